What follows belongs to an exercise in optimizing a design on an open flow for small area; a production flow would make more cautious choices. The RTL was checked by simulation tests, not by an equivalence proof against the original design. Runs are listed by start time; runs that overlapped did not see each other's results, and the first one shown may already differ from the original design. Some runs may be left out. An edit can pass the tests and still lose a function that they never use. Power and IR drop assume default switching activity.

==> design/flow/design.v <==
module pc_reg (
    input clk,
    input rst_n,
    input wire[31:0] jump_addr_i,
    input wire       jump_ena_i,
    output reg[31:0] pc_o
);
    always @(posedge clk ) begin
        if(!rst_n)
            pc_o <= 32'b0;
        else if(jump_ena_i)
            pc_o <= jump_addr_i;
        else
            pc_o <= pc_o + 32'd4;
    end
endmodule  
module ifeach (
    input [31:0]    pc_addr_i,
    input [31:0]    rom_inst_i,
    output [31:0]   if_rom_addr_o,
    output [31:0]   inst_addr_o,
    output [31:0]   inst_o
);
    assign if_rom_addr_o = pc_addr_i;
    assign inst_addr_o = pc_addr_i;
    assign inst_o = rom_inst_i;
endmodule  
module if_id (
    input clk,
    input rst_n,
    input [31:0] inst_i,
    input [31:0] inst_addr_i,
    input wire hold_flag_i,
    output reg [31:0] inst_o,
    output reg [31:0] inst_addr_o
);
  always @(posedge clk) begin
      if(!rst_n || hold_flag_i) begin
            inst_o <= 32'h00000013;
            inst_addr_o <= 32'd0;
      end else begin
            inst_o <= inst_i;
            inst_addr_o <= inst_addr_i;
      end
  end
endmodule  
module id (
    input [31:0]    inst_addr_i,
    input [31:0]    inst_i,
    output reg[4:0]   rs1_addr_o,
    output reg[4:0]   rs2_addr_o,
    input [31:0]    rs1_data_i,
    input [31:0]    rs2_data_i,
    output wire[31:0]   inst_addr_o,
    output wire[31:0]   inst_o,
    output reg[31:0]    op_1_o,
    output reg[31:0]    op_2_o,
    output reg[4:0]     wd_addr_o,
    output reg          reg_wen    
);
    assign inst_addr_o = inst_addr_i;
    assign inst_o = inst_i;
    wire [6:0] opcode;
    wire [4:0] rd;
    wire [2:0] func3;
    wire [4:0] rs1;
    wire [4:0] rs2;
    wire [6:0] func7;
    assign {func7, rs2, rs1, func3, rd, opcode} = inst_i;
  always @(*) begin
      case(opcode) 
         7'b0010011:begin
             case (func3)
                3'b000, 3'b010, 3'b011, 3'b100, 3'b110, 3'b111: begin
                    rs1_addr_o  = rs1;
                    rs2_addr_o  = 'b0;
                    op_1_o      = rs1_data_i;
                    op_2_o      = {{20{func7[6]}}, func7, rs2};
                    wd_addr_o   = rd;
                    reg_wen     = 1'b1;
                end
                3'b001, 3'b101: begin
                    rs1_addr_o  = rs1;
                    rs2_addr_o  = 'b0;
                    op_1_o      = rs1_data_i;
                    op_2_o      = {27'b0, rs2};
                    wd_addr_o   = rd;
                    reg_wen     = 1'b1;
                end
                default: begin
                    rs1_addr_o  = 'b0;
                    rs2_addr_o  = 'b0;
                    op_1_o      = 32'b0;
                    op_2_o      = 32'b0;
                    wd_addr_o   = 5'b0;
                    reg_wen     = 1'b0;
                end
             endcase
         end
         7'b0110011: begin
             case (func3)
                3'b000, 3'b001, 3'b010, 3'b011, 3'b100, 3'b101, 3'b110, 3'b111: begin
                    rs1_addr_o  = rs1;
                    rs2_addr_o  = rs2;
                    op_1_o      = rs1_data_i;
                    op_2_o      = rs2_data_i;
                    wd_addr_o   = rd;
                    reg_wen     = 1'b1;
                end   
                default: begin
                    rs1_addr_o  = 'b0;
                    rs2_addr_o  = 'b0;
                    op_1_o      = 32'b0;
                    op_2_o      = 32'b0;
                    wd_addr_o   = 5'b0;
                    reg_wen     = 1'b0;
                end 
             endcase
         end
         7'b1100011: begin
            case(func3)
                3'b001, 3'b000, 3'b100, 3'b101, 3'b110, 3'b111: begin
                    rs1_addr_o  = rs1;
                    rs2_addr_o  = rs2;
                    op_1_o      = rs1_data_i;
                    op_2_o      = rs2_data_i;
                    wd_addr_o   = 5'b0;
                    reg_wen     = 1'b0;
                end
                default: begin
                    rs1_addr_o  = 'b0;
                    rs2_addr_o  = 'b0;
                    op_1_o      = 32'b0;
                    op_2_o      = 32'b0;
                    wd_addr_o   = 5'b0;
                    reg_wen     = 1'b0;
                end
            endcase
         end
         7'b0110111: begin
            rs1_addr_o  = 'b0;
            rs2_addr_o  = 'b0;
            op_1_o      = {inst_i[31:12],12'b0};
            op_2_o      = 32'b0;
            wd_addr_o   = rd;
            reg_wen     = 1'b1;
        end
         7'b1101111: begin
            rs1_addr_o  = 'b0;
            rs2_addr_o  = 'b0;
            op_1_o      = {{12{inst_i[31]}}, inst_i[19:12], inst_i[20], inst_i[30:21], 1'b0};
            op_2_o      = 32'b0;
            wd_addr_o   = rd;
            reg_wen     = 1'b1;
         end
          7'b1100111: begin
            rs1_addr_o  = rs1;
            rs2_addr_o  = 'b0;
            op_1_o      = rs1_data_i;
            op_2_o      = {{20{func7[6]}}, func7, rs2};
            wd_addr_o   = rd;
            reg_wen     = 1'b1;
         end
         7'b0010111: begin
            rs1_addr_o  = 'b0;
            rs2_addr_o  = 'b0;
            op_1_o      = {inst_i[31:12],12'b0};
            op_2_o      = 32'b0;
            wd_addr_o   = rd;
            reg_wen     = 1'b1;
         end
        default: begin
            rs1_addr_o  = 'b0;
            rs2_addr_o  = 'b0;
            op_1_o      = 32'b0;
            op_2_o      = 32'b0;
            wd_addr_o   = 5'b0;
            reg_wen     = 1'b0;
        end 
      endcase
  end
endmodule  
module id_ex (
    input clk,
    input rst_n,
    input [31:0]   inst_i,
    input [31:0]   inst_addr_i,
    input [31:0]   rs1_data_i,
    input [31:0]   rs2_data_i,
    input [4:0]    wd_addr_i,
    input wire     rd_wen_i,
    input wire     hold_flag_i,
    output reg [31:0]   inst_addr_o,
    output reg [31:0]   inst_o,
    output reg [31:0]   rs1_data_o,
    output reg [31:0]   rs2_data_o,
    output reg [4:0]    rd_addr_o,
    output reg          rd_wen_o
);
  always @(posedge clk) begin
      if(!rst_n || hold_flag_i) begin
            inst_addr_o     <= 32'b0;
            inst_o          <= 32'h00000013;
            rs1_data_o      <= 32'b0;
            rs2_data_o      <= 32'b0;
            rd_addr_o       <= 5'b0;
            rd_wen_o        <= 1'b0;
      end else begin
            inst_addr_o     <= inst_addr_i;
            inst_o          <= inst_i;
            rs1_data_o      <= rs1_data_i;
            rs2_data_o      <= rs2_data_i;
            rd_addr_o       <= wd_addr_i;
            rd_wen_o        <= rd_wen_i;          
      end  
  end
endmodule  
module ex (
    input [31:0]        inst_i,
    input [31:0]        inst_addr_i,
    input [31:0]  rs1_data_i,
    input [31:0]  rs2_data_i,
    input [4:0]         rd_addr_i,
    input wire          rd_wen_i,
    output reg[4:0]     rd_addr_o,
    output reg[31:0]    rd_data_o,
    output reg          rd_wen_o,
    output reg[31:0]    jump_addr_o,
    output reg          jump_ena_o,
    output reg          hold_flag_o
);
    wire [6:0] opcode;
    wire [4:0] rd;
    wire [2:0] func3;
    wire [4:0] rs1;
    wire [4:0] rs2;
    wire [6:0] func7;
    wire op1_i_equal_op2_i;
    wire op1_i_less_than_op2_i_signed;
    wire op1_i_less_than_op2_i_unsigned;
    wire[31:0] jump_imm;
    assign {func7, rs2, rs1, func3, rd, opcode}   = inst_i;
    assign op1_i_equal_op2_i                      = (rs1_data_i == rs2_data_i);
    assign op1_i_less_than_op2_i_signed           = ($signed(rs1_data_i) < $signed(rs2_data_i));
    assign op1_i_less_than_op2_i_unsigned         = (rs1_data_i < rs2_data_i);
    assign jump_imm                               = {{20{func7[6]}}, rd[0], func7[5:0], rd[4:1], 1'b0};
  always @(*) begin
      case(opcode)
        7'b0010011: begin
            jump_addr_o = 32'b0;
            jump_ena_o  = 1'b0;
            hold_flag_o = 1'b0;
            case (func3)
                3'b000: begin
                    rd_addr_o = rd_addr_i;
                    rd_data_o = rs1_data_i + rs2_data_i;
                    rd_wen_o = rd_wen_i;
                end
                3'b010: begin
                    rd_addr_o = rd_addr_i;
                    rd_data_o = {31'b0, op1_i_less_than_op2_i_signed};
                    rd_wen_o = rd_wen_i;
                end
                3'b011: begin
                    rd_addr_o = rd_addr_i;
                    rd_data_o = {31'b0, op1_i_less_than_op2_i_unsigned};
                    rd_wen_o = rd_wen_i;
                end
                3'b100: begin
                    rd_addr_o = rd_addr_i;
                    rd_data_o = rs1_data_i ^ rs2_data_i;
                    rd_wen_o = rd_wen_i;
                end
                3'b110: begin
                    rd_addr_o = rd_addr_i;
                    rd_data_o = rs1_data_i | rs2_data_i;
                    rd_wen_o = rd_wen_i;
                end
                3'b111: begin
                    rd_addr_o = rd_addr_i;
                    rd_data_o = rs1_data_i & rs2_data_i;
                    rd_wen_o = rd_wen_i;
                end
                3'b001: begin
                    rd_addr_o = rd_addr_i;
                    rd_data_o = rs1_data_i << rs2_data_i;
                    rd_wen_o = rd_wen_i;
                end
                3'b101: begin
                    rd_addr_o = rd_addr_i;
                    rd_wen_o = rd_wen_i;
                    if(func7[5] == 1'b1) begin
                        rd_data_o = $signed(rs1_data_i)>>>rs2_data_i;
                    end else begin
                        rd_data_o = rs1_data_i>>rs2_data_i;
                    end
                end
                default: begin
                    rd_addr_o = 'b0;
                    rd_data_o = 'b0;
                    rd_wen_o = 'b0;
                end
            endcase
        end
        7'b0110011: begin
            jump_addr_o = 32'b0;
            jump_ena_o  = 1'b0;
            hold_flag_o = 1'b0;
            case (func3)
                3'b000: begin
                    if(func7 == 7'b000_0000) begin
                        rd_data_o = rs1_data_i + rs2_data_i;
                        rd_addr_o = rd_addr_i;
                        rd_wen_o = rd_wen_i;
                    end
                    else if(func7 == 7'b010_0000) begin
                        rd_data_o = rs1_data_i - rs2_data_i;
                        rd_addr_o = rd_addr_i;
                        rd_wen_o = rd_wen_i;
                    end
                    else begin
                        rd_data_o = 'b0;
                        rd_addr_o = 'b0;
                        rd_wen_o = 'b0;
                    end
                end 
                3'b001: begin
                    rd_data_o = rs1_data_i << rs2_data_i[4:0];
                    rd_addr_o = rd_addr_i;
                    rd_wen_o = rd_wen_i;
                end
                3'b010: begin
                    rd_data_o = {31'b0, op1_i_less_than_op2_i_signed};
                    rd_addr_o = rd_addr_i;
                    rd_wen_o = rd_wen_i;
                end
                3'b011: begin
                    rd_data_o = {31'b0, op1_i_less_than_op2_i_unsigned};
                    rd_addr_o = rd_addr_i;
                    rd_wen_o = rd_wen_i;
                end
                3'b100: begin
                    rd_data_o = rs2_data_i ^ rs1_data_i;
                    rd_addr_o = rd_addr_i;
                    rd_wen_o = rd_wen_i;
                end
                3'b101: begin
                    rd_addr_o = rd_addr_i;
                    rd_wen_o = rd_wen_i;
                    if(func7 == 7'b010_0000) begin
                        rd_data_o = $signed(rs1_data_i) >>> rs2_data_i[4:0];
                    end else begin
                        rd_data_o = rs1_data_i >> rs2_data_i[4:0];
                    end
                end
                3'b110: begin
                    rd_data_o = rs2_data_i | rs1_data_i;
                    rd_addr_o = rd_addr_i;
                    rd_wen_o = rd_wen_i;
                end
                3'b111: begin
                    rd_data_o = rs2_data_i & rs1_data_i;
                    rd_addr_o = rd_addr_i;
                    rd_wen_o = rd_wen_i;
                end
                default: begin
                    rd_addr_o = 'b0;
                    rd_data_o = 'b0;
                    rd_wen_o = 'b0;
                end
            endcase
        end 
        7'b1100011: begin
            rd_addr_o = 'b0;
            rd_data_o = 'b0;
            rd_wen_o = 'b0;
            case(func3) 
                3'b001: begin
                    jump_addr_o = (inst_addr_i + jump_imm) & {32{~op1_i_equal_op2_i}};
                    jump_ena_o  = ~op1_i_equal_op2_i;
                    hold_flag_o = 1'b0;
                end
                3'b000: begin
                    jump_addr_o = (inst_addr_i + jump_imm) & {32{op1_i_equal_op2_i}};
                    jump_ena_o  = op1_i_equal_op2_i;
                    hold_flag_o = 1'b0;
                end
                 3'b100: begin
                    jump_addr_o = (inst_addr_i + jump_imm) & {32{op1_i_less_than_op2_i_signed}};
                    jump_ena_o  = op1_i_less_than_op2_i_signed;
                    hold_flag_o = 1'b0;
                 end
                 3'b101: begin
                    jump_addr_o = (inst_addr_i + jump_imm) & {32{~op1_i_less_than_op2_i_signed}};
                    jump_ena_o  = ~op1_i_less_than_op2_i_signed;
                    hold_flag_o = 1'b0;
                 end
                 3'b110: begin
                    jump_addr_o = (inst_addr_i + jump_imm) & {32{op1_i_less_than_op2_i_unsigned}};
                    jump_ena_o  = op1_i_less_than_op2_i_unsigned;
                    hold_flag_o = 1'b0;
                 end
                 3'b111: begin
                    jump_addr_o = (inst_addr_i + jump_imm) & {32{~op1_i_less_than_op2_i_unsigned}};
                    jump_ena_o  = ~op1_i_less_than_op2_i_unsigned;
                    hold_flag_o = 1'b0;
                 end
                default: begin
                    jump_addr_o = 32'b0;
                    jump_ena_o  = 1'b0;
                    hold_flag_o = 1'b0;
                end
            endcase
        end
        7'b0110111: begin
            jump_addr_o = 32'b0;
            jump_ena_o  = 1'b0;
            hold_flag_o = 1'b0;
            rd_addr_o = rd_addr_i;
            rd_data_o = rs1_data_i;
            rd_wen_o = rd_wen_i;
        end
        7'b0010111: begin
            jump_addr_o = 32'b0;
            jump_ena_o  = 1'b0;
            hold_flag_o = 1'b0;
            rd_addr_o = rd_addr_i;
            rd_data_o = rs1_data_i + inst_addr_i;
            rd_wen_o = rd_wen_i;
        end
        7'b1101111: begin
            jump_addr_o = rs1_data_i + inst_addr_i;
            jump_ena_o  = 1'b1;
            hold_flag_o = 1'b0;
            rd_addr_o = rd_addr_i;
            rd_data_o = inst_addr_i+32'h4;
            rd_wen_o = rd_wen_i;
        end
        7'b1100111: begin
            jump_addr_o = rs1_data_i + rs2_data_i;
            jump_ena_o  = 1'b1;
            hold_flag_o = 1'b0;
            rd_addr_o = rd_addr_i;
            rd_data_o = inst_addr_i+32'h4;
            rd_wen_o = rd_wen_i;
        end
        default: begin
            jump_addr_o = 32'b0;
            jump_ena_o  = 1'b0;
            hold_flag_o = 1'b0;
            rd_addr_o = 'b0;
            rd_data_o = 'b0;
            rd_wen_o = 'b0;
        end
      endcase
  end
endmodule  
module regs (
    input clk,
    input rst_n,
    input [4:0] reg1_raddr_i,
    input [4:0] reg2_raddr_i,
    output reg [31:0] reg1_rdata_o,
    output reg [31:0] reg2_rdata_o,
    input [31:0] reg_wdata_i,
    input [4:0]  reg_waddr_i,
    input wire   reg_wen
);
    reg[31:0] rf[0:31];
    integer i;
    always @(*) begin
        if(!rst_n) begin
            reg1_rdata_o = 32'b0;
            reg2_rdata_o = 32'b0;
        end  else begin
            if(reg1_raddr_i == 32'b0)
                reg1_rdata_o = 32'b0;
            else if(reg_wen && reg1_raddr_i == reg_waddr_i)
                reg1_rdata_o = reg_wdata_i;
            else
                reg1_rdata_o = rf[reg1_raddr_i];
            if(reg2_raddr_i == 32'b0)
                reg2_rdata_o = 32'b0;
            else if(reg_wen && reg2_raddr_i == reg_waddr_i)
                reg2_rdata_o = reg_wdata_i;
            else
                reg2_rdata_o = rf[reg2_raddr_i];
        end
    end
    always @(posedge clk) begin
        if(!rst_n) begin
            for(i=0;i<32;i=i+1) begin
                rf[i] <= 32'b0;
            end
        end else begin
            if(reg_wen && reg_waddr_i != 5'b0) 
                rf[reg_waddr_i] <= reg_wdata_i;
        end
    end
endmodule  
module ctrl (
    input wire[31:0]    jump_addr_i,
    input wire          jump_ena_i,
    input wire          hold_flag_i,
    output wire[31:0]    jump_addr_o,
    output wire          jump_ena_o,
    output wire          hold_flag_o
);
    assign jump_addr_o = jump_addr_i;
    assign jump_ena_o = jump_ena_i;
    assign hold_flag_o = hold_flag_i | jump_ena_i;
endmodule  
module riscv_top (
    input           clk,
    input           rst_n,
    input [31:0]    inst_i,
    output[31:0]    inst_addr_o
);
    wire [31:0]     pc_io;
    wire [31:0]     if_inst_addr;
    wire [31:0]     if_inst;
    wire [31:0]     if_id_inst_addr;
    wire [31:0]     if_id_inst;
    wire [4:0]      id_rs1_addr;
    wire [4:0]      id_rs2_addr;
    wire [31:0]     regs_rs1_data;
    wire [31:0]     regs_rs2_data;
    wire [31:0]     id_inst_addr;
    wire [31:0]     id_inst;
    wire [31:0]     id_op_1;
    wire [31:0]     id_op_2;
    wire [4:0]      id_wd_addr;
    wire            id_reg_wen;  
    wire [31:0]     id_ex_inst_addr;
    wire [31:0]     id_ex_inst;
    wire [31:0]     id_ex_rs1_data;
    wire [31:0]     id_ex_rs2_data;
    wire [4:0]      id_ex_rd_addr;
    wire            id_ex_rd_wen;    
    wire [4:0]      ex_rd_addr;
    wire [31:0]     ex_rd_data;
    wire            ex_rd_wen;
    wire [31:0]     ex_jump_addr;
    wire            ex_jump_ena;
    wire            ex_hold_flag;
    wire [31:0]     ctrl_jump_addr;
    wire            ctrl_jump_ena;
    wire            ctrl_hold_flag;
    pc_reg m_pc_reg(
        .clk            (clk),
        .rst_n          (rst_n),
        .jump_addr_i    (ctrl_jump_addr),
        .jump_ena_i     (ctrl_jump_ena),        
        .pc_o           (pc_io)
    );
    ifeach m_ifeach(
        .pc_addr_i      (pc_io),
        .rom_inst_i     (inst_i),
        .if_rom_addr_o  (inst_addr_o),
        .inst_addr_o    (if_inst_addr),
        .inst_o         (if_inst)
    );
    if_id m_if_id(
        .clk            (clk),
        .rst_n          (rst_n),
        .hold_flag_i    (ctrl_hold_flag),
        .inst_i         (if_inst),
        .inst_addr_i    (if_inst_addr),
        .inst_o         (if_id_inst),
        .inst_addr_o    (if_id_inst_addr)
    );
    id m_id (
        .inst_addr_i    (if_id_inst_addr),
        .inst_i         (if_id_inst),
        .rs1_addr_o     (id_rs1_addr),
        .rs2_addr_o     (id_rs2_addr),
        .rs1_data_i     (regs_rs1_data),
        .rs2_data_i     (regs_rs2_data),
        .inst_addr_o    (id_inst_addr),
        .inst_o         (id_inst),
        .op_1_o         (id_op_1),
        .op_2_o         (id_op_2),
        .wd_addr_o      (id_wd_addr),
        .reg_wen        (id_reg_wen) 
    );    
    regs m_regs(
        .clk            (clk),
        .rst_n          (rst_n),
        .reg1_raddr_i   (id_rs1_addr),
        .reg2_raddr_i   (id_rs2_addr),
        .reg1_rdata_o   (regs_rs1_data),
        .reg2_rdata_o   (regs_rs2_data),
        .reg_wdata_i    (ex_rd_data),
        .reg_waddr_i    (ex_rd_addr),
        .reg_wen        (ex_rd_wen)
    );
    id_ex m_id_ex(
        .clk            (clk),
        .rst_n          (rst_n),
        .hold_flag_i    (ctrl_hold_flag),
        .inst_i         (id_inst),
        .inst_addr_i    (id_inst_addr),
        .rs1_data_i     (id_op_1),
        .rs2_data_i     (id_op_2),
        .wd_addr_i      (id_wd_addr),
        .rd_wen_i       (id_reg_wen),
        .inst_addr_o    (id_ex_inst_addr),
        .inst_o         (id_ex_inst),
        .rs1_data_o     (id_ex_rs1_data),
        .rs2_data_o     (id_ex_rs2_data),
        .rd_addr_o      (id_ex_rd_addr),
        .rd_wen_o       (id_ex_rd_wen)
    );
    ex m_ex(
        .inst_i         (id_ex_inst),
        .inst_addr_i    (id_ex_inst_addr),
        .rs1_data_i     (id_ex_rs1_data),
        .rs2_data_i     (id_ex_rs2_data),
        .rd_addr_i      (id_ex_rd_addr),
        .rd_wen_i       (id_ex_rd_wen),
        .rd_addr_o      (ex_rd_addr),
        .rd_data_o      (ex_rd_data),
        .rd_wen_o       (ex_rd_wen),
        .jump_addr_o    (ex_jump_addr),
        .jump_ena_o     (ex_jump_ena),
        .hold_flag_o    (ex_hold_flag)
    );
    ctrl m_ctrl(
        .jump_addr_i    (ex_jump_addr),
        .jump_ena_i     (ex_jump_ena),
        .hold_flag_i    (ex_hold_flag),
        .jump_addr_o    (ctrl_jump_addr),
        .jump_ena_o     (ctrl_jump_ena),
        .hold_flag_o    (ctrl_hold_flag)
    );
endmodule  
==> design/flow/run.sh <==
#!/bin/bash
# synth_recipe.tcl (not shown) runs the flow's synth.tcl, then flattens the netlist and writes it again
# the make line also repeats each setting of config.mk as NAME=value (left out here)
make -C /OpenROAD-flow-scripts/flow DESIGN_CONFIG=/design/flow/config.mk WORK_HOME=/design/flow/orfs CLKGATE_MAP_FILE= SYNTH_SCRIPT=/design/flow/synth_recipe.tcl finish
==> design/flow/config.mk <==
export PLATFORM = sky130hd
export DESIGN_NAME = riscv_top
export DESIGN_NICKNAME = riscv_top
export VERILOG_FILES = /design/flow/design.v
export SDC_FILE = /design/flow/constraint.sdc
export NUM_CORES = 4
export LEC_CHECK = 0
export CAP_MARGIN = 30
export CORE_MARGIN = 2
export CORE_UTILIZATION = 35
export SLEW_MARGIN = 30
==> design/flow/constraint.sdc <==
create_clock -name core_clock -period 8.0 [get_ports {clk}]
set_input_delay 1.6000 -clock core_clock [delete_from_list [all_inputs] [get_ports {clk}]]
set_output_delay 1.6000 -clock core_clock [all_outputs]
set_load 0.01 [all_outputs]
==> key figures, run 1 <==
Synthesis
  – Sequential area share after synthesis: 45.1%
  – Synth top area cells: edfxtp_1 (39%), nor2_1 (6.9%), mux2_2 (6.0%)
  – Netlist cell types: around 100
  – Top cell type's share of synthesized area: 39.4%
  – Syn avg cell area: about 10 um^2
  – Yosys top cell by area: edfxtp_1
  – Top FF cell, synth: edfxtp_1
  – Yosys Warn Count: 6
  – Yosys reg bits: 1244
  – Synth Cell Area: 0.0780 mm^2
  – EDFF count, synth: 1024
  – Fraction of registers with async set/reset: 0%
  – Cells after synthesis: 8027

Global routing
  – Vias in the first global route: 68600
  – Initial antenna violation count: 32
  – Global router's overall resource usage: 34.0%
  – Largest net degree at the start of global routing: 117
  – Remaining global-route overflow: 0
  – Global-route wire length before repair: 547000 um

Min path
  – HP Class: register to register

STA
  – Endpoints failing hold: 0
  – Final period util: 82.0%
  – Hold Slack: around 0.41 ns
  – Setup violators final: 0
  – Fmax: 0.152 GHz
  – Max-slew violations: 0
  – Worst setup margin: 1.44 ns
  – Relative slew margins: around a fifth
  – Layout Skew: approximately 0.1 ns
  – Final min period: 6.56 ns
  – Final setup TNS: 0 ns
  – RSZ-0062 raised after global routing: false
  – Tightest Pin Transition: 1.19 ns

Place
  – Placed Instances: around 11000
  – Setup WS pre-CTS: 1.89 ns
  – Cell Area, Placed: slightly above 0.08 mm^2
  – Port Buf Inserts: 65
  – DP HPWL: 269000 um
  – GPL Wtd Cong: 1.07

Power
  – VDD IR max: 0.189 mV
  – Power per Cell Area: ~180 mW/mm^2
  – Leakage power: 30.1 nW

Floorplan
  – # IOs: 66
  – DIE WIDTH: approximately 480 um
  – Core area: 0.222 mm^2
  – Die area: 0.227 mm^2
  – Die Ht: 476 um
  – Num rows: between 150 and 200
  – Starting Density: 35.2%

Clock tree
  – CTS max path bufs: 3
  – CTS root buf: clkbuf_16
  – Resize count post-CTS: 0
  – CTS tree: yes
  – TritonCTS Sinks: 1244
  – CTS buffer count: 141
  – H-tree Lvls: 4
  – Clk slew on worst S/H paths: around 0.060 ns
  – Hold_buf cts: 0
  – Clk Latency, worst-skew pair: between 0.8 and 0.9 ns
  – Post-CTS Setup Bufs: 0

Setup path
  – Crit path max fanout: 14
  – Arr. time, crit path: 7.27 ns
  – Critical path class: register to register
  – CP max-delay cell: nor3_1
  – Largest delay share family, worst path: simple AND/OR/NAND/NOR gates
  – Worst path required time: 8.71 ns
  – Slowest stage delay, CP: between 0.9 and 1 ns
  – Critical path buffers and inverters: 4
  – Crit. End Element: register
  – Critical Path, Cell by Cell: inv_1 -> ha_1 -> inv_1 -> a2111oi_0 -> a21o_1 -> o211ai_1 -> nand2b_1 -> a21oi_1 -> nor3b_2 -> buf_4 -> nand3_1 -> buf_4 -> nor3_1 -> a22o_1
  – Startpoint type of the worst setup path: register

Routing
  – Remaining antenna violation count: 0
  – Via Count: 72200
  – Vias/cell: 6.63
  – DR pass1 iterations: 8
  – DRC viols: 0
  – Final Routed Wirelength: 397000 um
  – WL/cell: between 30 and 40 um
  – Iter 0 DRT Violations: between 10000 and 15000

Cells and area
  – Total Nets Final: 7986
  – Design area: slightly below 0.09 mm^2
  – Register area: 0.0352 mm^2
  – Final Non-Filler Cells: 10900
  – Layout cells sized above 1: 16.1%
  – Area delta synth->final: 11.9%
  – Multi-input logic area: 0.0403 mm^2
  – Fill count: 21800

Run
  – Max-Cap Viols: 0

Status
  – Status: complete, no violations
## placed cells by master, fill, tap and decap left out, types with 71 or more instances in the layout
cell type / count
inv_1: 116
a21o_1: 71
xnor2_1: 113
mux4_2: 170
clkbuf_16: 143
nand2_1: 504
and2_1: 134
a221o_1: 163
a21oi_1: 706
dfxtp_1: 207
nor3_1: 144
ha_1: 160
nor2_1: 1424
o21ai_0: 310
nand3_1: 133
a31oi_1: 86
edfxtp_1: 1024
mux2_2: 413
a221oi_1: 248
buf_4: 268
## sequential cells by signal, indices dropped and copies added, names as in the netlist
register / cells
m_if_id.inst_addr_o: 32
m_id_ex.inst_addr_o: 32
m_id_ex.inst_o: 22
m_regs.rf: 1024
m_id_ex.rs2_data_o: 32
m_id_ex.rs1_data_o: 32
m_id_ex.rd_wen_o: 1
m_id_ex.rd_addr_o: 5
m_pc_reg.pc_o: 32
m_if_id.inst_o: 32
## final timing paths
check                                                         from                                 end  slack (ns)  cells past startpoint
worst min-delay path            m_if_id.inst_addr_o[19]$_SDFF_PP0_  m_id_ex.inst_addr_o[19]$_SDFF_PP0_        0.41                      1
worst max-delay path              m_id_ex.rs2_data_o[5]$_SDFF_PP0_    m_id_ex.rs1_data_o[8]$_SDFF_PP0_        1.44                     14
worst min register to register  m_if_id.inst_addr_o[19]$_SDFF_PP0_  m_id_ex.inst_addr_o[19]$_SDFF_PP0_        0.41                      1
worst max register to register    m_id_ex.rs2_data_o[5]$_SDFF_PP0_    m_id_ex.rs1_data_o[8]$_SDFF_PP0_        1.44                     14
## Yosys cell counts (all sizes together), types with 31 or more instances
cell,n
o221ai,41
nand2,558
mux2,414
nor2,1441
and2,136
a21o,71
nor3,153
o32ai,34
dfxtp,220
o21ai,332
a21oi,713
nand2b,69
clkbuf,611
a31oi,89
a221oi,248
and3,66
mux2i,45
ha,160
buf,151
nand3,139
mux4,170
a221o,163
a211oi,70
xnor2,113
inv,120
edfxtp,1024
nor2b,44
nor4,39
xor2,51
o2111ai,31
## layer usage
layer	wire (um)	vias up	part of all wire, %	global-route usage [%]
met3	47800	1335	12	9.40
met5	316	-	0.080	0.512
met4	31800	28	8.0	22.6
met2	175000	5587	44	52.7
met1	142000	35700	36	41.2
li1	-	29500	-	-
## where the power goes
group	switching (mW)	internal [mW]
combinational	1.60	0.578
sequential	0.163	7.19
clock	2.93	3.65
total	4.69	11.4
## metrics by stage
step                      total power, mW  utilization, %
final                                16.1            39.3
after global routing                 16.4            39.3
after CTS                            16.0            39.3
after detailed placement             9.53            37.2
after global placement               9.51            37.1
after floorplan                      8.52               -
## cell type report
type	count	share of cell area (%)
antenna	11	0.0316
clock buffer	176	4.28
clock inverter	80	0.982
inverter	123	0.531
multi-input combinational	5929	46.2
sequential	1244	40.3
tap	2975	4.27
timing repair buffer	349	3.37
## cells by family after synthesis
| family | count (synthesis) | share of synthesized area [%] |
|---|---|---|
| simple gates | 2776 | 15.6 |
| compound gates | 2164 | 18.9 |
| flops | 1244 | 45.1 |
| buf+inv | 885 | 4.44 |
| mux | 629 | 11.5 |
| fa+ha+maj | 164 | 2.67 |
| xor+xnor | 164 | 1.84 |
| other cells | 1 | 0.00481 |
==> inputs of run 2 (changes only) <==
==> design/flow/design.v (replaced) <==
module rf_rd_bit (
    input  [32:1] sel,
    input  [32:1] d,
    output        y
);
    assign y = |(sel & d);
endmodule
module riscv_top (
    input           clk,
    input           rst_n,
    input  [31:0]   inst_i,
    output [31:0]   inst_addr_o
);
    localparam [2:0] C_NONE   = 3'b000;
    localparam [2:0] C_BRANCH = 3'b001;
    localparam [2:0] C_OPIMM  = 3'b010;
    localparam [2:0] C_OP     = 3'b011;
    localparam [2:0] C_LUI    = 3'b100;
    localparam [2:0] C_AUIPC  = 3'b101;
    localparam [2:0] C_JAL    = 3'b110;
    localparam [2:0] C_JALR   = 3'b111;
    reg  [31:0] pc;          
    reg  [31:7] d_ir;        
    reg  [6:0]  d_op;
    reg         d_v;         
    reg  [31:7] e_ir;        
    reg  [2:0]  e_cls;
    wire        taken;
    wire [31:0] target;
    assign inst_addr_o = pc;
    reg  [2:0]  d_cls;
    always @(*) begin
        case (d_op)
            7'b0010011: d_cls = C_OPIMM;
            7'b0110011: d_cls = (d_ir[14:12] == 3'b000 && d_ir[31:25] != 7'b0000000 &&
                                 d_ir[31:25] != 7'b0100000) ? C_NONE : C_OP;
            7'b1100011: d_cls = (d_ir[14:13] == 2'b01) ? C_NONE : C_BRANCH;
            7'b0110111: d_cls = C_LUI;
            7'b0010111: d_cls = C_AUIPC;
            7'b1101111: d_cls = C_JAL;
            7'b1100111: d_cls = C_JALR;
            default:    d_cls = C_NONE;
        endcase
    end
    wire d_b30 = (d_op == 7'b0110011) ? (d_ir[31:25] == 7'b0100000) : d_ir[30];
    wire kill = !rst_n || taken;
    always @(posedge clk) begin
        if (!rst_n)     pc <= 32'b0;
        else if (taken) pc <= target;
        else            pc <= pc + 32'd4;
        d_ir  <= inst_i[31:7];
        d_op  <= inst_i[6:0];
        d_v   <= !kill;
        e_ir  <= {d_ir[31], d_b30, d_ir[29:7]};
        e_cls <= (kill || !d_v) ? C_NONE : d_cls;
    end
    wire [2:0]  f3   = e_ir[14:12];
    wire [4:0]  rs1a = e_ir[19:15];
    wire [4:0]  rs2a = e_ir[24:20];
    wire [4:0]  rda  = e_ir[11:7];
    wire        b30  = e_ir[30];
    wire is_branch = (e_cls == C_BRANCH);
    wire is_op     = (e_cls == C_OP);
    wire is_alu    = (e_cls == C_OPIMM) || is_op;
    wire is_lui    = (e_cls == C_LUI);
    wire is_auipc  = (e_cls == C_AUIPC);
    wire is_jal    = (e_cls == C_JAL);
    wire is_jalr   = (e_cls == C_JALR);
    wire we        = e_cls[2] | e_cls[1];
    wire use_rs1   = is_alu || is_branch || is_jalr;
    wire use_rs2   = is_op || is_branch;
    wire use_pc    = is_auipc || is_jal;
    wire [31:0] pc_ex = pc - 32'd8;
    wire [31:0] imm_i = {{20{e_ir[31]}}, e_ir[31:20]};
    wire [31:0] imm_b = {{20{e_ir[31]}}, e_ir[7], e_ir[30:25], e_ir[11:8], 1'b0};
    wire [31:0] imm_j = {{12{e_ir[31]}}, e_ir[19:12], e_ir[20], e_ir[30:21], 1'b0};
    wire [31:0] imm_u = {e_ir[31:12], 12'b0};
    wire [31:0] imm   = e_cls[2] ? (e_cls[1] ? (e_cls[0] ? imm_i : imm_j) : imm_u) : imm_i;
    reg  [31:0] rf [1:31];
    wire [31:0] wd;
    wire [31:0] wdr = rst_n ? wd : 32'b0;
    integer k;
    always @(posedge clk) begin
        for (k = 1; k < 32; k = k + 1) begin
            if (!rst_n || (we && rda == k))
                rf[k] <= wdr;
        end
    end
    reg  [32:1] sel1, sel2;
    always @(*) begin
        for (k = 1; k < 32; k = k + 1) begin
            sel1[k] = use_rs1 && (rs1a == k);
            sel2[k] = use_rs2 && (rs2a == k);
        end
        sel1[32] = use_pc;
        sel2[32] = !use_rs2;
    end
    wire [31:0] a, b;
    genvar gi, gj;
    generate
        for (gi = 0; gi < 32; gi = gi + 1) begin : g_rd
            wire [31:1] col;
            for (gj = 1; gj < 32; gj = gj + 1) begin : g_col
                assign col[gj] = rf[gj][gi];
            end
            rf_rd_bit u_rd1 (.sel(sel1), .d({pc_ex[gi], col}), .y(a[gi]));
            rf_rd_bit u_rd2 (.sel(sel2), .d({imm[gi],   col}), .y(b[gi]));
        end
    endgenerate
    wire        sub = is_branch || (is_alu && f3[2:1] == 2'b01) ||
                      (is_op && f3 == 3'b000 && b30);
    wire [32:0] s1  = {1'b0, a} + {1'b0, b ^ {32{sub}}} + {32'b0, sub};
    wire [31:0] sum = s1[31:0];
    wire        eq  = (a == b);
    wire        ltu = !s1[32];
    wire        lt  = (a[31] ^ b[31]) ? a[31] : sum[31];
    wire        left = (f3 == 3'b001);
    wire [4:0]  sham = b[4:0];
    reg  [31:0] a_rev, sl;
    always @(*) begin
        for (k = 0; k < 32; k = k + 1) a_rev[k] = a[31-k];
    end
    wire [31:0] sh_in = left ? a_rev : a;
    wire        fill  = !left && b30 && a[31];
    wire [63:0] sh_w  = {{32{fill}}, sh_in} >> sham;
    wire [31:0] sr    = sh_w[31:0];
    always @(*) begin
        for (k = 0; k < 32; k = k + 1) sl[k] = sr[31-k];
    end
    reg [31:0] alu;
    always @(*) begin
        case (f3)
            3'b000: alu = sum;
            3'b001: alu = sl;
            3'b010: alu = {31'b0, lt};
            3'b011: alu = {31'b0, ltu};
            3'b100: alu = a ^ b;
            3'b101: alu = sr;
            3'b110: alu = a | b;
            default: alu = a & b;
        endcase
    end
    wire [31:0] sum2 = pc_ex + (is_branch ? imm_b : 32'd4);
    assign wd = is_alu ? alu : (e_cls[1] ? sum2 : sum);
    wire cond = (f3[2] ? (f3[1] ? ltu : lt) : eq) ^ f3[0];
    assign taken  = is_jal || is_jalr || (is_branch && cond);
    assign target = is_branch ? sum2 : sum;
endmodule
--- a/design/flow/config.mk
+++ b/design/flow/config.mk
@@ -7,5 +7,6 @@
 export LEC_CHECK = 0
 export CAP_MARGIN = 30
 export CORE_MARGIN = 2
-export CORE_UTILIZATION = 35
+export CORE_UTILIZATION = 40
 export SLEW_MARGIN = 30
+export SYNTH_HIERARCHICAL = 1
==> key figures, run 2 <==
Setup path
  – Worst path required time: 8.44 ns
  – Startpoint type of the worst setup path: register
  – Crit. End Element: register
  – Crit path max fanout: 31
  – Arr. time, crit path: 8.13 ns
  – Critical path class: register to register

Synthesis
  – Fraction of registers with async set/reset: 0%
  – Yosys reg bits: 1085
  – Netlist cell types: 77
  – Yosys Warn Count: 8
  – Top cell type's share of synthesized area: 55.8%
  – Top FF cell, synth: edfxtp_1
  – Cells after synthesis: 4210
  – Compound-Gate Fraction of Synth Area: 21.6%
  – Sequential area share after synthesis: 59.3%
  – Xor/xnor cell area share of the yosys netlist: 2.35%
  – Area share of fa/ha/maj cells after synthesis: just over 3%
  – EDFF count, synth: 992
  – Synth Cell Area: roughly 0.053 mm^2
  – Mux contribution to synthesized area: 2.42%
  – Post-synth top cells: edfxtp_1 (992), a22oi_1 (971), nand4_1 (265)
  – Count leader, synth: edfxtp_1
  – Yosys top cell by area: edfxtp_1
  – Synth top area cells: edfxtp_1 (56%), a22oi_1 (14%), dfxtp_1 (3.5%)
  – Largest family of logic cells by synthesized area: compound AO/OA/AOI/OAI gates
  – Post-Synth Simple-Gate Area: 9.55%
  – Syn avg cell area: 12.7 um^2

Cells and area
  – Multi-input logic area: 0.0217 mm^2
  – Register area: roughly 0.032 mm^2
  – Area delta synth->final: 17.6%
  – Final Non-Filler Cells: between 6000 and 7000
  – Final Core Density: 47.5%
  – Max FFs per register: 992
  – Commonest non-fill, non-tap cell in the layout: edfxtp_1
  – Most flop-heavy register: rf
  – Largest registers: rf (992), pc (32)
  – Total Nets Final: 4670
  – Fill count: 11700
  – Layout cells sized above 1: 14.7%
  – Most frequent cells in the layout: edfxtp_1 (992), a22oi_1 (971), nand4_1 (265)

Place
  – Setup WS pre-CTS: 0.638 ns
  – Placed Instances: 6148
  – DP HPWL: 167000 um
  – GPL Wtd Cong: between 1 and 1.5
  – Port Buf Inserts: 65

Power
  – Power per Cell Area: 212 mW/mm^2
  – VDD IR max: between 0.15 and 0.2 mV
  – Leakage power: around 22 nW

Routing
  – Via Count: around 45000
  – Final Routed Wirelength: 245000 um
  – Vias/cell: between 7 and 8
  – DRC viols: 0
  – Iter 0 DRT Violations: between 7000 and 8000
  – DR pass1 iterations: 7
  – WL/cell: 38.4 um
  – Remaining antenna violation count: 0

Floorplan
  – Core area: 0.132 mm^2
  – Die Ht: 369 um
  – Die area: 0.136 mm^2
  – # IOs: 66
  – Starting Density: 40.4%
  – Num rows: 133
  – DIE WIDTH: 369 um

STA
  – Tightest Pin Transition: 1.14 ns
  – Hold Slack: 0.324 ns
  – Final period util: 96.2%
  – Fmax: 0.130 GHz
  – Layout Skew: 0.0654 ns
  – Final setup TNS: 0 ns
  – Relative slew margins: a little under a quarter
  – Worst setup margin: 0.307 ns
  – Final min period: between 7 and 8 ns
  – Setup violators final: 0
  – Endpoints failing hold: 0
  – RSZ-0062 raised after global routing: false
  – Max-slew violations: 0

Global routing
  – Remaining global-route overflow: 0
  – Global-route wire length before repair: 335000 um
  – Initial antenna violation count: 56
  – Global router's overall resource usage: 35.0%
  – Largest net degree at the start of global routing: 49
  – Vias in the first global route: 41000

Clock tree
  – CTS buffer count: 111
  – TritonCTS Sinks: approximately 1100
  – CTS root buf: clkbuf_16
  – Clk slew on worst S/H paths: 0.06 ns
  – Post-CTS Setup Bufs: 0
  – CTS tree: yes
  – Clk Latency, worst-skew pair: 0.78 ns
  – Hold_buf cts: 0
  – Resize count post-CTS: 0
  – H-tree Lvls: 3
  – CTS max path bufs: 3

Run
  – Max-Cap Viols: 0

Status
  – Status: complete, no violations

Min path
  – HP Class: register to register
run 2: cell types whose count changed in the layout (fill, tap and decap cells not counted), moves of 116 or more:
cell / previous run / this run
mux4_2: 170 / 35
a221oi_1: 248 / 12
a221o_1: 163 / 3
mux2_2: 413 / 3
a21oi_1: 706 / 127
nand2_1: 504 / 209
a22oi_1: 25 / 971
o21ai_0: 310 / 107
nor2_1: 1424 / 139
and2_1: 134 / 16
dfxtp_1: 207 / 91
nor3_1: 144 / 18
nand4_1: 23 / 265
run 2: worst max-delay path, stage by stage, from the launching register on:
cell	delay, ns
dfxtp_1	0.41
nor2_1	0.21
nand3_1	0.13
or3_1	0.39
nor4_1	0.42
nand2_1	0.17
nor3_1	0.18
buf_4	0.17
nand2_1	0.07
xnor2_1	0.21
a22oi_1	0.23
nand4_1	0.65
or4_1	1.14
mux4_2	0.66
mux2i_1	0.26
mux2i_1	0.15
o21ai_0	0.49
a21oi_1	0.26
o21ai_0	0.48
a21oi_1	0.22
o21ai_0	0.14
a21oi_2	0.08
buf_12	0.19
run 2: report_power, final:
group	internal [mW]	switching, mW
clock	3.02	2.31
combinational	0.306	0.872
sequential	6.61	0.212
total	9.93	3.39
run 2: metrics by stage:
stage / area, um^2 / total power [mW]
6_report: 62700 / 13.3
5_1_grt: 62700 / 13.6
4_1_cts: 62700 / 13.3
3_5_place_dp: 58900 / 8.06
3_3_place_gp: 58900 / 8.04
2_1_floorplan: 53400 / 7.44
run 2: Yosys stat by module (local to each module, per instance):
module | cells inside | flops+latches | times used
riscv_top | 2866 | 1085 | 1
rf_rd_bit | 21 | 0 | 64
run 2: logic make-up after synthesis:
logic type / Yosys count
AO/OA/AOI/OAI: 1571
XOR/XNOR: 143
adder cells (fa/ha/maj): 130
buffers and inverters: 224
flip-flops: 1085
multiplexers: 85
AND/OR/NAND/NOR: 972
run 2: final timing paths:
kind	startpoint	endpoint	slack, ns	cells past startpoint
worst max-delay path	pc[5]$_SDFF_PN0_	rf[6][25]$_DFFE_PP_	0.31	22
worst min-delay path	d_ir[23]$_DFF_P_	e_ir[23]$_DFF_P_	0.32	0
worst max register to register	pc[5]$_SDFF_PN0_	rf[6][25]$_DFFE_PP_	0.31	22
worst min register to register	d_ir[23]$_DFF_P_	e_ir[23]$_DFF_P_	0.32	0
run 2: metal layers:
metal / vias up / GRT usage [%] / wire [um]
met5: - / 0 / 274
met1: 22300 / 44.8 / 87700
met2: 3750 / 50.4 / 104000
met3: 740 / 11.9 / 34200
met4: 40 / 23.0 / 19500
li1: 18200 / - / -
run 2: area by class of cell:
class | count | area share [%]
clock inverter | 58 | 1.03
tap | 1755 | 3.50
timing repair buffer | 309 | 4.72
sequential | 1085 | 50.5
multi-input combinational | 2901 | 34.7
clock buffer | 152 | 4.94
antenna | 24 | 0.0958
inverter | 98 | 0.587
==> inputs of run 3 (changes only) <==
--- a/design/flow/design.v
+++ b/design/flow/design.v
@@ -28,6 +28,27 @@
     wire        taken;
     wire [31:0] target;
     assign inst_addr_o = pc;
+    function [32:0] bk_carry(input [31:0] pp, input [31:0] gg, input cin);
+        reg [31:0] G, P;
+        integer l, i;
+        begin
+            G = gg; P = pp;
+            G[0] = gg[0] | (pp[0] & cin);
+            for (l = 0; l < 5; l = l + 1)
+                for (i = 0; i < 32; i = i + 1)
+                    if (((i + 1) % (2 << l)) == 0) begin
+                        G[i] = G[i] | (P[i] & G[i - (1 << l)]);
+                        P[i] = P[i] & P[i - (1 << l)];
+                    end
+            for (l = 3; l >= 0; l = l - 1)
+                for (i = 0; i < 32; i = i + 1)
+                    if (((i + 1) % (2 << l)) == (1 << l) && i >= (2 << l)) begin
+                        G[i] = G[i] | (P[i] & G[i - (1 << l)]);
+                        P[i] = P[i] & P[i - (1 << l)];
+                    end
+            bk_carry = {G, cin};
+        end
+    endfunction
     reg  [2:0]  d_cls;
     always @(*) begin
         case (d_op)
@@ -109,11 +130,14 @@
     endgenerate
     wire        sub = is_branch || (is_alu && f3[2:1] == 2'b01) ||
                       (is_op && f3 == 3'b000 && b30);
-    wire [32:0] s1  = {1'b0, a} + {1'b0, b ^ {32{sub}}} + {32'b0, sub};
-    wire [31:0] sum = s1[31:0];
-    wire        eq  = (a == b);
-    wire        ltu = !s1[32];
-    wire        lt  = (a[31] ^ b[31]) ? a[31] : sum[31];
+    wire [31:0] bx  = b ^ {32{sub}};
+    wire [31:0] p   = a ^ bx;
+    wire [31:0] g   = a & bx;
+    wire [32:0] c   = bk_carry(p, g, sub);
+    wire [31:0] sum = p ^ c[31:0];
+    wire        eq  = &p;                
+    wire        ltu = !c[32];
+    wire        lt  = p[31] ? sum[31] : a[31];
     wire        left = (f3 == 3'b001);
     wire [4:0]  sham = b[4:0];
     reg  [31:0] a_rev, sl;
@@ -127,21 +151,20 @@
     always @(*) begin
         for (k = 0; k < 32; k = k + 1) sl[k] = sr[31-k];
     end
-    reg [31:0] alu;
-    always @(*) begin
-        case (f3)
-            3'b000: alu = sum;
-            3'b001: alu = sl;
-            3'b010: alu = {31'b0, lt};
-            3'b011: alu = {31'b0, ltu};
-            3'b100: alu = a ^ b;
-            3'b101: alu = sr;
-            3'b110: alu = a | b;
-            default: alu = a & b;
-        endcase
-    end
-    wire [31:0] sum2 = pc_ex + (is_branch ? imm_b : 32'd4);
-    assign wd = is_alu ? alu : (e_cls[1] ? sum2 : sum);
+    wire [31:0] i2   = is_branch ? imm_b : 32'd4;
+    wire [32:0] c2   = bk_carry(pc_ex ^ i2, pc_ex & i2, 1'b0);
+    wire [31:0] sum2 = pc_ex ^ i2 ^ c2[31:0];
+    wire s_sum  = (is_alu && f3 == 3'b000) || is_lui || is_auipc;
+    wire s_sl   = is_alu && f3 == 3'b001;
+    wire s_lt   = is_alu && f3 == 3'b010;
+    wire s_ltu  = is_alu && f3 == 3'b011;
+    wire s_sr   = is_alu && f3 == 3'b101;
+    wire s_p    = is_alu && (f3 == 3'b100 || f3 == 3'b110);
+    wire s_g    = is_alu && (f3 == 3'b110 || f3 == 3'b111);
+    wire s_link = is_jal || is_jalr;
+    assign wd = ({32{s_sum}} & sum) | ({32{s_sl}} & sl) | ({32{s_sr}} & sr) |
+                ({32{s_p}} & p) | ({32{s_g}} & g) | ({32{s_link}} & sum2) |
+                {31'b0, (s_lt && lt) || (s_ltu && ltu)};
     wire cond = (f3[2] ? (f3[1] ? ltu : lt) : eq) ^ f3[0];
     assign taken  = is_jal || is_jalr || (is_branch && cond);
     assign target = is_branch ? sum2 : sum;
==> key figures, run 3 <==
STA
  – Endpoints failing hold: 0
  – Final period util: 97.3%
  – Relative slew margins: 25.5%
  – Final min period: between 7 and 8 ns
  – Tightest Pin Transition: 1.11 ns
  – Setup violators final: 0
  – Layout Skew: 0.0600 ns
  – Max-slew violations: 0
  – Worst setup margin: 0.214 ns
  – Hold Slack: 0.323 ns
  – Fmax: 0.128 GHz

Setup path
  – Critical path class: register to register
  – Crit path max fanout: 23
  – Worst path required time: 8.67 ns
  – R2R depth: 27
  – Crit. End Element: register
  – Arr. time, crit path: 8.46 ns
  – Startpoint type of the worst setup path: register

Run
  – Max-Cap Viols: 0

Power
  – Comb pwr share: 6.3%
  – Sequential share of power: 51.6%
  – Leakage power: 20.9 nW
  – Net Sw Power: 3.06 mW
  – Internal power: 9.62 mW
  – Switching share of power: approximately 24%
  – VDD IR max: about 0.17 mV
  – Power per Cell Area: between 200 and 250 mW/mm^2
  – Clock power frac: 42.1%

Synthesis
  – EDFF count, synth: about 990
  – Sequential area share after synthesis: 61.8%
  – Yosys top cell by area: edfxtp_1
  – Area share of fa/ha/maj cells after synthesis: 2.77%
  – Count leader, synth: edfxtp_1
  – Fraction of registers with async set/reset: 0%
  – Top FF cell, synth: edfxtp_1
  – Synth Cell Area: 0.0512 mm^2
  – Yosys reg bits: around 1100
  – Xor/xnor cell area share of the yosys netlist: slightly above 2%
  – Mux contribution to synthesized area: 2.61%
  – Top cell type's share of synthesized area: 58.1%
  – Post-synth top cells: edfxtp_1 (992), a22oi_1 (965), nand4_1 (268)
  – Cells after synthesis: between 3000 and 4000
  – Netlist cell types: 79
  – Yosys Warn Count: 8
  – Synth top area cells: edfxtp_1 (58%), a22oi_1 (14%), dfxtp_1 (3.6%)
  – Syn avg cell area: about 14 um^2
  – Largest family of logic cells by synthesized area: compound AO/OA/AOI/OAI gates
  – Compound-Gate Fraction of Synth Area: a little over a fifth
  – Post-Synth Simple-Gate Area: under 10%

Routing
  – DRC viols: 0
  – Via Count: 41900
  – Vias/cell: 7.09
  – DR pass1 iterations: 9
  – WL/cell: 38.8 um
  – Remaining antenna violation count: 0
  – Final Routed Wirelength: 229000 um
  – Iter 0 DRT Violations: 6853

Place
  – Setup WS pre-CTS: 0.314 ns
  – Port Buf Inserts: 65
  – GPL Wtd Cong: ~1.1
  – DP HPWL: 154000 um

Clock tree
  – CTS buffer count: 114
  – H-tree Lvls: 3
  – CTS max path bufs: 3
  – Clk slew on worst S/H paths: 0.07 ns
  – TritonCTS Sinks: between 1000 and 1500
  – Clk Latency, worst-skew pair: 0.78 ns
  – CTS tree: yes
  – CTS root buf: clkbuf_16
  – Hold_buf cts: 0

Cells and area
  – Layout cells sized above 1: 16.5%
  – Fill count: 11000
  – Most frequent cells in the layout: edfxtp_1 (992), a22oi_1 (965), nand4_1 (268)
  – Register area: 0.0317 mm^2
  – Total Nets Final: approximately 4200
  – Commonest non-fill, non-tap cell in the layout: edfxtp_1
  – Max FFs per register: just under 1000
  – Multi-input logic area: 0.0197 mm^2
  – Largest registers: rf (992), pc (32)
  – Area delta synth->final: 18.5%
  – Most flop-heavy register: rf

Floorplan
  – Core area: 0.127 mm^2
  – Num rows: 131
  – # IOs: 66
  – Die area: ~0.13 mm^2
  – Starting Density: 40.2%
  – DIE WIDTH: 362 um
  – Die Ht: ~360 um

Status
  – Status: complete, no violations

Global routing
  – Vias in the first global route: 38200
  – Remaining global-route overflow: 0
  – Initial antenna violation count: 47
  – Global router's overall resource usage: between 30 and 40%
  – Largest net degree at the start of global routing: 52
  – Global-route wire length before repair: 309000 um

Min path
  – Hold path cells: 0
  – HP Class: register to register
run 3: cell type report:
type                            count  share of cell area (%)
Antenna cell                       26                   0.107
Clock buffer                      146                    4.91
Clock inverter                     68                    1.23
Inverter                           33                   0.212
Multi-Input combinational cell   2542                    32.5
Sequential cell                  1085                    52.1
Tap cell                         1662                    3.43
Timing Repair Buffer              342                    5.47
run 3: layer usage:
metal	global-route usage, %	up-vias	routed length (um)
li1	-	16800	-
met1	44.5	21000	84400
met3	8.92	647	29800
met5	0	-	179
met4	22.6	28	17800
met2	49.0	3333	97000
run 3: modules after synthesis, one instance, submodules excluded:
module | flip-flops and latches | copies in the design | cells
riscv_top | 1085 | 1 | 2421
rf_rd_bit | 0 | 64 | 21
run 3: worst paths after layout:
| kind | from | to | slack (ns) |
|---|---|---|---|
| hold reg to reg | d_ir[10]$_DFF_P_ | e_ir[10]$_DFF_P_ | 0.32 |
| hold / removal | d_ir[10]$_DFF_P_ | e_ir[10]$_DFF_P_ | 0.32 |
| setup reg to reg | e_ir[21]$_DFF_P_ | e_cls[2]$_SDFF_PP0_ | 0.21 |
| setup / recovery | e_ir[21]$_DFF_P_ | e_cls[2]$_SDFF_PP0_ | 0.21 |
run 3: power by group through the flow:
stage               combinational [mW]  clock (mW)  sequential, mW
floorplan                        0.392           0            6.63
global placement                 0.762           0            6.65
detailed placement               0.761           0            6.66
CTS                              0.763        5.37            6.54
global route                     0.805        5.59            6.56
finish                           0.793        5.35            6.55
run 3: repair_timing:
| action | in CTS | in global routing |
|---|---|---|
| gates resized for setup | 0 | 10 |
| buffers inserted | 0 | 7 |
| endpoints found under the setup margin | 0 | 15 |
run 3: kinds of logic (layout without fill, tap and decap cells):
| group | after synthesis | count (layout) |
|---|---|---|
| DFF | 1085 | 1085 |
| other | 0 | 26 |
| adders and majority gates | 95 | 95 |
| xor gates and xnor gates | 117 | 117 |
| muxes | 95 | 95 |
| and+or+nand+nor | 799 | 802 |
| AOI/OAI and AO/OA | 1433 | 1433 |
| buffers and inverters | 141 | 589 |
run 3: critical path: stages (launching register included):
cell and delay, ns:
dfxtp_1 0.42, buf_4 0.24, nand3_1 0.40, nor2_2 0.11
buf_4 0.22, buf_4 0.28, a22oi_1 0.26, nand4_1 0.55
or4_1 0.74, xor2_1 0.26, ha_1 0.44, nand4_1 0.19
nor3_1 0.28, o21ai_0 0.21, nand3_1 0.17, a21o_1 0.26
a211o_1 0.20, a21o_1 0.12, a21oi_1 0.07, fa_1 0.43
mux2i_1 0.19, nor3b_1 0.08, a31o_2 0.22, a31oi_2 0.26
mux2i_4 0.32, buf_4 0.24, nand2_1 0.13, nor4_1 0.33
run 3: metrics by stage:
step            TNS, ns  total power [mW]  cell area (um^2)  cells  util (%)
2_1_floorplan         0              7.02             51300   3765         -
6_report              0              12.7             60700   5904      47.7
3_5_place_dp          0              7.42             56700   5651      44.5
5_1_grt        -0.00526              13.0             60600   5880      47.6
3_3_place_gp          0              7.41             56500   5647      44.4
4_1_cts               0              12.7             60400   5865      47.4
==> inputs of run 4 (changes only) <==
==> design/flow/design.v (replaced) <==
module rf_ao3n (
    input  [2:0] sel,
    input  [2:0] d,
    output       y_n
);
    assign y_n = ~|(sel & d);
endmodule
module rf_rd_bit (
    input  [32:1] sel,
    input  [32:1] d,
    output        y
);
    wire [10:0] t_n;
    genvar gk;
    generate
        for (gk = 0; gk < 10; gk = gk + 1) begin : g_t
            rf_ao3n u_t (.sel(sel[3*gk+3:3*gk+1]), .d(d[3*gk+3:3*gk+1]), .y_n(t_n[gk]));
        end
    endgenerate
    assign t_n[10] = ~|(sel[32:31] & d[32:31]);
    assign y = ~&t_n;
endmodule
module sh_mux2i (
    input         s,
    input  [31:0] d1,
    input  [31:0] d0,
    output [31:0] y
);
    assign y = ~(s ? d1 : d0);
endmodule
module riscv_top (
    input           clk,
    input           rst_n,
    input  [31:0]   inst_i,
    output [31:0]   inst_addr_o
);
    localparam [3:0] C_NONE   = 4'b0000;
    localparam [3:0] C_LUI    = 4'b0001;
    localparam [3:0] C_OPIMM  = 4'b1000;
    localparam [3:0] C_JALR   = 4'b1001;
    localparam [3:0] C_OP     = 4'b1100;
    localparam [3:0] C_BRANCH = 4'b1101;
    localparam [3:0] C_AUIPC  = 4'b0010;
    localparam [3:0] C_JAL    = 4'b0011;
    reg  [31:0] pc;          
    reg  [31:7] d_ir;        
    reg  [3:0]  d_cls;
    reg  [31:7] e_ir;        
    reg  [3:0]  e_cls;
    wire        taken;
    wire [31:0] target;
    assign inst_addr_o = pc;
    function [32:0] bk_carry(input [31:0] pp, input [31:0] gg, input cin);
        reg [31:0] G, P;
        integer l, i;
        begin
            G = gg; P = pp;
            G[0] = gg[0] | (pp[0] & cin);
            for (l = 0; l < 5; l = l + 1)
                for (i = 0; i < 32; i = i + 1)
                    if (((i + 1) % (2 << l)) == 0) begin
                        G[i] = G[i] | (P[i] & G[i - (1 << l)]);
                        P[i] = P[i] & P[i - (1 << l)];
                    end
            for (l = 3; l >= 0; l = l - 1)
                for (i = 0; i < 32; i = i + 1)
                    if (((i + 1) % (2 << l)) == (1 << l) && i >= (2 << l)) begin
                        G[i] = G[i] | (P[i] & G[i - (1 << l)]);
                        P[i] = P[i] & P[i - (1 << l)];
                    end
            bk_carry = {G, cin};
        end
    endfunction
    wire [6:0] f_op = inst_i[6:0];
    wire [6:0] f_f7 = inst_i[31:25];
    wire [2:0] f_f3 = inst_i[14:12];
    reg  [3:0] f_cls;
    always @(*) begin
        case (f_op)
            7'b0010011: f_cls = C_OPIMM;
            7'b0110011: f_cls = (f_f3 == 3'b000 && f_f7 != 7'b0000000 &&
                                 f_f7 != 7'b0100000) ? C_NONE : C_OP;
            7'b1100011: f_cls = (f_f3[2:1] == 2'b01) ? C_NONE : C_BRANCH;
            7'b0110111: f_cls = C_LUI;
            7'b0010111: f_cls = C_AUIPC;
            7'b1101111: f_cls = C_JAL;
            7'b1100111: f_cls = C_JALR;
            default:    f_cls = C_NONE;
        endcase
    end
    wire f_b30 = (f_op == 7'b0110011) ? (f_f7 == 7'b0100000) : inst_i[30];
    wire kill = !rst_n || taken;
    always @(posedge clk) begin
        if (!rst_n)     pc <= 32'b0;
        else if (taken) pc <= target;
        else            pc <= pc + 32'd4;
        d_ir  <= {inst_i[31], f_b30, inst_i[29:7]};
        d_cls <= kill ? C_NONE : f_cls;
        e_ir  <= d_ir;
        e_cls <= kill ? C_NONE : d_cls;
    end
    wire [2:0]  f3   = e_ir[14:12];
    wire [4:0]  rs1a = e_ir[19:15];
    wire [4:0]  rs2a = e_ir[24:20];
    wire [4:0]  rda  = e_ir[11:7];
    wire        b30  = e_ir[30];
    wire use_rs1   = e_cls[3];
    wire use_rs2   = e_cls[2];
    wire use_pc    = e_cls[1];
    wire cx        = e_cls[0];
    wire is_branch = use_rs2 && cx;
    wire is_op     = use_rs2 && !cx;
    wire is_alu    = use_rs1 && !cx;
    wire is_jalr   = use_rs1 && !use_rs2 && cx;
    wire is_jal    = use_pc && cx;
    wire is_jump   = is_jal || is_jalr;
    wire is_upper  = (!use_rs1 && cx && !use_pc) || (use_pc && !cx);   
    wire we        = (use_rs1 && !use_rs2) || is_op || use_pc || (cx && !use_rs1);
    wire [31:0] pc_ex = pc - 32'd8;
    wire [31:0] imm_i = {{20{e_ir[31]}}, e_ir[31:20]};
    wire [31:0] imm_b = {{20{e_ir[31]}}, e_ir[7], e_ir[30:25], e_ir[11:8], 1'b0};
    wire [31:0] imm_j = {{12{e_ir[31]}}, e_ir[19:12], e_ir[20], e_ir[30:21], 1'b0};
    wire [31:0] imm_u = {e_ir[31:12], 12'b0};
    wire [31:0] imm   = use_rs1 ? imm_i : (is_upper ? imm_u : imm_j);
    reg  [31:0] rf [1:31];
    wire [31:0] wd;
    wire [31:0] wdr = rst_n ? wd : 32'b0;
    integer k;
    always @(posedge clk) begin
        for (k = 1; k < 32; k = k + 1) begin
            if (!rst_n || (we && rda == k))
                rf[k] <= wdr;
        end
    end
    reg  [32:1] sel1, sel2;
    always @(*) begin
        for (k = 1; k < 32; k = k + 1) begin
            sel1[k] = use_rs1 && (rs1a == k);
            sel2[k] = use_rs2 && (rs2a == k);
        end
        sel1[32] = use_pc;
        sel2[32] = !use_rs2;
    end
    wire [31:0] a, b;
    genvar gi, gj;
    generate
        for (gi = 0; gi < 32; gi = gi + 1) begin : g_rd
            wire [31:1] col;
            for (gj = 1; gj < 32; gj = gj + 1) begin : g_col
                assign col[gj] = rf[gj][gi];
            end
            rf_rd_bit u_rd1 (.sel(sel1), .d({pc_ex[gi], col}), .y(a[gi]));
            rf_rd_bit u_rd2 (.sel(sel2), .d({imm[gi],   col}), .y(b[gi]));
        end
    endgenerate
    wire        sub = is_branch || (is_alu && f3[2:1] == 2'b01) ||
                      (is_op && f3 == 3'b000 && b30);
    wire [31:0] bx  = b ^ {32{sub}};
    wire [31:0] p   = a ^ bx;
    wire [31:0] g   = a & bx;
    wire [32:0] c   = bk_carry(p, g, sub);
    wire [31:0] sum = p ^ c[31:0];
    wire        eq  = &p;                
    wire        ltu = !c[32];
    wire        lt  = p[31] ? sum[31] : a[31];
    wire        left   = (f3 == 3'b001);
    wire [4:0]  sham   = b[4:0];
    wire        fill   = !left && b30 && a[31];
    wire        fill_n = !fill;
    reg  [31:0] a_rev, sl;
    always @(*) begin
        for (k = 0; k < 32; k = k + 1) a_rev[k] = a[31-k];
    end
    wire [31:0] st0_n, st1, st2_n, st3, st4_n, sr;
    sh_mux2i u_st0 (.s(left),    .d1(a_rev),                        .d0(a),     .y(st0_n));
    sh_mux2i u_st1 (.s(sham[4]), .d1({{16{fill_n}}, st0_n[31:16]}), .d0(st0_n), .y(st1));
    sh_mux2i u_st2 (.s(sham[3]), .d1({{8{fill}},    st1[31:8]}),    .d0(st1),   .y(st2_n));
    sh_mux2i u_st3 (.s(sham[2]), .d1({{4{fill_n}},  st2_n[31:4]}),  .d0(st2_n), .y(st3));
    sh_mux2i u_st4 (.s(sham[1]), .d1({{2{fill}},    st3[31:2]}),    .d0(st3),   .y(st4_n));
    sh_mux2i u_st5 (.s(sham[0]), .d1({fill_n,       st4_n[31:1]}),  .d0(st4_n), .y(sr));
    always @(*) begin
        for (k = 0; k < 32; k = k + 1) sl[k] = sr[31-k];
    end
    wire [31:0] i2   = is_branch ? imm_b : 32'd4;
    wire [32:0] c2   = bk_carry(pc_ex ^ i2, pc_ex & i2, 1'b0);
    wire [31:0] sum2 = pc_ex ^ i2 ^ c2[31:0];
    wire s_sum  = (is_alu && f3 == 3'b000) || is_upper;
    wire s_sl   = is_alu && f3 == 3'b001;
    wire s_lt   = is_alu && f3 == 3'b010;
    wire s_ltu  = is_alu && f3 == 3'b011;
    wire s_sr   = is_alu && f3 == 3'b101;
    wire s_p    = is_alu && (f3 == 3'b100 || f3 == 3'b110);
    wire s_g    = is_alu && (f3 == 3'b110 || f3 == 3'b111);
    assign wd = ({32{s_sum}} & sum) | ({32{s_sl}} & sl) | ({32{s_sr}} & sr) |
                ({32{s_p}} & p) | ({32{s_g}} & g) | ({32{is_jump}} & sum2) |
                {31'b0, (s_lt && lt) || (s_ltu && ltu)};
    wire cond = (f3[2] ? (f3[1] ? ltu : lt) : eq) ^ f3[0];
    assign taken  = is_jump || (is_branch && cond);
    assign target = is_branch ? sum2 : sum;
endmodule
--- a/design/flow/config.mk
+++ b/design/flow/config.mk
@@ -8,5 +8,7 @@
 export CAP_MARGIN = 30
 export CORE_MARGIN = 2
 export CORE_UTILIZATION = 40
+export CTS_CLUSTER_DIAMETER = 120
+export CTS_CLUSTER_SIZE = 25
 export SLEW_MARGIN = 30
 export SYNTH_HIERARCHICAL = 1
==> key figures, run 4 <==
Place
  – DP HPWL: 133000 um
  – Port Buf Inserts: 65
  – GPL Wtd Cong: 1.03

Cells and area
  – Commonest non-fill, non-tap cell in the layout: edfxtp_1
  – Most frequent cells in the layout: edfxtp_1 (992), a222oi_1 (655), mux2i_1 (206)
  – Most flop-heavy register: rf
  – Multi-input logic area: 0.0187 mm^2
  – Area delta synth->final: 12.0%
  – Fill count: between 10000 and 15000
  – Register area: 0.0316 mm^2
  – Max FFs per register: 992
  – Total Nets Final: 3702
  – Largest registers: rf (992), pc (32)
  – Layout cells sized above 1: 13.5%

Clock tree
  – Clk slew on worst S/H paths: around 0.11 ns
  – Resize count post-CTS: 0
  – H-tree Lvls: 2
  – CTS buffer count: 50
  – TritonCTS Sinks: 1082
  – Post-CTS Setup Bufs: 0
  – CTS tree: yes
  – Hold_buf cts: 0
  – Clk Latency, worst-skew pair: 0.70 ns
  – CTS max path bufs: 3
  – CTS root buf: clkbuf_16

Setup path
  – Crit path max fanout: 21
  – Slowest stage delay, CP: about 0.59 ns
  – Flop-to-flop setup slack: ~0.42 ns
  – Crit. End Element: register
  – Arr. time, crit path: 8.16 ns
  – Largest delay share family, worst path: simple AND/OR/NAND/NOR gates
  – Critical path class: register to register
  – Worst Setup SP: e_ir[20]$_DFF_P_
  – WP depth: 26
  – CP max-delay cell: or4_4
  – Worst path required time: 8.58 ns
  – R2R depth: 26
  – Startpoint type of the worst setup path: register
  – Critical path buffers and inverters: 3
  – Setup crit end: pc[15]$_SDFF_PN0_
  – Critical R2R Capture: pc[15]$_SDFF_PN0_
  – Reg2Reg Launch Point: e_ir[20]$_DFF_P_

Synthesis
  – Netlist cell types: 71
  – Count leader, synth: edfxtp_1
  – Synth Cell Area: 0.0502 mm^2
  – Top cell type's share of synthesized area: between 50% and 60%
  – Cells after synthesis: 3361
  – EDFF count, synth: 992
  – Yosys top cell by area: edfxtp_1
  – Top FF cell, synth: edfxtp_1
  – Yosys Warn Count: 8
  – Syn avg cell area: 14.9 um^2
  – Sequential area share after synthesis: around 63%
  – Yosys reg bits: 1082
  – Post-synth top cells: edfxtp_1 (992), a222oi_1 (655), mux2i_1 (206), nand2_1 (206), nand4_1 (146)
  – Synth top area cells: edfxtp_1 (59%), a222oi_1 (13%), mux2i_1 (4.1%)
  – Fraction of registers with async set/reset: 0%

STA
  – Final setup TNS: 0 ns
  – Relative slew margins: between 20% and 30%
  – Max-slew violations: 0
  – Fmax: roughly 0.13 GHz
  – Final min period: 7.58 ns
  – Tightest Pin Transition: 1.11 ns
  – Layout Skew: 0.0533 ns
  – Setup violators final: 0
  – Endpoints failing hold: 0
  – Hold Slack: roughly 0.33 ns
  – Final period util: between 90% and 100%
  – RSZ-0062 raised after global routing: false

Routing
  – Remaining antenna violation count: 0
  – Vias/cell: 7.19
  – WL/cell: 37.3 um
  – Iter 0 DRT Violations: a little under 9000
  – DR pass1 iterations: 14
  – DRC viols: 0
  – Final Routed Wirelength: around 200000 um
  – Via Count: ~38000

Global routing
  – Global-route wire length before repair: approximately 270000 um
  – Initial antenna violation count: 15
  – Vias in the first global route: 35500
  – Largest net degree at the start of global routing: 81
  – Remaining global-route overflow: 0
  – Global router's overall resource usage: 29.7%

Run
  – Max-Cap Viols: 0

Power
  – Total power: approximately 10 mW
  – VDD IR max: 0.159 mV
  – Leakage power: slightly below 20 nW
  – Power per Cell Area: 181 mW/mm^2

Floorplan
  – Num rows: 129
  – DIE WIDTH: 358 um
  – Core area: 0.124 mm^2
  – # IOs: 66
  – Starting Density: 40.4%
  – Die area: 0.128 mm^2
  – Die Ht: 358 um

Status
  – Status: complete, no violations

Min path
  – HP Class: register to register
[run 4: cell count changes in the layout (fill, tap and decap cells not counted), moves of 46 or more]
cell | before | now
a22o_1 | 13 | 64
a22oi_1 | 965 | 34
nand2_1 | 128 | 205
mux2i_1 | 57 | 206
a222oi_1 | 15 | 655
a22oi_2 | 64 | 0
or4_1 | 63 | 1
nand4_1 | 268 | 146
a21oi_1 | 92 | 33
nor2_1 | 89 | 43
clkbuf_16 | 114 | 51
or4_4 | 5 | 66
[run 4: power by group]
| group | switching (mW) | internal, mW |
|---|---|---|
| Sequential | 0.134 | 6.37 |
| Combinational | 0.450 | 0.198 |
| Clock | 1.79 | 1.23 |
| Total | 2.37 | 7.80 |
[run 4: worst min path at each step]
stage | start | cells after the start | to | slack [ns]
finish | d_ir[7]$_DFF_P_ | 0 | e_ir[7]$_DFF_P_ | 0.33
global route | d_ir[14]$_DFF_P_ | 0 | e_ir[14]$_DFF_P_ | 0.34
CTS | d_ir[7]$_DFF_P_ | 0 | e_ir[7]$_DFF_P_ | 0.33
detailed placement | d_ir[30]$_DFF_P_ | 0 | e_ir[30]$_DFF_P_ | 0.31
global placement | d_ir[13]$_DFF_P_ | 0 | e_ir[13]$_DFF_P_ | 0.31
floorplan | d_ir[10]$_DFF_P_ | 0 | e_ir[10]$_DFF_P_ | 0.31
[run 4: Yosys stat by module (local to each module, per instance)]
module	area, um^2	times used	flip-flops and latches
riscv_top	39200	1	1082
sh_mux2i	377	6	0
rf_rd_bit	36.3	64	0
rf_ao3n	10.0	640	0
[run 4: worst reg2reg max path, cell delays in order, from the launching register on]
cell and delay [ns]:
dfxtp_1 0.47, nand2b_1 0.41, buf_4 0.28, nor2_4 0.20, a222oi_1 0.52, nand4_1 0.49
or4_4 0.59, xor2_1 0.20, ha_1 0.38, nand4_1 0.16, nor3_1 0.33, o31ai_1 0.20
a21oi_1 0.20, nor2b_1 0.08, o21ai_1 0.28, a211o_1 0.24, a31o_2 0.18, fa_1 0.18
inv_1 0.06, fa_1 0.39, and3_1 0.16, a31oi_1 0.26, nand3_1 0.12, mux2_4 0.40
and2_1 0.21, buf_4 0.22, o211a_1 0.25
[run 4: layout make-up]
type	count	share of cell area [%]
Antenna cell	5	0.0223
Clock buffer	87	2.51
Clock inverter	6	0.116
Inverter	28	0.187
Multi-Input combinational cell	2146	33.2
Sequential cell	1082	56.2
Tap cell	1637	3.65
Timing Repair Buffer	264	4.10
[run 4: per-layer routing]
layer  wire (um)  up-vias  share of wire [%]  GRT usage (%)
li1            -    15500                  -              -
met1       71400    18900                 36           39.1
met2       83900     2875                 43           44.1
met3       28800      446                 15           9.87
met4       11600       14                5.9           14.4
met5          87        -              0.044              0
[run 4: kinds of logic after synthesis]
logic type | share of synthesized area, %
DFF | 63.0
AOI/OAI and AO/OA | 18.1
and+or+nand+nor | 7.87
muxes | 4.50
buffers and inverters | 1.58
xor gates and xnor gates | 2.04
adders and majority gates | 2.87
[run 4: stage by stage]
stage	std cells	worst slack (ns)	utilization, %	area [um^2]
after floorplan	3361	0.215	-	50200
after global placement	5149	0.480	43.9	54500
after detailed placement	5151	0.387	43.9	54500
after CTS	5244	0.313	45.1	56000
after global routing	5250	0.0619	45.3	56200
final	5255	0.421	45.3	56200
==> inputs of run 5 (changes only) <==
==> design/flow/flow/run.sh (new file) <==
#!/bin/bash
# Own layout flow: the standard flow (standard synthesis unchanged), with
# two changes to how the layout is made:
#  - clock tree synthesis without dummy loads, with larger sink clusters
#  - port buffers of the smallest buffer cell
# The full output of the flow's tools goes to flow_make.log in this folder;
# ORFS also keeps each step's own log under orfs/logs/.
set -euo pipefail
export CTS_ARGS="-sink_clustering_enable -repair_clock_nets -sink_clustering_size 25 -sink_clustering_max_diameter 120 -dont_use_dummy_load"
export BUFFER_PORTS_ARGS="-buffer_cell sky130_fd_sc_hd__buf_1"
bash standard.sh > flow_make.log 2>&1
==> design/flow/standard.sh (new file) <==
#!/bin/bash
# synth_recipe.tcl (not shown) runs the flow's synth.tcl, then flattens the netlist and writes it again
# the make line also repeats each setting of config.mk as NAME=value (left out here)
make -C /OpenROAD-flow-scripts/flow DESIGN_CONFIG=/design/flow/config.mk WORK_HOME=/design/flow/orfs CLKGATE_MAP_FILE= SYNTH_SCRIPT=/design/flow/synth_recipe.tcl "${@:-finish}"
removed: design/flow/run.sh
==> key figures, run 5 <==
Clock tree
  – Post-CTS Setup Bufs: 0
  – Clk slew on worst S/H paths: 0.09 ns
  – CTS max path bufs: 3
  – CTS tree: yes
  – CTS buffer count: 50
  – Clk Latency, worst-skew pair: 0.72 ns
  – TritonCTS Sinks: between 1000 and 1500
  – H-tree Lvls: 2
  – CTS root buf: clkbuf_16

Setup path
  – Arr. time, crit path: 8.33 ns
  – CP max-delay cell: nor2_4
  – Critical path buffers and inverters: 4
  – Critical path class: register to register
  – Largest delay share family, worst path: simple AND/OR/NAND/NOR gates
  – Crit path max fanout: 35
  – WP depth: 28
  – Crit. End Element: register
  – Slowest stage delay, CP: 0.77 ns
  – Worst path required time: 8.56 ns
  – Startpoint type of the worst setup path: register
  – R2R depth: 28

Routing
  – Via Count: 38000
  – Remaining antenna violation count: 0
  – DRC viols: 0
  – Final Routed Wirelength: roughly 200000 um
  – DR pass1 iterations: 13
  – WL/cell: around 38 um
  – Vias/cell: around 7.3
  – Iter 0 DRT Violations: 9118

Floorplan
  – DIE WIDTH: 358 um
  – Num rows: 129
  – # IOs: 66
  – Die Ht: 358 um
  – Core area: 0.124 mm^2
  – Starting Density: 40.4%
  – Die area: ~0.13 mm^2

Synthesis
  – Top cell type's share of synthesized area: 59.4%
  – Cells after synthesis: 3361
  – Post-synth top cells: edfxtp_1 (992), a222oi_1 (655), mux2i_1 (206), nand2_1 (206), nand4_1 (146)
  – Count leader, synth: edfxtp_1
  – Fraction of registers with async set/reset: 0%
  – Synth Cell Area: 0.0502 mm^2
  – Top FF cell, synth: edfxtp_1
  – Yosys reg bits: roughly 1100
  – Sequential area share after synthesis: 63.0%
  – Yosys Warn Count: 8
  – EDFF count, synth: 992
  – Netlist cell types: 71
  – Yosys top cell by area: edfxtp_1
  – Syn avg cell area: 14.9 um^2
  – Synth top area cells: edfxtp_1 (59%), a222oi_1 (13%), mux2i_1 (4.1%)

Global routing
  – Global-route wire length before repair: 271000 um
  – Vias in the first global route: 35600
  – Remaining global-route overflow: 0
  – Global router's overall resource usage: 29.6%
  – Initial antenna violation count: 13
  – Largest net degree at the start of global routing: slightly below 70

STA
  – Max-slew violations: 0
  – Final setup TNS: 0 ns
  – RSZ-0062 raised after global routing: false
  – Final period util: 97.2%
  – Final min period: just under 8 ns
  – Fmax: 0.129 GHz
  – Setup violators final: 0
  – Relative slew margins: between 20% and 30%
  – Endpoints failing hold: 0
  – Tightest Pin Transition: 1.08 ns
  – Layout Skew: 0.108 ns
  – Hold Slack: between 0.3 and 0.4 ns

Power
  – Power per Cell Area: 179 mW/mm^2
  – Leakage power: a little under 20 nW
  – Total power: 9.97 mW
  – VDD IR max: roughly 0.17 mV

Place
  – GPL Wtd Cong: 1.03
  – Port Buf Inserts: 65
  – Placed Instances: 5146
  – DP HPWL: 133000 um

Cells and area
  – Total Nets Final: 3697
  – Largest registers: rf (992), pc (32)
  – Commonest non-fill, non-tap cell in the layout: edfxtp_1
  – Area delta synth->final: 11.1%
  – Fill count: 10900
  – Final Non-Filler Cells: 5207
  – Register area: roughly 0.032 mm^2
  – Layout cells sized above 1: between 10% and 20%
  – Most frequent cells in the layout: edfxtp_1 (992), a222oi_1 (655), mux2i_1 (206)
  – Max FFs per register: 992
  – Most flop-heavy register: rf
  – Multi-input logic area: 0.0187 mm^2

Min path
  – Hold path cells: 0
  – HP Class: register to register

Status
  – Status: complete, no violations

Run
  – Max-Cap Viols: 0
## run 5: cell count changes in the layout (fill, tap and decap cells not counted), sizes merged
cell           change
clkdlybuf4s50     -64
buf               +56
clkbuf            -36
clkinv             -2
nor2               +2
inv                -4
## run 5: modules after synthesis, one instance, submodules excluded
module	area, um^2	flip-flops and latches	copies in the design	cells inside
rf_ao3n	10.0	0	640	1
rf_rd_bit	36.3	0	64	5
riscv_top	39200	1082	1	2185
sh_mux2i	377	0	6	36
## run 5: worst paths after layout
| path | start | end | slack, ns |
|---|---|---|---|
| setup / recovery | e_cls[2]$_SDFF_PP0_ | pc[2]$_SDFF_PN0_ | 0.23 |
| hold / removal | d_ir[31]$_DFF_P_ | e_ir[31]$_DFF_P_ | 0.33 |
| setup reg to reg | e_cls[2]$_SDFF_PP0_ | pc[2]$_SDFF_PN0_ | 0.23 |
| hold reg to reg | d_ir[31]$_DFF_P_ | e_ir[31]$_DFF_P_ | 0.33 |
## run 5: routing by layer
| layer | track usage (%) | wire length [um] | vias to the layer above |
|---|---|---|---|
| met3 | 9.81 | 28600 | 457 |
| li1 | - | - | 15500 |
| met1 | 39.2 | 71500 | 19100 |
| met4 | 15.5 | 12400 | 14 |
| met2 | 43.1 | 82800 | 2910 |
| met5 | 0 | 264 | - |
## run 5: area by class of cell
type,count,share of cell area (%)
diodes,5,0.0224
clock buffers,50,2.24
inverters,28,0.189
multi-input cells,2148,33.5
flip-flops and latches,1082,56.7
well taps,1637,3.67
repair buffers,257,3.69
## run 5: timing repair
action	4_1_cts	5_1_grt
gates resized for setup	0	6
hold buffers	0	0
setup endpoints to repair	0	35
## run 5: kinds of logic (layout without fill, tap and decap cells)
group | after synthesis | count (layout) | share of synthesized area [%]
DFF | 1082 | 1082 | 63.0
xor gates and xnor gates | 116 | 116 | 2.04
buffers and inverters | 133 | 335 | 1.58
other | 0 | 5 | 0
adders and majority gates | 96 | 96 | 2.87
and+or+nand+nor | 701 | 703 | 7.87
AOI/OAI and AO/OA | 1010 | 1010 | 18.1
muxes | 223 | 223 | 4.50
## run 5: through the flow
stage / setup WS (ns) / instance area (um^2) / util [%]
6_report: 0.228 / 55700 / 44.9
5_1_grt: 0.0580 / 55700 / 44.9
4_1_cts: 0.327 / 55600 / 44.8
3_5_place_dp: 0.369 / 54300 / 43.8
3_3_place_gp: 0.453 / 54000 / 43.5
2_1_floorplan: 0.215 / 50200 / -
## run 5: power by group
| part | switching, mW | internal [mW] | total (mW) |
|---|---|---|---|
| logic | 0.445 | 0.186 | 0.631 |
| registers | 0.141 | 6.37 | 6.51 |
| clock network | 1.71 | 1.12 | 2.83 |
| total | 2.30 | 7.68 | 9.97 |
==> inputs of run 6 (changes only) <==
--- a/design/flow/design.v
+++ b/design/flow/design.v
@@ -124,12 +124,11 @@
     wire [31:0] imm   = use_rs1 ? imm_i : (is_upper ? imm_u : imm_j);
     reg  [31:0] rf [1:31];
     wire [31:0] wd;
-    wire [31:0] wdr = rst_n ? wd : 32'b0;
     integer k;
     always @(posedge clk) begin
         for (k = 1; k < 32; k = k + 1) begin
             if (!rst_n || (we && rda == k))
-                rf[k] <= wdr;
+                rf[k] <= wd;
         end
     end
     reg  [32:1] sel1, sel2;
@@ -184,15 +183,17 @@
     wire [31:0] i2   = is_branch ? imm_b : 32'd4;
     wire [32:0] c2   = bk_carry(pc_ex ^ i2, pc_ex & i2, 1'b0);
     wire [31:0] sum2 = pc_ex ^ i2 ^ c2[31:0];
-    wire s_sum  = (is_alu && f3 == 3'b000) || is_upper;
-    wire s_sl   = is_alu && f3 == 3'b001;
-    wire s_lt   = is_alu && f3 == 3'b010;
-    wire s_ltu  = is_alu && f3 == 3'b011;
-    wire s_sr   = is_alu && f3 == 3'b101;
-    wire s_p    = is_alu && (f3 == 3'b100 || f3 == 3'b110);
-    wire s_g    = is_alu && (f3 == 3'b110 || f3 == 3'b111);
+    wire alu_r  = is_alu && rst_n;
+    wire s_sum  = (alu_r && f3 == 3'b000) || (is_upper && rst_n);
+    wire s_sl   = alu_r && f3 == 3'b001;
+    wire s_lt   = alu_r && f3 == 3'b010;
+    wire s_ltu  = alu_r && f3 == 3'b011;
+    wire s_sr   = alu_r && f3 == 3'b101;
+    wire s_p    = alu_r && (f3 == 3'b100 || f3 == 3'b110);
+    wire s_g    = alu_r && (f3 == 3'b110 || f3 == 3'b111);
+    wire s_link = is_jump && rst_n;
     assign wd = ({32{s_sum}} & sum) | ({32{s_sl}} & sl) | ({32{s_sr}} & sr) |
-                ({32{s_p}} & p) | ({32{s_g}} & g) | ({32{is_jump}} & sum2) |
+                ({32{s_p}} & p) | ({32{s_g}} & g) | ({32{s_link}} & sum2) |
                 {31'b0, (s_lt && lt) || (s_ltu && ltu)};
     wire cond = (f3[2] ? (f3[1] ? ltu : lt) : eq) ^ f3[0];
     assign taken  = is_jump || (is_branch && cond);
==> key figures, run 6 <==
Setup path
  – Startpoint type of the worst setup path: register
  – Critical path class: register to register
  – Crit. End Element: register
  – Arr. time, crit path: 7.75 ns
  – Crit path max fanout: 31
  – Critical Path, Cell by Cell: inv_1 -> ha_1 -> nor3b_1 -> nand2_1 -> or3_1 -> or2_2 -> nor4_1 -> xor2_1 -> ha_1 -> and4_1 -> nand3_1 -> or4_1 -> o22ai_1 -> a31oi_1 -> o21ai_0 -> nor4_1 -> o31ai_1 -> fa_1 -> a221oi_1 -> o21ai_2 -> buf_4
  – Worst path required time: 8.36 ns
  – Slowest stage delay, CP: roughly 0.66 ns
  – CP max-delay cell: xor2_1

Synthesis
  – Synth Cell Area: 0.0501 mm^2
  – Cells after synthesis: 3376
  – Top FF cell, synth: edfxtp_1
  – Synth top area cells: edfxtp_1 (60%), a222oi_1 (13%), mux2i_1 (3.9%)
  – Netlist cell types: 73
  – EDFF count, synth: between 900 and 1000
  – Top cell type's share of synthesized area: 59.5%
  – Fraction of registers with async set/reset: 0%
  – Post-synth top cells: edfxtp_1 (992), a222oi_1 (646), nand2_1 (199)
  – Syn avg cell area: 14.8 um^2
  – Count leader, synth: edfxtp_1
  – Sequential area share after synthesis: between 60% and 70%
  – Yosys Warn Count: 8
  – Yosys top cell by area: edfxtp_1
  – Yosys reg bits: 1082

Floorplan
  – # IOs: 66
  – Starting Density: 40.4%
  – DIE WIDTH: approximately 360 um
  – Num rows: 129
  – Die area: 0.128 mm^2
  – Die Ht: ~360 um
  – Core area: 0.124 mm^2

Power
  – Comb pwr share: ~6.5%
  – Net Sw Power: 2.36 mW
  – VDD IR max: 0.184 mV
  – Power per Cell Area: 182 mW/mm^2
  – Clock power frac: 28.2%
  – Switching share of power: 23.4%
  – Internal power: 7.72 mW
  – Leakage power: 19.4 nW
  – Total power: 10.1 mW
  – Sequential share of power: between 60% and 70%

Clock tree
  – CTS tree: yes
  – Clk Latency, worst-skew pair: roughly 0.7 ns
  – Post-CTS Setup Bufs: 0
  – Hold_buf cts: 0
  – TritonCTS Sinks: between 1000 and 1500
  – H-tree Lvls: 2
  – CTS buffer count: 50
  – Resize count post-CTS: 0
  – CTS root buf: clkbuf_16
  – CTS max path bufs: 3
  – Clk slew on worst S/H paths: roughly 0.11 ns

STA
  – Final period util: 92.4%
  – Max-slew violations: 0
  – Final setup TNS: 0 ns
  – Setup violators final: 0
  – Fmax: 0.135 GHz
  – Tightest Pin Transition: approximately 1.1 ns
  – Layout Skew: 0.126 ns
  – Endpoints failing hold: 0
  – Final min period: 7.39 ns
  – RSZ-0062 raised after global routing: false
  – Relative slew margins: roughly a quarter

Routing
  – Final Routed Wirelength: 205000 um
  – Vias/cell: 7.41
  – DR pass1 iterations: 14
  – DRC viols: 0
  – Remaining antenna violation count: 0
  – Via Count: slightly below 40000
  – Iter 0 DRT Violations: 9438
  – WL/cell: 39.2 um

Global routing
  – Global router's overall resource usage: 31.0%
  – Global-route wire length before repair: 280000 um
  – Largest net degree at the start of global routing: 53
  – Vias in the first global route: 35900
  – Remaining global-route overflow: 0
  – Initial antenna violation count: 12

Min path
  – HP Class: register to register

Cells and area
  – Largest registers: rf (992), pc (32)
  – Most flop-heavy register: rf
  – Fill count: ~11000
  – Most frequent cells in the layout: edfxtp_1 (992), a222oi_1 (646), nand2_1 (199)
  – Max FFs per register: 992
  – Design area: 0.0553 mm^2
  – Total Nets Final: 3718
  – Commonest non-fill, non-tap cell in the layout: edfxtp_1
  – Layout cells sized above 1: 12.3%
  – Area delta synth->final: 10.5%

Status
  – Status: complete, no violations

Place
  – DP HPWL: 138000 um
  – Cell Area, Placed: 0.0540 mm^2
  – GPL Wtd Cong: 1.06
  – Port Buf Inserts: 65

Run
  – Max-Cap Viols: 0
run 6: cell types whose count changed in the layout (fill, tap and decap cells not counted), moves of 12 or more:
cell / previous run / this run
a21oi_1: 33 / 58
mux2_2: 16 / 1
o211a_1: 13 / 1
a21boi_2: 16 / 0
buf_4: 172 / 190
buf_16: 17 / 1
a311oi_1: 1 / 13
o22ai_1: 15 / 1
mux2i_1: 206 / 193
nor2b_2: 16 / 0
nand3_1: 36 / 65
o221ai_1: 1 / 15
run 6: worst paths after layout:
kind                    start                   end  slack (ns)  cells after the start
min reg2reg   d_ir[9]$_DFF_P_       e_ir[9]$_DFF_P_        0.33                      0
max reg2reg  pc[3]$_SDFF_PN0_  rf[27][30]$_DFFE_PP_        0.61                     21
max          pc[3]$_SDFF_PN0_  rf[27][30]$_DFFE_PP_        0.61                     21
min           d_ir[9]$_DFF_P_       e_ir[9]$_DFF_P_        0.33                      0
run 6: cells by family after synthesis:
group | Yosys count | share of synthesized area (%)
adders and majority gates | 95 | 2.84
and+or+nand+nor | 725 | 8.12
DFF | 1082 | 63.1
xor gates and xnor gates | 119 | 2.10
AOI/OAI and AO/OA | 1023 | 18.2
buffers and inverters | 138 | 1.71
muxes | 194 | 3.88
run 6: metrics by stage:
| stage | hold slack, ns | cells | worst slack, ns | utilization (%) |
|---|---|---|---|---|
| 6_report | 0.334 | 5229 | 0.608 | 44.6 |
| 5_1_grt | 0.344 | 5224 | 0.236 | 44.6 |
| 4_1_cts | 0.336 | 5223 | 0.797 | 44.6 |
| 3_5_place_dp | 0.312 | 5173 | 0.837 | 43.6 |
| 3_3_place_gp | 0.311 | 5171 | 0.885 | 43.5 |
| 2_1_floorplan | 0.310 | 3376 | 0.826 | - |
run 6: layout make-up:
cell class / count / area [um^2] / share of cell area [%]
sequential: 1082 / 31600 / 57.1
clock buffer: 50 / 1250 / 2.26
timing repair buffer: 264 / 1850 / 3.35
antenna: 5 / 12.5 / 0.0226
tap: 1637 / 2050 / 3.70
inverter: 35 / 131 / 0.237
multi-input combinational: 2156 / 18400 / 33.3
run 6: Yosys stat by module, one instance, submodules excluded:
| module | copies in the design | flops+latches |
|---|---|---|
| rf_ao3n | 640 | 0 |
| rf_rd_bit | 64 | 0 |
| riscv_top | 1 | 1082 |
| sh_mux2i | 6 | 0 |
run 6: critical path: cells and delay by family, from the launching register on:
family / cells / cell delay [ns]
simple gates: 9 / 2.47
compound gates: 6 / 1.99
fa+ha+maj: 3 / 1.12
xor+xnor: 1 / 0.66
buf+inv: 2 / 0.42
flops: 1 / 0.39
run 6: metal layers:
| layer | GRT usage (%) | vias to the layer above | routed length (um) |
|---|---|---|---|
| li1 | - | 15500 | - |
| met5 | 0 | - | 75 |
| met4 | 16.5 | 12 | 13400 |
| met3 | 8.23 | 489 | 29300 |
| met1 | 42.3 | 19400 | 75700 |
| met2 | 45.1 | 3302 | 86400 |
run 6: power by group through the flow:
stage	Clock [mW]	Sequential [mW]	Combinational, mW
final	2.84	6.57	0.654
after detailed placement	0	6.69	0.639
after floorplan	0	6.66	0.352
after CTS	2.86	6.57	0.641
after global placement	0	6.68	0.639
after global routing	3.04	6.60	0.676
==> inputs of run 7 (changes only) <==
--- a/design/flow/config.mk
+++ b/design/flow/config.mk
@@ -5,10 +5,10 @@
 export SDC_FILE = /design/flow/constraint.sdc
 export NUM_CORES = 4
 export LEC_CHECK = 0
-export CAP_MARGIN = 30
+export CAP_MARGIN = 10
 export CORE_MARGIN = 2
 export CORE_UTILIZATION = 40
 export CTS_CLUSTER_DIAMETER = 120
 export CTS_CLUSTER_SIZE = 25
-export SLEW_MARGIN = 30
+export SLEW_MARGIN = 10
 export SYNTH_HIERARCHICAL = 1
==> key figures, run 7 <==
STA
  – Fmax: 0.135 GHz
  – Final period util: 92.8%
  – Setup violators final: 0
  – Endpoints failing hold: 0
  – Tightest Pin Transition: about 1.4 ns
  – RSZ-0062 raised after global routing: false
  – Final setup TNS: 0 ns
  – Worst setup margin: 0.578 ns
  – Layout Skew: 0.113 ns
  – Max-slew violations: 0
  – Final min period: about 7.4 ns
  – Relative slew margins: 8.62%

Floorplan
  – Core area: 0.124 mm^2
  – Num rows: 129
  – Starting Density: 40.4%
  – # IOs: 66
  – DIE WIDTH: 358 um
  – Die Ht: 358 um
  – Die area: 0.128 mm^2

Setup path
  – Crit path max fanout: 33
  – Reg2Reg Launch Point: pc[3]$_SDFF_PN0_
  – Critical path class: register to register
  – Flop-to-flop setup slack: around 0.58 ns
  – R2R depth: 27
  – Worst Setup SP: pc[3]$_SDFF_PN0_
  – Critical R2R Capture: e_cls[3]$_SDFF_PP0_
  – Arr. time, crit path: 7.99 ns
  – Worst path required time: 8.56 ns
  – Crit. End Element: register
  – Startpoint type of the worst setup path: register

Power
  – Power per Cell Area: 182 mW/mm^2
  – Net Sw Power: 2.34 mW
  – Internal power: 7.72 mW
  – Comb pwr share: around 6.5%
  – VDD IR max: 0.149 mV
  – Leakage power: 19.4 nW
  – Switching share of power: 23.2%
  – Sequential share of power: 65.4%
  – Clock power frac: 28.1%

Routing
  – Via Count: 38600
  – Remaining antenna violation count: 0
  – DRC viols: 0
  – DR pass1 iterations: 14
  – Iter 0 DRT Violations: 9596
  – Vias/cell: 7.39
  – Final Routed Wirelength: around 200000 um
  – WL/cell: 39.0 um

Cells and area
  – Total Nets Final: 3715
  – Area delta synth->final: 10.3%
  – Final Core Density: 44.6%
  – Most flop-heavy register: rf
  – Layout cells sized above 1: between 10% and 20%
  – Max FFs per register: 992
  – Commonest non-fill, non-tap cell in the layout: edfxtp_1
  – Most frequent cells in the layout: edfxtp_1 (992), a222oi_1 (646), nand2_1 (199)
  – Design area: 0.0552 mm^2
  – Largest registers: rf (992), pc (32)

Place
  – Setup WS pre-CTS: 0.831 ns
  – Cell Area, Placed: 0.0540 mm^2
  – GPL Wtd Cong: roughly 1.1
  – DP HPWL: 138000 um
  – Port Buf Inserts: 65

Clock tree
  – Post-CTS Setup Bufs: 0
  – TritonCTS Sinks: 1082
  – Clk Latency, worst-skew pair: roughly 0.72 ns
  – CTS max path bufs: 3
  – H-tree Lvls: 2
  – Clk slew on worst S/H paths: 0.11 ns
  – CTS tree: yes
  – Hold_buf cts: 0
  – CTS buffer count: 50
  – CTS root buf: clkbuf_16
  – Resize count post-CTS: 0

Synthesis
  – Post-synth top cells: edfxtp_1 (992), a222oi_1 (646), nand2_1 (199)
  – Cells after synthesis: approximately 3400
  – Yosys top cell by area: edfxtp_1
  – Top FF cell, synth: edfxtp_1
  – Syn avg cell area: 14.8 um^2
  – Yosys reg bits: 1082
  – Fraction of registers with async set/reset: 0%
  – EDFF count, synth: 992
  – Top cell type's share of synthesized area: 59.5%
  – Synth Cell Area: 0.0501 mm^2
  – Sequential area share after synthesis: between 60% and 70%
  – Yosys Warn Count: 8
  – Count leader, synth: edfxtp_1
  – Synth top area cells: edfxtp_1 (60%), a222oi_1 (13%), mux2i_1 (3.9%)
  – Netlist cell types: 73

Min path
  – HP Class: register to register
  – Hold path cells: 0
  – HP Start: d_ir[13]$_DFF_P_
  – Hold Path End: e_ir[13]$_DFF_P_

Global routing
  – Global-route wire length before repair: about 280000 um
  – Vias in the first global route: about 36000
  – Global router's overall resource usage: a little under a third
  – Initial antenna violation count: 12
  – Largest net degree at the start of global routing: 53
  – Remaining global-route overflow: 0

Status
  – Status: complete, no violations

Run
  – Max-Cap Viols: 0
-- run 7: final cells by class --
class,count,area (um^2)
clock buffers,50,1250
repair buffers,261,1790
inverters,35,131
fillers,11000,68700
flip-flops and latches,1082,31600
well taps,1637,2050
multi-input cells,2156,18400
diodes,1,2.50
-- run 7: metal layers --
layer	up-vias	global-route usage (%)	wire, um
met5	-	0	69
met4	12	16.0	12900
met3	457	7.24	29300
met2	3335	45.1	86200
met1	19200	42.7	75000
li1	15500	-	-
-- run 7: how the worst max path moves through the flow --
stage,end,cells after the start
after global placement,rf[9][30]$_DFFE_PP_,21
final,e_cls[3]$_SDFF_PP0_,27
after detailed placement,rf[29][30]$_DFFE_PP_,21
after CTS,rf[24][30]$_DFFE_PP_,21
after global routing,pc[10]$_SDFF_PN0_,27
after floorplan,rf[10][0]$_DFFE_PP_,22
-- run 7: modules after synthesis (local to each module, per instance) --
module | area (um^2) | copies in the design | flops+latches
riscv_top | 39100 | 1 | 1082
sh_mux2i | 377 | 6 | 0
rf_rd_bit | 36.3 | 64 | 0
rf_ao3n | 10.0 | 640 | 0
-- run 7: metrics by stage --
stage	cells	total power, mW	hold WS [ns]
after floorplan	3376	7.01	0.310
after global placement	5171	7.32	0.311
after detailed placement	5171	7.33	0.312
after CTS	5221	10.1	0.269
after global routing	5221	10.3	0.266
final	5222	10.1	0.269
-- run 7: critical path, cell delays in order, from the launching register on --
cell and delay [ns]:
dfxtp_1 0.39, inv_1 0.15, ha_1 0.19, nor3b_1 0.55, nand4b_2 0.30, nor3_1 0.55, nand2_1 0.18, nor3_1 0.20
xor2_1 0.16, a22o_1 0.22, or4_4 0.53, ha_1 0.43, nand2_1 0.07, o21ai_0 0.45, nor2_1 0.16, a21oi_1 0.29
and2_1 0.24, a21o_1 0.13, a21oi_1 0.07, fa_1 0.42, mux2i_1 0.28, nor2_1 0.08, a21oi_1 0.12, o211a_1 0.19
and4_1 0.19, buf_4 0.37, nor2_1 0.15, and3_1 0.22
-- run 7: power groups by stage --
stage	Sequential, mW	Combinational [mW]	Clock (mW)
after floorplan	6.66	0.352	0
after global placement	6.68	0.639	0
after detailed placement	6.69	0.639	0
after CTS	6.57	0.640	2.86
after global routing	6.60	0.674	3.03
final	6.57	0.651	2.83
-- run 7: kinds of logic (layout without fill, tap and decap cells) --
kind of cell,count (synthesis),in the layout,share of synthesized area (%)
AOI/OAI and AO/OA,1023,1023,18.2
xor gates and xnor gates,119,119,2.10
adders and majority gates,95,95,2.84
buffers and inverters,138,346,1.71
DFF,1082,1082,63.1
muxes,194,194,3.88
other,0,1,0
and+or+nand+nor,725,725,8.12
==> inputs of run 8 (changes only) <==
--- a/design/flow/design.v
+++ b/design/flow/design.v
@@ -8,7 +8,7 @@
 module rf_rd_bit (
     input  [32:1] sel,
     input  [32:1] d,
-    output        y
+    output [2:0]  u
 );
     wire [10:0] t_n;
     genvar gk;
@@ -18,7 +18,7 @@
         end
     endgenerate
     assign t_n[10] = ~|(sel[32:31] & d[32:31]);
-    assign y = ~&t_n;
+    assign u = {~&t_n[10:8], ~&t_n[7:4], ~&t_n[3:0]};
 endmodule
 module sh_mux2i (
     input         s,
@@ -148,8 +148,11 @@
             for (gj = 1; gj < 32; gj = gj + 1) begin : g_col
                 assign col[gj] = rf[gj][gi];
             end
-            rf_rd_bit u_rd1 (.sel(sel1), .d({pc_ex[gi], col}), .y(a[gi]));
-            rf_rd_bit u_rd2 (.sel(sel2), .d({imm[gi],   col}), .y(b[gi]));
+            wire [2:0] ua, ub;
+            rf_rd_bit u_rd1 (.sel(sel1), .d({pc_ex[gi], col}), .u(ua));
+            rf_rd_bit u_rd2 (.sel(sel2), .d({imm[gi],   col}), .u(ub));
+            assign a[gi] = |ua;
+            assign b[gi] = |ub;
         end
     endgenerate
     wire        sub = is_branch || (is_alu && f3[2:1] == 2'b01) ||
==> key figures, run 8 <==
Clock tree
  – CTS root buf: clkbuf_16
  – Hold_buf cts: 0
  – CTS max path bufs: 3
  – Clk Latency, worst-skew pair: 0.72 ns
  – Clk slew on worst S/H paths: 0.10 ns
  – TritonCTS Sinks: around 1100
  – CTS buffer count: 51
  – CTS tree: yes
  – H-tree Lvls: 2

Routing
  – DR pass1 iterations: 17
  – DRC viols: 0
  – Final Routed Wirelength: 206000 um
  – Via Count: 39300
  – Vias/cell: 7.42
  – Remaining antenna violation count: 0
  – WL/cell: a little under 40 um
  – Iter 0 DRT Violations: around 10000

Min path
  – HP Start: d_ir[9]$_DFF_P_
  – HP Class: register to register
  – Hold path cells: 0
  – Hold Path End: e_ir[9]$_DFF_P_

Place
  – Port Buf Inserts: 65
  – Placed Instances: 5236
  – Cell Area, Placed: 0.0539 mm^2
  – DP HPWL: 141000 um
  – GPL Wtd Cong: 1.03

Cells and area
  – Most frequent cells in the layout: edfxtp_1 (992), a222oi_1 (652), buf_4 (200)
  – Area delta synth->final: 11.0%
  – Layout cells sized above 1: 10.8%
  – Commonest non-fill, non-tap cell in the layout: edfxtp_1
  – Most flop-heavy register: rf
  – Max FFs per register: between 900 and 1000
  – Largest registers: rf (992), pc (32)
  – Final Non-Filler Cells: 5300
  – Design area: 0.0553 mm^2
  – Total Nets Final: 3788
  – Fill count: 11000

STA
  – Tightest Pin Transition: 1.18 ns
  – Final setup TNS: 0 ns
  – Setup violators final: 0
  – Final min period: about 7.8 ns
  – Relative slew margins: roughly a fifth
  – Endpoints failing hold: 0
  – RSZ-0062 raised after global routing: false
  – Final period util: 97.4%
  – Fmax: roughly 0.13 GHz
  – Layout Skew: 0.0728 ns
  – Max-slew violations: 0

Setup path
  – Crit. End Element: register
  – CP max-delay cell: nor2_2
  – Critical R2R Capture: pc[31]$_SDFF_PN0_
  – Reg2Reg Launch Point: e_cls[3]$_SDFF_PP0_
  – Startpoint type of the worst setup path: register
  – Largest delay share family, worst path: simple AND/OR/NAND/NOR gates
  – Critical path class: register to register
  – Arr. time, crit path: ~8.4 ns
  – Slowest stage delay, CP: 1.02 ns
  – Worst path required time: 8.64 ns
  – R2R depth: 25
  – Critical path buffers and inverters: 3
  – Crit path max fanout: 26
  – Flop-to-flop setup slack: 0.21 ns

Synthesis
  – Top cell type's share of synthesized area: about three fifths
  – Yosys reg bits: 1082
  – Netlist cell types: 64
  – Cells after synthesis: 3431
  – Synth top area cells: edfxtp_1 (60%), a222oi_1 (13%), mux2i_1 (3.9%)
  – Yosys top cell by area: edfxtp_1
  – Sequential area share after synthesis: 63.4%
  – Top FF cell, synth: edfxtp_1
  – Count leader, synth: edfxtp_1
  – Synth Cell Area: 0.0498 mm^2
  – Fraction of registers with async set/reset: 0%
  – Post-synth top cells: edfxtp_1 (992), a222oi_1 (652), mux2i_1 (194)
  – Syn avg cell area: around 15 um^2
  – EDFF count, synth: 992
  – Yosys Warn Count: 8

Global routing
  – Global-route wire length before repair: approximately 280000 um
  – Largest net degree at the start of global routing: 42
  – Global router's overall resource usage: 31.3%
  – Vias in the first global route: 36300
  – Remaining global-route overflow: 0
  – Initial antenna violation count: 12

Power
  – VDD IR max: 0.157 mV
  – Power per Cell Area: 181 mW/mm^2
  – Leakage power: 19.4 nW

Status
  – Status: complete, no violations

Floorplan
  – Die area: 0.127 mm^2
  – Starting Density: 40.3%
  – # IOs: 66
  – DIE WIDTH: 357 um
  – Num rows: approximately 130
  – Die Ht: around 360 um
  – Core area: 0.124 mm^2

Run
  – Max-Cap Viols: 0
==> run 8: cell count changes after synthesis, moves of 29 or more <==
| cell | change |
|---|---|
| nand2_1 | -99 |
| or4_4 | -66 |
| a22o_1 | -57 |
| a22oi_1 | +54 |
| nand3_1 | +47 |
| or3_1 | +42 |
| nor2_1 | +34 |
| nor3_1 | +33 |
| inv_1 | +29 |
==> run 8: kinds of logic after synthesis <==
group	Yosys count	share of synthesized area, %
flops	1082	63.4
xor+xnor	116	2.07
fa+ha+maj	95	2.85
buf+inv	162	1.76
compound gates	1070	18.6
mux	195	3.92
simple gates	711	7.35
==> run 8: how the worst max path moves through the flow <==
stage          depth (start not counted)           startpoint  slack (ns)                    to
6_report                              25  e_cls[3]$_SDFF_PP0_        0.21     pc[31]$_SDFF_PN0_
5_1_grt                               28  e_cls[2]$_SDFF_PP0_       0.006     pc[31]$_SDFF_PN0_
4_1_cts                               28     pc[3]$_SDFF_PN0_        0.38     pc[31]$_SDFF_PN0_
3_5_place_dp                          28     pc[3]$_SDFF_PN0_        0.42     pc[31]$_SDFF_PN0_
3_3_place_gp                          24     pc[3]$_SDFF_PN0_        0.46  rf[14][29]$_DFFE_PP_
2_1_floorplan                         20  e_cls[2]$_SDFF_PP0_        0.56  rf[10][28]$_DFFE_PP_
==> run 8: cell type report <==
| class | count | area (um^2) | area share (%) |
|---|---|---|---|
| repair buffers | 272 | 1890 | 3.42 |
| well taps | 1637 | 2050 | 3.71 |
| multi-input cells | 2189 | 18200 | 33.0 |
| inverters | 63 | 236 | 0.428 |
| diodes | 6 | 15.0 | 0.0272 |
| clock buffers | 51 | 1280 | 2.31 |
| flip-flops and latches | 1082 | 31600 | 57.1 |
==> run 8: where the power goes <==
part | total [mW] | leakage, nW | switching (mW) | internal [mW]
combinational | 0.688 | 7.39 | 0.512 | 0.176
sequential | 6.44 | 11.3 | 0.110 | 6.33
clock | 2.86 | 0.628 | 1.72 | 1.14
==> run 8: repair_timing <==
item / 4_1_cts / 5_1_grt
setup buffers: 0 / 5
setup endpoints to repair: 0 / 16
resized for setup: 0 / 1
==> run 8: worst register-to-register path, stage by stage (launching register included) <==
cell	delay, ns
dfxtp_1	0.68
nand3_1	0.45
nor2_2	1.02
buf_4	0.44
a222oi_1	0.17
nand4_1	0.19
or3_1	0.37
ha_1	0.32
nand4_1	0.22
nor3_1	0.37
o31a_1	0.26
or2_2	0.16
a21boi_0	0.08
buf_4	0.16
o21a_1	0.24
nor2_1	0.19
o41ai_1	0.11
fa_1	0.45
nand2b_1	0.19
o2111a_1	0.15
a31o_2	0.25
a32o_1	0.24
o31a_1	0.38
buf_12	0.21
a221o_1	0.34
a21oi_2	0.10
==> run 8: stage by stage <==
step           util [%]  worst slack [ns]  power [mW]  hold WS [ns]
6_report           44.7             0.208        9.98         0.324
5_1_grt            44.7           0.00591        10.2         0.332
4_1_cts            44.6             0.383        9.98         0.327
3_5_place_dp       43.6             0.422        7.22         0.312
3_3_place_gp       43.6             0.464        7.22         0.312
2_1_floorplan         -             0.561        6.90         0.310
==> run 8: per-module statistics from Yosys, one instance, submodules excluded <==
module     cells  flip-flops and latches  copies in the design  area, um^2
sh_mux2i      36                       0                     6         377
riscv_top   2319                    1082                     1       39500
rf_ao3n        1                       0                   640        10.0
rf_rd_bit      4                       0                    64        25.0
==> run 8: metal layers <==
metal | vias to the layer above | routed length (um) | global-route usage [%]
met2 | 3476 | 87000 | 46.1
met4 | 2 | 14100 | 16.9
li1 | 15800 | - | -
met1 | 19500 | 75800 | 42.5
met5 | - | 11 | 0
met3 | 560 | 29600 | 8.04

-- afterwards: timing with drivers on the ports --
The flow's constraints put no driver on any port. The routed layouts listed below were extracted and timed again, unchanged, in two steps.
Step 1 (the two cells are an assumption about what drives the block):
set clk [get_ports {clk}]
set_driving_cell -lib_cell sky130_fd_sc_hd__clkbuf_16 $clk
set_driving_cell -lib_cell sky130_fd_sc_hd__buf_2 [delete_from_list [all_inputs] $clk]
Step 2 adds t to the input delays and takes it off the output delays; t is the mean of the earliest and latest rising clock arrival at the registers after step 1. Input paths then give back, and output paths get back, about the clock's delay inside the block.
Three values: ideal, step 1, step 2; two values: the first two.
run	t (ns)	setup slack, ns	worst slew at a driven data input, ns
run 1	0.910	1.439 / 1.439 / 1.439	0.04
run 2	0.821	0.307 / 0.307 / 0.307	0.04
run 3	0.832	0.214 / 0.214 / 0.214	0.04
run 4	0.749	0.421 / 0.421 / 0.421	0.06
run 5	0.736	0.228 / 0.228 / 0.228	0.06
run 6	0.735	0.608 / 0.608 / 0.608	0.07
run 7	0.735	0.578 / 0.578 / 0.578	0.06
run 8	0.760	0.208 / 0.208 / 0.208	0.03
After both steps every run listed still meets setup and hold.
